Context: an optimization exercise on an open-source flow, tuned for a short achievable clock period and few clock cycles. The choices shown serve that exercise and are no tape-out recipe. In this exercise RTL edits were held to simulation tests only and were not proved equivalent to the original. The runs stand in the order in which they began. Some may have run side by side, so a run need not build on the results above it, and the first need not be the original design. Not every run is shown, and edits may drop behaviour that the tests do not exercise. Power figures rest on the tool's default switching activity, not on a simulated workload.

==> flow/config.mk <==
export PLATFORM = sky130hd
export DESIGN_NAME = CPU
export DESIGN_NICKNAME = CPU
export VERILOG_FILES = /design/flow/design.v
export SDC_FILE = /design/flow/constraint.sdc
export NUM_CORES = 4
export LEC_CHECK = 0
export CAP_MARGIN = 40
export CORE_MARGIN = 2
export CORE_UTILIZATION = 40
export SLEW_MARGIN = 30
==> flow/constraint.sdc <==
create_clock -name core_clock -period 9.5 [get_ports {clk}]
set_input_delay 1.9000 -clock core_clock [delete_from_list [all_inputs] [get_ports {clk}]]
set_output_delay 1.9000 -clock core_clock [all_outputs]
set_load 0.01 [all_outputs]
==> flow/design.v <==
module ALU(in1, in2, out, sign, funct);
input [31:0] in1;
input [31:0] in2;
input sign;
input [5:0] funct;
output reg [31:0] out;
wire [31:0]in2_2;
wire [31:0]out_1;
wire [32:0]out_2;
wire [32:0]in1_ext;
wire [32:0]in2_ext;
wire [32:0]in2_ext_2;
reg [63:0] out_ext;
wire [32:0] out_ext_;
wire Z, V, N;
assign in1_ext[31:0] = in1;
assign in2_ext[31:0] = in2;
assign in1_ext[32] = 0;
assign in2_ext[32] = 0;
assign in2_ext_2 = ~in2_ext + 1; 
assign out_ext_ = in1_ext + in2_ext_2;  
assign in2_2 = ~in2 + 1; 
assign out_1 = in1 + in2; 
assign out_2 = in1 + in2_2;  
assign Z = (in1 == in2);
assign N = sign ? ((in1[31] ^ in2[31]) ? in1[31] : out_2[31]) : out_ext_[32];
assign V = (sign&&(in1[31]&&in2_2[31]&&(out_2[31]==0)||(in1[31]==0)&&(in2_2[31]==0)&&out_2[31]))||((~sign)&&out_ext_[32]);
always @(*)
begin
out_ext = 64'd0;
case (funct)
    6'b000000: out = in1 + in2;
    6'b000001: out = in1 + in2_2;
    6'b011000: out = in1 & in2;
    6'b011110: out = in1 | in2;
    6'b010110: out = in1 ^ in2;
    6'b010001: out = ~(in1|in2);
    6'b011010: out = in2;
    6'b100000: begin
            out_ext = {32'b0, in2};
            if (in1[0]) out_ext = out_ext << 1;
            if (in1[1]) out_ext = out_ext << 2;
            if (in1[2]) out_ext = out_ext << 4;
            if (in1[3]) out_ext = out_ext << 8;
            if (in1[4]) out_ext = out_ext << 16;
            out = out_ext[31:0];
    end
    6'b100001: begin
            out_ext = {32'b0, in2};
            if (in1[0]) out_ext = out_ext >> 1;
            if (in1[1]) out_ext = out_ext >> 2;
            if (in1[2]) out_ext = out_ext >> 4;
            if (in1[3]) out_ext = out_ext >> 8;
            if (in1[4]) out_ext = out_ext >> 16;
            out = out_ext[31:0];
    end
    6'b100011: begin
            out_ext = {{32{in2[31]}}, in2};
            if (in1[0]) out_ext = out_ext >> 1;
            if (in1[1]) out_ext = out_ext >> 2;
            if (in1[2]) out_ext = out_ext >> 4;
            if (in1[3]) out_ext = out_ext >> 8;
            if (in1[4]) out_ext = out_ext >> 16;
            out = out_ext[31:0];
    end
    6'b110011: out = (Z==1)?1:0;
    6'b110001: out = (Z==1)?0:1;
    6'b110101: out = (N==1)?1:0;
    6'b111101: out = (in1[31] == 1 || in1 == 32'b0)?1:0;
    6'b111011: out = (in1[31] == 0 && in1 != 32'b0)?1:0;
    6'b111111: out = (in1[31] == 1)?1:0;
    default: out = 32'd0;
endcase
end
endmodule
module Control(OpCode, Funct, ker, IRQ,
	PCSrc, RegWrite, RegDst, 
	MemRead, MemWrite, MemtoReg, 
	ALUSrc1, ALUSrc2, ExtOp, LuOp, ALUFun, sign, Interrupt);
	input wire[5:0] OpCode;
	input wire[5:0] Funct;
	input wire ker;
	input wire IRQ;
	output wire [2:0] PCSrc;
	output wire RegWrite;
	output wire [1:0] RegDst;
	output wire MemRead;
	output wire MemWrite;
	output wire [1:0] MemtoReg;
	output wire ALUSrc1;
	output wire ALUSrc2;
	output wire ExtOp;
	output wire LuOp;
	output wire [5:0] ALUFun;
	output wire sign;
	output wire Interrupt;
	wire Exception;
	assign Exception = ~((OpCode == 6'h0 &&(Funct == 6'h0 || (Funct >= 6'h20 && Funct <= 6'h27) || Funct == 6'h02 || Funct == 6'h03 || Funct == 6'h2a || Funct == 6'h08 || Funct == 6'h09)) || (OpCode >= 6'h01 && OpCode <= 6'h0c) || OpCode == 6'h0f || OpCode == 6'h23 || OpCode == 6'h2b);
	assign Interrupt = IRQ&&(~ker);
	assign PCSrc =  Interrupt?3'd4: Exception?3'd5: (OpCode == 6'h01 || (OpCode >= 6'h04 && OpCode <= 6'h07))?3'd1:
				   (OpCode >= 6'h02 && OpCode <= 6'h03)?3'd2:
				   (OpCode == 6'h00 && (Funct >= 6'h08 && Funct <= 6'h09))?3'd3:3'd0;
	assign RegWrite = (~Interrupt && (OpCode == 6'h2b || (OpCode >= 6'h04 && OpCode <= 6'h07) || OpCode == 6'h02 || OpCode == 6'h01 || (OpCode == 0 && Funct == 6'h08)))?0:1;
	assign RegDst = (Interrupt || Exception)?2'd3:
					(OpCode == 6'h03)?2'd2:
					(OpCode == 6'h00)?2'd0:2'd1;
	assign MemRead = (~Interrupt) && (OpCode == 6'h23);
	assign MemWrite = (~Interrupt) && (OpCode == 6'h2b);
	assign MemtoReg = (OpCode == 6'h03 || (OpCode == 6'h00 && Funct == 6'h09) || (Interrupt || Exception))?2'd2:
					  (OpCode == 6'h23)?2'd1:2'd0;
	assign ALUSrc1 = (OpCode == 6'h00 && (Funct == 6'h00||Funct == 6'h02||Funct == 6'h03));
	assign ALUSrc2 = ~(OpCode >= 6'h00 && OpCode <= 6'h07);
	assign ExtOp = (OpCode == 6'h23||OpCode == 6'h2b||OpCode == 6'h08||OpCode == 6'h09||OpCode == 6'h0a||OpCode == 6'h0b||(OpCode >= 6'h04 && OpCode <= 6'h07)||OpCode == 6'h01)?1:0;
	assign LuOp = (OpCode == 6'h0f)?1:0;
	assign ALUFun = (OpCode == 6'h00 && (Funct == 6'h22 || Funct == 6'h23))?6'b000001:
					((OpCode == 6'h00 && Funct == 6'h24) || OpCode == 6'h0c)?6'b011000:
					(OpCode == 6'h00 && Funct == 6'h25)?6'b011110:
					(OpCode == 6'h00 && Funct == 6'h26)?6'b010110:
					(OpCode == 6'h00 && Funct == 6'h27)?6'b010001:
					(OpCode == 6'h0f)?6'b011010:
					(Funct == 6'h00 && OpCode == 6'h00)?6'b100000:
					(OpCode == 6'h00 && Funct == 6'h02)?6'b100001:
					(OpCode == 6'h00 && Funct == 6'h03)?6'b100011:
					(OpCode == 6'h04)?6'b110011:
					(OpCode == 6'h05)?6'b110001:
					(OpCode == 6'h0a || OpCode == 6'h0b || (OpCode == 6'h00 && Funct == 6'h2a))?6'b110101:
					(OpCode == 6'h06)?6'b111101:
					(OpCode == 6'h07)?6'b111011:
					(OpCode == 6'h01)?6'b111111:6'b000000;
	assign sign = (OpCode == 6'h0b)?0:1;
endmodule
module RegFile (reset,clk,addr1,data1,addr2,data2,wr,addr3,data3);
input reset,clk;
input wr;
input [4:0] addr1,addr2,addr3;
output [31:0] data1,data2;
input [31:0] data3;
reg [31:0] RF_DATA[31:1];
integer i;
assign data1=(addr1==5'b0)?32'b0:RF_DATA[addr1];	 
assign data2=(addr2==5'b0)?32'b0:RF_DATA[addr2];
always@(posedge reset or posedge clk) begin
	if(reset) begin
		for(i=1;i<32;i=i+1) RF_DATA[i]<=32'b0;
	end
	else begin
		if(wr && addr3) RF_DATA[addr3] <= data3;
	end
end
endmodule
module CPU(reset, clk, imem_addr, imem_data, dmem_addr, dmem_wdata, dmem_we, dmem_re, dmem_rdata);
input reset, clk;
output [31:0] imem_addr;
input [31:0] imem_data;
output [31:0] dmem_addr;
output [31:0] dmem_wdata;
output dmem_we, dmem_re;
input [31:0] dmem_rdata;
reg [31:0] PC;
wire [31:0] PC_plus_4, PC_next, Instruction;
reg [31:0] IFID_PC, IFID_PC4, IFID_Instru;
wire IRQ, RegWrite, MemRead, MemWrite, ALUSrc1, ALUSrc2, ExtOp, LuOp, sign, interrupt;
wire [2:0] PCSrc;
wire [1:0] RegDst, MemtoReg;
wire [5:0] ALUFun;
wire [4:0] Write_register;
wire [31:0] Databus1, Databus2, Ext_out, LU_out;
wire Branch, Jump, Jr;
wire [31:0] Branch_target;
wire [31:0] Jump_target;
reg [2:0] IDEX_PCSrc;
reg [31:0] IDEX_PC, IDEX_Databus1, IDEX_Databus2, IDEX_LUout;
reg [4:0] IDEX_Writereg, IDEX_Rs, IDEX_Rt, IDEX_Shamt;
reg IDEX_ExtOp, IDEX_ALUSrc1, IDEX_ALUSrc2, IDEX_sign, IDEX_LuOp, IDEX_MemRead, IDEX_MemWrite, IDEX_RegWrite, IDEX_Jump;
reg [1:0] IDEX_MemtoReg;
reg [5:0] IDEX_ALUFun;
reg [31:0] IDEX_Brantar, IDEX_Jt;
wire Load_use;
wire [31:0] ALU_in1, ALU_in2, ALU_out;
reg [31:0] EXME_PC, EXME_ALUout, EXME_Databus2;
reg [4:0] EXME_Writereg;
reg EXME_MemRead, EXME_MemWrite, EXME_RegWrite;
reg [1:0] EXME_MemtoReg;
wire [31:0] rdata1, rdata2, Read_data, Databus3;
reg MEWB_RegWrite;
reg [31:0] MEWB_Databus3;
reg [4:0] MEWB_Writereg;
reg [1:0] MEWB_MemtoReg;
wire [31:0] Fwd_rs, Fwd_rt;
assign IRQ = 1'b0;
assign PC_plus_4 = PC + 32'd4;
always @(posedge clk or posedge reset)
	if(reset)
		PC <= 32'h00000000;
	else if(PCSrc == 3'd4 && ~Branch)
		PC <= 32'h80000004;
	else if(PCSrc == 3'd5 && ~Branch)
		PC <= 32'h80000008;
	else if(~Load_use)
		PC <= (Branch)? IDEX_Brantar: (Jump)? Jump_target: (Jr)?Fwd_rs: PC_plus_4;
assign imem_addr = PC;
assign Instruction = imem_data;
always @(posedge clk or posedge reset) begin
	if(reset) begin
		IFID_PC <= 32'h00000000;
		IFID_PC4 <= 32'h00000000;
		IFID_Instru <= 32'h0;
	end
	else if(interrupt) begin
		IFID_PC <= 32'h80000000;
		IFID_PC4 <= 32'h80000000;
		IFID_Instru <= 32'd0;
	end
	else if(Branch || ((Jump || Jr) && ~Load_use)) begin
		IFID_PC <= {IFID_PC[31], 31'd0};
		IFID_PC4 <= {IFID_PC4[31], 31'd0};
		IFID_Instru <= 32'd0;
	end
	else if(~Load_use) begin
		IFID_PC <= PC;
		IFID_PC4 <= PC_plus_4;
		IFID_Instru <= Instruction;
	end
end
Control control(
		.OpCode(IFID_Instru[31:26]), .Funct(IFID_Instru[5:0]), .ker(IFID_PC[31]), .IRQ(IRQ),   
		.PCSrc(PCSrc), .RegWrite(RegWrite), .RegDst(RegDst), 
		.MemRead(MemRead),	.MemWrite(MemWrite), .MemtoReg(MemtoReg),
		.ALUSrc1(ALUSrc1), .ALUSrc2(ALUSrc2), .ExtOp(ExtOp), .LuOp(LuOp), .ALUFun(ALUFun), .sign(sign), .Interrupt(interrupt));
assign Write_register = (RegDst == 2'b00)? IFID_Instru[15:11]: 
						(RegDst == 2'b01)? IFID_Instru[20:16]:
						(RegDst == 2'b10)? 5'd31: 5'd26;
RegFile regfile(.reset(reset), .clk(clk), .addr1(IFID_Instru[25:21]), .data1(Databus1), .addr2(IFID_Instru[20:16]),
				.data2(Databus2), .wr(MEWB_RegWrite), .addr3(MEWB_Writereg), .data3(MEWB_Databus3));
assign Ext_out = {ExtOp? {16{IFID_Instru[15]}}: 16'd0, IFID_Instru[15:0]};
assign LU_out = LuOp? {IFID_Instru[15:0], 16'd0}: Ext_out;
assign Jump = (PCSrc == 3'd2);
assign Jr = (PCSrc == 3'd3);
assign Jump_target = {IFID_PC4[31:28], IFID_Instru[25:0], 2'b00};
assign Branch_target = IFID_PC4 + {Ext_out[29:0], 2'b00};
assign Fwd_rs = (IFID_Instru[25:21] == 5'd0)?32'd0:
				(IDEX_RegWrite && IDEX_Writereg == IFID_Instru[25:21])?ALU_out:
				(EXME_RegWrite && EXME_Writereg == IFID_Instru[25:21])?Databus3:
				(MEWB_RegWrite && MEWB_Writereg == IFID_Instru[25:21])?MEWB_Databus3: Databus1;
assign Fwd_rt = (IFID_Instru[20:16] == 5'd0)?32'd0:
				(IDEX_RegWrite && IDEX_Writereg == IFID_Instru[20:16])?ALU_out:
				(EXME_RegWrite && EXME_Writereg == IFID_Instru[20:16])?Databus3:
				(MEWB_RegWrite && MEWB_Writereg == IFID_Instru[20:16])?MEWB_Databus3: Databus2;
always @(posedge clk or posedge reset) begin
	if (reset) begin
		IDEX_ALUFun <= 6'd0;
		IDEX_ALUSrc1 <= 1'b0;
		IDEX_ALUSrc2 <= 1'b0;
		IDEX_Databus1 <= 32'd0;
		IDEX_Databus2 <= 32'd0;
		IDEX_ExtOp <= 1'b0;
		IDEX_LUout <= 32'd0;
		IDEX_LuOp <= 1'b0;
		IDEX_MemRead <= 1'b0;
		IDEX_MemWrite <= 1'b0;
		IDEX_MemtoReg <= 2'd0;
		IDEX_PC <= 32'd0;
		IDEX_PCSrc <= 3'd0;
		IDEX_RegWrite <= 1'b0;
		IDEX_Rs <= 5'd0;
		IDEX_Rt <= 5'd0;
		IDEX_Shamt <= 5'd0;
		IDEX_Writereg <= 5'd0;
		IDEX_sign <= 1'b0;
		IDEX_Brantar <= 32'd0;
		IDEX_Jump <= 1'b0;
		IDEX_Jt <= 1'b0;
	end
	else begin
		IDEX_ALUFun <= ALUFun;
		IDEX_ALUSrc1 <= ALUSrc1;
		IDEX_ALUSrc2 <= ALUSrc2;
		IDEX_Databus1 <= Fwd_rs;
		IDEX_Databus2 <= Fwd_rt;
		IDEX_ExtOp <= ExtOp;
		IDEX_LUout <= LU_out;
		IDEX_LuOp <= LuOp;
		IDEX_MemtoReg <= MemtoReg;
		IDEX_PC <= (IDEX_Jump)?IDEX_Jt: (Jump || Jr)?IFID_PC4: IFID_PC;
		IDEX_Rs <= IFID_Instru[25:21];
		IDEX_Rt <= IFID_Instru[20:16];
		IDEX_Shamt <= IFID_Instru[10:6];
		IDEX_Writereg <= Write_register;
		IDEX_sign <= sign;
		IDEX_Brantar <= Branch_target;
		if ((Branch || Load_use) && ~interrupt) begin
			IDEX_MemRead <= 1'b0;
			IDEX_MemWrite <= 1'b0;
			IDEX_RegWrite <= 1'b0;
			IDEX_Jump <= 1'b0;
			IDEX_Jt <= 32'd0; 
			IDEX_PCSrc <= 3'd0;
		end
		else begin
			IDEX_PCSrc <= PCSrc;
			IDEX_MemRead <= MemRead;
			IDEX_MemWrite <= MemWrite;
			IDEX_RegWrite <=RegWrite;
			IDEX_Jump <= Jump;
			IDEX_Jt <= Jump_target; 
		end
	end
end
assign Load_use = (IDEX_MemRead && (IDEX_Rt==IFID_Instru[20:16] || IDEX_Rt==IFID_Instru[25:21]));	
assign ALU_in1 = IDEX_ALUSrc1? {27'd0, IDEX_Shamt}: IDEX_Databus1;
assign ALU_in2 = IDEX_ALUSrc2? IDEX_LUout: IDEX_Databus2;		
ALU alu(.in1(ALU_in1), .in2(ALU_in2), .out(ALU_out), .sign(IDEX_sign), .funct(IDEX_ALUFun));
assign Branch = (IDEX_PCSrc == 3'd1 && ALU_out[0]);	
always @(posedge clk or posedge reset) begin
	if (reset) begin
			EXME_ALUout <= 32'd0;
			EXME_Databus2 <= 32'd0;
			EXME_MemRead <= 1'b0;
			EXME_MemWrite <= 1'b0;
			EXME_MemtoReg <= 2'd0;
			EXME_PC <= 32'd0;
			EXME_RegWrite <= 1'b0;
			EXME_Writereg <= 5'd0;
	end
	else begin
		EXME_ALUout <= ALU_out;
		EXME_Databus2 <= IDEX_Databus2;
		EXME_MemRead <= IDEX_MemRead;
		EXME_MemWrite <= IDEX_MemWrite;
		EXME_MemtoReg <= IDEX_MemtoReg;
		EXME_PC <= IDEX_PC;
		EXME_RegWrite <= IDEX_RegWrite;
		EXME_Writereg <= IDEX_Writereg;
	end
end
assign dmem_addr = EXME_ALUout;
assign dmem_wdata = EXME_Databus2;
assign dmem_we = EXME_MemWrite;
assign dmem_re = EXME_MemRead;
assign Read_data = dmem_rdata;
assign Databus3 = (EXME_MemtoReg == 2'b00)? EXME_ALUout: (EXME_MemtoReg == 2'b01)? Read_data: EXME_PC;
always @(posedge clk or posedge reset) begin
	if (reset) begin
		MEWB_Databus3 <= 32'd0;
		MEWB_RegWrite <= 1'b0;
		MEWB_Writereg <= 5'd0;
		MEWB_MemtoReg <= 2'd0;
	end
	else begin
		MEWB_Databus3 <= Databus3;
		MEWB_RegWrite <= EXME_RegWrite;
		MEWB_Writereg <= EXME_Writereg;
		MEWB_MemtoReg <= EXME_MemtoReg;
	end
end
endmodule
==> flow/run.sh <==
#!/bin/bash
# synth_recipe.tcl (not shown) runs the flow's synth.tcl, then flattens the netlist and writes it again
# the make line also repeats each setting of config.mk as NAME=value (left out here)
make -C /OpenROAD-flow-scripts/flow DESIGN_CONFIG=/design/flow/config.mk WORK_HOME=/design/flow/orfs CLKGATE_MAP_FILE= SYNTH_SCRIPT=/design/flow/synth_recipe.tcl finish
==> impl_metrics.py, run 1 <==
metrics = {
    "die": {
        "core-area_um2": 205000,
        "initial_core_util_pct": 40.2,
        "die_y_um": 458,
        "io_pins": 164,
        "core.rowCount": 166,
        "die_x_um": 458,
        "die-area_um2": 209000,
    },
    "sta": {
        "rsz0062_at_grt": "no",
        "worst_pin_slew_ps": 1080,
        "tns_ps": 0,
        "clock_skew_ps": 47.5,
        "finalSetupViolCount": 0,
        "finalCritPeriodShare_pct": 79.4,
        "report.final.slew_viol_count": 0,
        "fin_crit_ps": 7550,
        "hold_viol": 0,
        "fmax_mhz": 132,
        "max_slew_margin_pct": 27.8,
    },
    "global_routing": {
        "grt_first_pass_wirelength_um": 616000,
        "grt_max_degree": 161,
        "grt_pass1_vias": 73800,
        "grt_use_met3_pct": 15.6,
        "gr-max-usage-layer": "met2",
        "grtUsageMet1_pct": 55.4,
        "grt.overflow.total": 0,
        "grtUsageTotal_pct": 42.0,
        "antenna_found_initial": 38,
        "met2_usage_pct": 56.2,
    },
    "synthesis": {
        "synth_seq_cells": 1485,
        "synth-xor-area-share_pct": 1.72,
        "synth.distinct_cells": 90,
        "synthMuxAreaShare_pct": 17.3,
        "yosysSeqAreaShare_pct": 45.1,
        "synth_fa_ha_area_share_pct": 2.46,
        "yosys.area_share.simple_pct": 11.4,
        "synthesis.nets": 8085,
        "syn_avg_cell_area_um2": 10.5,
        "yosys_warnings": 4,
        "synth_edf_count": 0,
        "synth_top_family_by_area": "compound AO/OA/AOI/OAI gates",
        "synth_cells": 7859,
        "syn-cell-area_um2": 82300,
        "synth_compound_area_share_pct": 18.2,
        "synth_ff_type": "dfrtp_1",
        "async_flop_share_pct": 100,
    },
    "final_layout": {
        "most-common-layout-cells": "1468 x dfrtp_1, 1019 x mux2_2, 791 x a22oi_1, 434 x nand2_1, 407 x nor2_1",
        "final_common_cell": "dfrtp_1",
        "nNetsFinal": 8105,
        "area_growth_pct": 15.4,
        "layout.cells.non_filler": 10700,
        "n_fill_cell": 18900,
        "drive_gt1_share_pct": 23.8,
    },
    "placed_design": {
        "dp.cells": 10400,
        "place.gp.congestion": 1.06,
        "portBuffers": 163,
        "detailed_place_hpwl_um": 302000,
    },
    "drt": {
        "routed_via_density": 7.28,
        "dr_total_vias": 78100,
        "drc": 0,
        "wirelength_um": 452000,
        "final_antenna_net_count": 0,
        "drt_iter0_drc": 15000,
        "wl_per_cell_um": 42.2,
        "drtPass1Iterations": 13,
    },
    "clock_network": {
        "clk_path_buf_depth": 3,
        "clock_latency_ps": 860,
        "ctsHtreeMaxLevel": 4,
        "cts_resized": 0,
        "cts_setup_buffers": 0,
        "cts_tree": "done",
        "root_buffer": "clkbuf_16",
        "cts_made_buffers": 159,
        "postCtsHoldBufs": 0,
        "cts.sinks": 1485,
        "clkTransAtPathRegs_ps": 60,
    },
    "critical_path": {
        "worst-r2r-cell-count": 20,
        "reg2reg_from": "IDEX_ALUSrc2$_DFF_PP0_",
        "rrSetupSlack_ps": 1950,
        "cp_max_fo": 42,
        "critical_path.startpoint": "IDEX_ALUSrc2$_DFF_PP0_",
        "worst_setup_path_start_kind": "flip-flop",
        "worst_ep_arrival_time_ps": 8300,
        "critPathCaptureType": "flip-flop",
        "cp_data_required_time_ps": 10260,
        "r2r-end": "IFID_Instru[22]$_DFFE_PP0P_",
        "path_class": "flip-flop to flip-flop",
        "crit_end": "IFID_Instru[22]$_DFFE_PP0P_",
    },
    "power_and_ir_drop": {
        "p_per_area_nw_per_um2": 282,
        "p_leak_uw": 0.0436,
        "irDropWorstVdd_mv": 0.166,
        "power_uw": 26800,
    },
    "min_path": {
        "hold_class": "flip-flop to flip-flop",
    },
    "run_status": {
        "status": "timing/DRC/antenna clean",
    },
    "job": {
        "cap_violations": 0,
    },
}
## how the worst min path moves through the flow
stage / from / to / slack (ps) / depth (start not counted)
floorplan: IDEX_MemWrite$_DFF_PP0_ / EXME_MemWrite$_DFF_PP0_ / 330 / 0
global placement: IDEX_MemtoReg[1]$_DFF_PP0_ / EXME_MemtoReg[1]$_DFF_PP0_ / 330 / 0
detailed placement: IDEX_PC[10]$_DFF_PP0_ / EXME_PC[10]$_DFF_PP0_ / 330 / 0
CTS: IDEX_PC[17]$_DFF_PP0_ / EXME_PC[17]$_DFF_PP0_ / 330 / 0
global route: IDEX_PC[17]$_DFF_PP0_ / EXME_PC[17]$_DFF_PP0_ / 330 / 0
finish: IDEX_PC[17]$_DFF_PP0_ / EXME_PC[17]$_DFF_PP0_ / 330 / 0
## worst max-delay path, cell delays in order, from the launching register on
cell	delay, ps
dfrtp_2	740
buf_4	590
mux2i_2	670
clkinv_1	430
nor3_1	520
nand4_1	410
nor2_1	270
xnor2_1	150
ha_1	340
a21oi_1	230
o21a_1	200
o21a_1	170
nor2_1	70
nor3_1	320
a211oi_1	180
a2111o_1	560
and2_1	320
buf_4	290
nor3_4	230
buf_4	440
a22o_1	220
## layout make-up
type                            count  area (um^2)  area share (%)
Antenna cell                       26         65.1          0.0685
Clock buffer                      222         4620            4.86
Clock inverter                     74          998            1.05
Inverter                          116          439           0.462
Multi-Input combinational cell   5572        43000            45.2
Sequential cell                  1485        37200            39.1
Tap cell                         2688         3360            3.54
Timing Repair Buffer              545         5400            5.68
## cell usage after synthesis (40+ instances only)
library cell / number / area [um^2]
dfrtp_1: 1485 / 37200
mux2_2: 1019 / 11500
a22oi_1: 791 / 5940
clkbuf_1: 534 / 2000
nor2_1: 489 / 1840
nand2_1: 448 / 1680
a21oi_1: 294 / 1470
mux2i_1: 249 / 2490
o21ai_0: 189 / 946
nand4_1: 182 / 1140
nand3_1: 164 / 821
ha_1: 157 / 1960
nor3_1: 143 / 716
buf_1: 114 / 428
inv_1: 96 / 360
a22o_1: 95 / 832
xnor2_1: 93 / 815
and3_1: 89 / 557
xor2_1: 67 / 587
a222oi_1: 65 / 651
nor4_1: 63 / 394
a211oi_1: 62 / 465
nand2b_1: 59 / 369
or3_1: 57 / 357
a21o_1: 54 / 405
and2_1: 50 / 313
o211ai_1: 49 / 368
o22ai_1: 47 / 294
a221oi_1: 40 / 350
## stage by stage
stage	instance area (um^2)	setup slack [ps]	hold slack, ps	util [%]
after floorplan	82300	-12960	331	-
after global placement	87600	2220	332	42.8
after detailed placement	89000	2190	335	43.5
after CTS	94700	2130	329	46.3
after global routing	95000	1540	332	46.4
final	95000	1950	326	46.5
## layer usage
metal | vias up | share of wire (%)
met4 | 16 | 9.0
met5 | - | 0.030
met1 | 39100 | 38
met2 | 7100 | 39
li1 | 29800 | -
met3 | 2048 | 14
## state kept, by name, summed over array words and instances (netlist names), 2 cells and up
register,flops
IFID_Instru,32
EXME_ALUout,32
IDEX_Rt,5
IDEX_Jt,30
EXME_Writereg,5
IDEX_Databus2,32
IDEX_ALUFun,6
regfile.RF_DATA,992
IDEX_Writereg,5
IFID_PC,32
PC,32
IDEX_Shamt,5
MEWB_Databus3,32
MEWB_Writereg,5
IDEX_LUout,32
IDEX_PCSrc,3
IDEX_PC,32
IDEX_Databus1,32
EXME_MemtoReg,2
IDEX_MemtoReg,2
EXME_PC,32
EXME_Databus2,32
IFID_PC4,30
IDEX_Brantar,32
## report_power, final
| part | leakage [uW] | switching, uW | internal, uW |
|---|---|---|---|
| Sequential | 0.0201 | 1500 | 7490 |
| Clock | 0.00275 | 2880 | 3870 |
| Combinational | 0.0207 | 7630 | 3400 |
## kinds of logic after synthesis
group           after synthesis
xor+xnor                    161
fa+ha+maj                   160
buf+inv                     802
flops                      1485
simple gates               1901
mux                        1284
compound gates             2066
Testbench counts, summed over its fixed seeds: cycles 26,904.
==> run 2, diff against run 1 <==
==> flow/design.v (replaced) <==
module ALU(A, B, Sh, SelAdd, Sub, SelLog, LogOp, SelSlt, SltSigned, SelSh, ShOp, SelPass, Out);
	input  [31:0] A, B;
	input  [4:0] Sh;
	input  SelAdd, Sub, SelLog, SelSlt, SltSigned, SelSh, SelPass;
	input  [1:0] LogOp, ShOp;
	output [31:0] Out;
	wire [31:0] sum = Sub ? (A - B) : (A + B);
	wire ltu = (A < B);
	wire lt = (SltSigned && (A[31] ^ B[31])) ? A[31] : ltu;
	reg [31:0] lg;
	always @(*)
		case (LogOp)
			2'd0: lg = A & B;
			2'd1: lg = A | B;
			2'd2: lg = A ^ B;
			default: lg = ~(A | B);
		endcase
	wire fill = ShOp[0] && B[31];
	wire [31:0] sh = ShOp[1] ? (((B ^ {32{fill}}) >> Sh) ^ {32{fill}}) : (B << Sh);
	assign Out = ({32{SelAdd}} & sum) | ({32{SelLog}} & lg) | {31'd0, SelSlt & lt} |
	             ({32{SelSh}} & sh) | ({32{SelPass}} & B);
endmodule
module Control(Instr, IsBr, BrEq, BrNe, BrLtz, BrLez, BrGtz, IsJ, IsJr, IsLink,
	IsLoad, IsStore, RegWr, WrReg, UseImm, Imm, Shamt,
	SelAdd, Sub, SelLog, LogOp, SelSlt, SltSigned, SelSh, ShOp, SelPass);
	input  [31:0] Instr;
	output IsBr, BrEq, BrNe, BrLtz, BrLez, BrGtz, IsJ, IsJr, IsLink;
	output IsLoad, IsStore, RegWr;
	output [4:0] WrReg;
	output UseImm;
	output [31:0] Imm;
	output [4:0] Shamt;
	output SelAdd, Sub, SelLog, SelSlt, SltSigned, SelSh, SelPass;
	output [1:0] LogOp;    
	output [1:0] ShOp;     
	wire [5:0] op = Instr[31:26];
	wire [5:0] fn = Instr[5:0];
	wire [4:0] rt = Instr[20:16];
	wire [4:0] rd = Instr[15:11];
	wire rtype = (op == 6'h00);
	wire r_sh  = rtype && (fn[5:2] == 4'b0000);           
	wire r_jr  = rtype && (fn[5:1] == 5'b00100);          
	wire r_add = rtype && (fn[5:1] == 5'b10000);          
	wire r_sub = rtype && (fn[5:1] == 5'b10001);          
	wire r_log = rtype && (fn[5:2] == 4'b1001);           
	wire r_slt = rtype && (fn == 6'h2a);
	wire i_add = (op[5:1] == 5'b00100);                   
	wire i_slt = (op == 6'h0a);
	wire i_sltu = (op == 6'h0b);
	wire i_and = (op == 6'h0c);
	wire i_lui = (op == 6'h0f);
	wire jal   = (op == 6'h03);
	assign IsBr  = (op == 6'h01) || (op[5:2] == 4'b0001);
	assign BrEq  = (op == 6'h04);
	assign BrNe  = (op == 6'h05);
	assign BrLtz = (op == 6'h01);
	assign BrLez = (op == 6'h06);
	assign BrGtz = (op == 6'h07);
	assign IsJ   = (op[5:1] == 5'b00001);
	assign IsJr  = r_jr;
	assign IsLink = jal || (r_jr && fn[0]);
	assign IsLoad  = (op == 6'h23);
	assign IsStore = (op == 6'h2b);
	wire wr_rd = r_sh || r_add || r_sub || r_log || r_slt || (r_jr && fn[0]);
	wire wr_rt = i_add || i_slt || i_sltu || i_and || i_lui || IsLoad;
	assign WrReg = jal ? 5'd31 : wr_rd ? rd : rt;
	assign RegWr = (jal || wr_rd || wr_rt) && (WrReg != 5'd0);
	assign UseImm = i_add || i_slt || i_sltu || i_and || i_lui;
	assign Imm = i_lui ? {Instr[15:0], 16'd0} :
	             i_and ? {16'd0, Instr[15:0]} : {{16{Instr[15]}}, Instr[15:0]};
	assign Shamt = Instr[10:6];
	assign SelAdd = r_add || r_sub || i_add;
	assign Sub    = r_sub || r_slt || i_slt || i_sltu;
	assign SelLog = r_log || i_and;
	assign LogOp  = i_and ? 2'd0 : fn[1:0];
	assign SelSlt = r_slt || i_slt || i_sltu;
	assign SltSigned = !i_sltu;
	assign SelSh  = r_sh;
	assign ShOp   = fn[1:0];
	assign SelPass = i_lui || IsLink;
endmodule
module RegFile (reset, clk, addr1, data1, addr2, data2, wr, addr3, data3);
input reset, clk;
input wr;
input [4:0] addr1, addr2, addr3;
output [31:0] data1, data2;
input [31:0] data3;
reg [31:0] RF_DATA [31:1];
integer i;
assign data1 = (addr1 == 5'b0) ? 32'b0 : RF_DATA[addr1];
assign data2 = (addr2 == 5'b0) ? 32'b0 : RF_DATA[addr2];
always @(posedge reset or posedge clk) begin
	if (reset) begin
		for (i = 1; i < 32; i = i + 1) RF_DATA[i] <= 32'b0;
	end
	else begin
		if (wr && addr3 != 5'b0) RF_DATA[addr3] <= data3;
	end
end
endmodule
module CPU(reset, clk, imem_addr, imem_data, dmem_addr, dmem_wdata, dmem_we, dmem_re, dmem_rdata);
input reset, clk;
output [31:0] imem_addr;
input [31:0] imem_data;
output [31:0] dmem_addr;
output [31:0] dmem_wdata;
output dmem_we, dmem_re;
input [31:0] dmem_rdata;
localparam BI = 5;                
localparam BT = 5;                
localparam BN = 1 << BI;
reg [31:0] PC;
reg        IFID_valid;
reg [31:0] IFID_instr, IFID_pc4;
reg [BI+BT+1:2] IFID_pcb;
reg        IFID_hit, IFID_ptaken;
reg [1:0]  IFID_ctr;
reg [31:0] IFID_ptgt;
reg        IDEX_valid;
reg [31:0] IDEX_A, IDEX_B, IDEX_pc4, IDEX_ctgt, IDEX_ptgt;
reg [4:0]  IDEX_sh, IDEX_rd;
reg        IDEX_wr, IDEX_load, IDEX_isbr, IDEX_isj, IDEX_isjr;
reg        IDEX_beq, IDEX_bne, IDEX_bltz, IDEX_blez, IDEX_bgtz;
reg        IDEX_seladd, IDEX_sub, IDEX_sellog, IDEX_selslt, IDEX_sltsigned, IDEX_selsh, IDEX_selpass;
reg [1:0]  IDEX_logop, IDEX_shop;
reg [BI+BT+1:2] IDEX_pcb;
reg        IDEX_hit, IDEX_ptaken;
reg [1:0]  IDEX_ctr;
reg [31:0] dmem_addr_r, dmem_wdata_r;
reg        dmem_we_r, dmem_re_r;
reg        WB_we;
reg [4:0]  WB_rd;
reg [31:0] WB_val;
reg [BN-1:0] btb_v;
reg [BT-1:0] btb_tag [0:BN-1];
reg [31:0]   btb_tgt [0:BN-1];
reg [1:0]    btb_ctr [0:BN-1];
reg          U_we, U_v;
reg [BI-1:0] U_idx;
reg [BT-1:0] U_tag;
reg [31:0]   U_tgt;
reg [1:0]    U_ctr;
wire [31:0] pc4_if = PC + 32'd4;
wire [BI-1:0] f_idx = PC[BI+1:2];
wire f_hit = btb_v[f_idx] && (btb_tag[f_idx] == PC[BI+BT+1:BI+2]);
wire [1:0] f_ctr = btb_ctr[f_idx];
wire [31:0] f_tgt = btb_tgt[f_idx];
wire f_ptaken = f_hit && f_ctr[1];
assign imem_addr = PC;
wire d_isbr, d_beq, d_bne, d_bltz, d_blez, d_bgtz, d_isj, d_isjr, d_link;
wire d_load, d_store, d_wr, d_useimm;
wire [4:0] d_wrreg, d_shamt;
wire [31:0] d_imm;
wire d_seladd, d_sub, d_sellog, d_selslt, d_sltsigned, d_selsh, d_selpass;
wire [1:0] d_logop, d_shop;
Control control(.Instr(IFID_instr), .IsBr(d_isbr), .BrEq(d_beq), .BrNe(d_bne), .BrLtz(d_bltz),
	.BrLez(d_blez), .BrGtz(d_bgtz), .IsJ(d_isj), .IsJr(d_isjr), .IsLink(d_link),
	.IsLoad(d_load), .IsStore(d_store), .RegWr(d_wr), .WrReg(d_wrreg), .UseImm(d_useimm),
	.Imm(d_imm), .Shamt(d_shamt), .SelAdd(d_seladd), .Sub(d_sub), .SelLog(d_sellog),
	.LogOp(d_logop), .SelSlt(d_selslt), .SltSigned(d_sltsigned), .SelSh(d_selsh),
	.ShOp(d_shop), .SelPass(d_selpass));
wire [4:0] rs = IFID_instr[25:21];
wire [4:0] rt = IFID_instr[20:16];
wire [31:0] rf_rs, rf_rt;
RegFile regfile(.reset(reset), .clk(clk), .addr1(rs), .data1(rf_rs), .addr2(rt), .data2(rf_rt),
	.wr(WB_we), .addr3(WB_rd), .data3(WB_val));
wire [31:0] alu_out;
wire [31:0] ex_result = IDEX_load ? dmem_rdata : alu_out;
wire ex_w = IDEX_valid && IDEX_wr;
wire hit_ex_rs = ex_w && (IDEX_rd == rs);
wire hit_ex_rt = ex_w && (IDEX_rd == rt);
wire hit_wb_rs = WB_we && (WB_rd == rs) && (rs != 5'd0);
wire hit_wb_rt = WB_we && (WB_rd == rt) && (rt != 5'd0);
wire [31:0] old_rs = hit_wb_rs ? WB_val : rf_rs;
wire [31:0] old_rt = hit_wb_rt ? WB_val : rf_rt;
wire [31:0] fwd_rs = hit_ex_rs ? ex_result : old_rs;
wire [31:0] fwd_rt = hit_ex_rt ? ex_result : old_rt;
wire stall = IFID_valid && (d_load || d_store) && hit_ex_rs;
wire [31:0] d_btgt = IFID_pc4 + {d_imm[29:0], 2'b00};
wire [31:0] d_jtgt = {IFID_pc4[31:28], IFID_instr[25:0], 2'b00};
wire fix_j = d_isj && !(IFID_ptaken && IFID_ptgt == d_jtgt);
wire fix_other = !d_isbr && !d_isj && !d_isjr && IFID_ptaken;
wire static_bt = d_isbr && !IFID_hit && IFID_instr[15];
wire id_redirect = IFID_valid && !stall && (fix_j || fix_other || static_bt);
wire [31:0] id_target = d_isj ? d_jtgt : d_isbr ? d_btgt : IFID_pc4;
wire d_ptaken = d_isj || (d_isbr && (IFID_ptaken || static_bt)) || (d_isjr && IFID_ptaken);
wire [31:0] d_ptgt = d_isj ? d_jtgt : static_bt ? d_btgt : IFID_ptgt;
ALU alu(.A(IDEX_A), .B(IDEX_B), .Sh(IDEX_sh), .SelAdd(IDEX_seladd), .Sub(IDEX_sub),
	.SelLog(IDEX_sellog), .LogOp(IDEX_logop), .SelSlt(IDEX_selslt), .SltSigned(IDEX_sltsigned),
	.SelSh(IDEX_selsh), .ShOp(IDEX_shop), .SelPass(IDEX_selpass), .Out(alu_out));
wire eq = (IDEX_A == IDEX_B);
wire taken = (IDEX_beq && eq) || (IDEX_bne && !eq) || (IDEX_bltz && IDEX_A[31]) ||
             (IDEX_blez && (IDEX_A[31] || eq)) || (IDEX_bgtz && !IDEX_A[31] && !eq);
wire ctgt_ok = (IDEX_ptgt == IDEX_ctgt);
wire jr_ok = (IDEX_ptgt == IDEX_A);
wire mis_br = taken ? !(IDEX_ptaken && ctgt_ok) : IDEX_ptaken;
wire mis_jr = !(IDEX_ptaken && jr_ok);
wire ex_redirect = IDEX_valid && ((IDEX_isbr && mis_br) || (IDEX_isjr && mis_jr));
wire [31:0] ex_target = IDEX_isjr ? IDEX_A : taken ? IDEX_ctgt : IDEX_pc4;
assign dmem_addr = dmem_addr_r;
assign dmem_wdata = dmem_wdata_r;
assign dmem_we = dmem_we_r;
assign dmem_re = dmem_re_r;
always @(posedge clk or posedge reset)
	if (reset)
		PC <= 32'd0;
	else if (ex_redirect)
		PC <= ex_target;
	else if (id_redirect)
		PC <= id_target;
	else if (!stall)
		PC <= f_ptaken ? f_tgt : pc4_if;
always @(posedge clk or posedge reset)
	if (reset)
		IFID_valid <= 1'b0;
	else if (ex_redirect || id_redirect)
		IFID_valid <= 1'b0;
	else if (!stall)
		IFID_valid <= 1'b1;
always @(posedge clk)
	if (!stall) begin
		IFID_instr <= imem_data;
		IFID_pc4 <= pc4_if;
		IFID_pcb <= PC[BI+BT+1:2];
		IFID_hit <= f_hit;
		IFID_ptaken <= f_ptaken;
		IFID_ctr <= f_ctr;
		IFID_ptgt <= f_tgt;
	end
always @(posedge clk or posedge reset)
	if (reset) begin
		IDEX_valid <= 1'b0;
		dmem_we_r <= 1'b0;
		dmem_re_r <= 1'b0;
	end else begin
		IDEX_valid <= IFID_valid && !stall && !ex_redirect;
		dmem_we_r <= IFID_valid && !stall && !ex_redirect && d_store;
		dmem_re_r <= IFID_valid && !stall && !ex_redirect && d_load;
	end
always @(posedge clk) begin
	IDEX_A <= fwd_rs;
	IDEX_B <= d_useimm ? d_imm : d_link ? IFID_pc4 : fwd_rt;
	IDEX_pc4 <= IFID_pc4;
	IDEX_ctgt <= d_isj ? d_jtgt : d_btgt;
	IDEX_ptgt <= d_ptgt;
	IDEX_ptaken <= d_ptaken;
	IDEX_hit <= IFID_hit;
	IDEX_ctr <= IFID_ctr;
	IDEX_pcb <= IFID_pcb;
	IDEX_sh <= d_shamt;
	IDEX_rd <= d_wrreg;
	IDEX_wr <= d_wr;
	IDEX_load <= d_load;
	IDEX_isbr <= d_isbr;
	IDEX_isj <= d_isj;
	IDEX_isjr <= d_isjr;
	IDEX_beq <= d_beq;
	IDEX_bne <= d_bne;
	IDEX_bltz <= d_bltz;
	IDEX_blez <= d_blez;
	IDEX_bgtz <= d_bgtz;
	IDEX_seladd <= d_seladd;
	IDEX_sub <= d_sub;
	IDEX_sellog <= d_sellog;
	IDEX_logop <= d_logop;
	IDEX_selslt <= d_selslt;
	IDEX_sltsigned <= d_sltsigned;
	IDEX_selsh <= d_selsh;
	IDEX_shop <= d_shop;
	IDEX_selpass <= d_selpass;
	dmem_addr_r <= old_rs + d_imm;
	dmem_wdata_r <= fwd_rt;
end
always @(posedge clk or posedge reset)
	if (reset)
		WB_we <= 1'b0;
	else
		WB_we <= ex_w;
always @(posedge clk) begin
	WB_rd <= IDEX_rd;
	WB_val <= ex_result;
end
wire [1:0] ctr_inc = (IDEX_ctr == 2'b11) ? 2'b11 : IDEX_ctr + 2'b01;
wire [1:0] ctr_dec = (IDEX_ctr == 2'b00) ? 2'b00 : IDEX_ctr - 2'b01;
always @(posedge clk or posedge reset)
	if (reset)
		U_we <= 1'b0;
	else
		U_we <= IDEX_valid && (IDEX_isbr ? (taken || IDEX_hit) : (IDEX_isj || IDEX_isjr || IDEX_hit));
always @(posedge clk) begin
	U_v <= IDEX_isbr || IDEX_isj || IDEX_isjr;
	U_idx <= IDEX_pcb[BI+1:2];
	U_tag <= IDEX_pcb[BI+BT+1:BI+2];
	U_tgt <= IDEX_isjr ? IDEX_A : IDEX_ctgt;
	U_ctr <= !IDEX_isbr ? 2'b11 : taken ? (IDEX_hit ? ctr_inc : 2'b11) : ctr_dec;
end
always @(posedge clk or posedge reset)
	if (reset)
		btb_v <= {BN{1'b0}};
	else if (U_we)
		btb_v[U_idx] <= U_v;
always @(posedge clk)
	if (U_we) begin
		btb_tag[U_idx] <= U_tag;
		btb_tgt[U_idx] <= U_tgt;
		btb_ctr[U_idx] <= U_ctr;
	end
endmodule
--- a/flow/config.mk
+++ b/flow/config.mk
@@ -7,2 +7,3 @@
 export LEC_CHECK = 0
+export ABC_CLOCK_PERIOD_IN_PS = 3500
 export CAP_MARGIN = 40
@@ -10,2 +11,3 @@
 export CORE_UTILIZATION = 40
+export SETUP_SLACK_MARGIN = 5
 export SLEW_MARGIN = 30
==> impl_metrics.py, run 2 <==
metrics = {
    "clock_network": {
        "ctsHtreeMaxLevel": 5,
        "cts_made_buffers": 307,
        "clk_path_buf_depth": 4,
        "clkTransAtPathRegs_ps": 60,
        "cts.sinks": 2771,
        "root_buffer": "clkbuf_16",
        "cts_tree": "done",
        "clock_latency_ps": 980,
    },
    "synthesis": {
        "synth-xor-area-share_pct": 1.56,
        "yosysSeqAreaShare_pct": 57.0,
        "synth_top_family_by_area": "multiplexers",
        "async_flop_share_pct": 38.3,
        "synth_common_cells": "1358 x edfxtp_1, 1062 x dfrtp_1, 1045 x mux2_2",
        "synthesis.nets": 10500,
        "synth_edf_count": 1358,
        "synth_seq_cells": 2771,
        "post-synth-top-count-cell": "edfxtp_1",
        "synth_ff_type": "edfxtp_1",
        "synth.distinct_cells": 101,
        "synth_top_area_share_pct": 31.3,
        "synthMuxAreaShare_pct": 16.2,
        "synth_cells": 10300,
        "syn-cell-area_um2": 130000,
        "synth_compound_area_share_pct": 13.5,
        "synth_fa_ha_area_share_pct": 1.61,
        "synth.area.top_cells": "edfxtp_1 31%, dfrtp_1 20%, mux2_2 9.0%",
        "yosys.area_share.simple_pct": 7.06,
        "yosys_warnings": 4,
        "syn_avg_cell_area_um2": 12.6,
        "yosys.area.top_type": "edfxtp_1",
    },
    "drt": {
        "drc": 0,
        "wl_per_cell_um": 39.6,
        "wirelength_um": 603000,
        "final_antenna_net_count": 0,
        "drtPass1Iterations": 13,
        "routed_via_density": 6.72,
        "drt_iter0_drc": 15900,
        "dr_total_vias": 102000,
    },
    "min_path": {
        "hold_class": "flip-flop to flip-flop",
        "hold_path_depth": 0,
    },
    "sta": {
        "rsz0062_at_grt": "yes",
        "worst_pin_slew_ps": 1070,
        "fmax_mhz": 200,
        "finalCritPeriodShare_pct": 52.7,
        "clock_skew_ps": 119,
        "fin_crit_ps": 5010,
        "layout_setup_ws_ps": 4490,
        "max_slew_margin_pct": 28.5,
        "report.final.slew_viol_count": 0,
        "hold_viol": 0,
        "finalSetupViolCount": 0,
    },
    "global_routing": {
        "grt_first_pass_wirelength_um": 815000,
        "antenna_found_initial": 37,
        "grt_pass1_vias": 98400,
        "grt.overflow.total": 0,
        "grt_max_degree": 178,
        "grtUsageTotal_pct": 35.2,
    },
    "final_layout": {
        "final_common_cell": "edfxtp_1",
        "area_growth_pct": 18.0,
        "drive_gt1_share_pct": 26.4,
        "most-common-layout-cells": "1358 x edfxtp_1, 1057 x dfrtp_1, 1044 x mux2_2, 753 x a22oi_1, 665 x nand2_1",
        "largest_reg_flops": 1024,
        "reg_top3": "btb_tgt (1024), regfile.RF_DATA (992), btb_tag (160)",
        "nNetsFinal": 10800,
        "layout.cells.non_filler": 15200,
        "final_cell_area_um2": 154000,
        "top_register": "btb_tgt",
    },
    "placed_design": {
        "place.gp.congestion": 0.987,
        "dp_slack_ps": 3120,
        "place_area_um2": 139000,
        "dp.cells": 14400,
        "detailed_place_hpwl_um": 382000,
        "portBuffers": 163,
    },
    "critical_path": {
        "worst-r2r-cell-count": 19,
        "worst_setup_path_start_kind": "flip-flop",
        "cp_data_required_time_ps": 10290,
        "path_class": "flip-flop to flip-flop",
        "critPathCaptureType": "flip-flop",
        "cp_max_fo": 11,
        "worst_ep_arrival_time_ps": 5790,
    },
    "power_and_ir_drop": {
        "p_per_area_nw_per_um2": 238,
        "p_leak_uw": 0.0609,
        "irDropWorstVdd_mv": 0.186,
    },
    "die": {
        "core.rowCount": 209,
        "die-area_um2": 331000,
        "initial_core_util_pct": 40.2,
        "die_x_um": 575,
        "core-area_um2": 325000,
        "io_pins": 164,
        "die_y_um": 575,
    },
    "run_status": {
        "status": "timing/DRC/antenna clean",
    },
    "job": {
        "cap_violations": 0,
    },
}
## run 2: cell count changes after synthesis, moves of 46 or more
cell      previous run  this run
nand2_1            448       679
dfxtp_1              0       351
mux2i_1            249       395
o21ai_0            189       358
and3_1              89        31
mux4_2               4       239
edfxtp_1             0      1358
o31ai_1             21        67
o221ai_1            20       172
dfrtp_1           1485      1062
a221oi_1            40        97
inv_1               96       195
a21oi_1            294       420
xnor2_1             93       159
## run 2: cells by family (layout without fill, tap and decap cells)
group | after synthesis | count (layout)
flops | 2771 | 2771
compound gates | 2507 | 2507
simple gates | 1957 | 1960
mux | 1680 | 1680
buf+inv | 1004 | 1545
xor+xnor | 233 | 233
fa+ha+maj | 165 | 165
other cells | 0 | 21
## run 2: area by class of cell
class	count	area, um^2
clock buffer	421	8730
sequential	2771	74500
inverter	201	764
tap	4325	5410
fill	28400	171000
timing repair buffer	780	8380
antenna	21	52.6
multi-input combinational	6545	54500
clock inverter	143	1690
## run 2: critical path, cell delays in order (launching register included)
cell	delay (ps)
edfxtp_1	440
buf_6	140
buf_16	100
or3b_4	180
nor2_4	90
buf_4	170
bufbuf_16	310
a221oi_2	250
nand3_1	150
nor4_4	760
o31ai_4	180
ha_4	330
nand3_4	120
nor3_4	240
a21oi_4	100
o41a_1	460
a311oi_2	410
a211o_1	210
a21oi_2	60
xnor2_1	130
## run 2: worst paths after layout
path                                                       to                startpoint  slack [ps]
setup / recovery                      dmem_addr_r[30]$_DFF_P_  IFID_instr[21]$_DFFE_PN_        4490
hold / removal                               U_tag[4]$_DFF_P_      IDEX_pcb[11]$_DFF_P_         330
setup reg to reg                      dmem_addr_r[30]$_DFF_P_  IFID_instr[21]$_DFFE_PN_        4490
max in group asynchronous  regfile.RF_DATA[3][15]$_DFFE_PP0P_                     reset        5980
min in group asynchronous                  PC[31]$_DFFE_PP0P_                     reset        1350
hold reg to reg                              U_tag[4]$_DFF_P_      IDEX_pcb[11]$_DFF_P_         330
## run 2: power breakdown
part / internal, uW / total, uW / switching (uW)
combinational: 3230 / 8750 / 5510
sequential: 14100 / 15400 / 1310
clock: 7270 / 12400 / 5160
## run 2: repair_timing
action	in CTS	in global routing
cloned	13	8
setup buffers	114	46
hold buffers	0	0
gates resized for setup	274	148
endpoints found under the setup margin	158	87
pin swaps	74	54
## run 2: metrics by stage
stage               power [uW]  setup TNS, ps  hold slack (ps)  util, %
finish                   36600              0              327     47.5
detailed placement       23800              0              315     43.0
global placement         23600              0              311     42.5
floorplan                20100       -7482280              310        -
global route             37700              0              326     47.4
CTS                      36400              0              329     47.0
## run 2: per-layer routing
layer | up-vias | track usage, % | routed length (um)
li1 | 40400 | - | -
met1 | 52800 | 46.8 | 236000
met2 | 7176 | 52.5 | 260000
met3 | 1921 | 8.05 | 62300
met4 | 12 | 20.8 | 44100
met5 | - | 0.129 | 89
Testbench counts for the RTL of run 2, summed over its fixed seeds: cycles 22,910.
==> run 3, diff against run 2 <==
--- a/flow/design.v
+++ b/flow/design.v
@@ -22,2 +22,28 @@
 endmodule
+module PAdd #(parameter W = 32, parameter L = 6) (a, b, ci, s, co);   
+	input  [W-1:0] a, b;
+	input  ci;
+	output [W-1:0] s;
+	output co;
+	wire [W:0] g [0:L];
+	wire [W:0] p [0:L];
+	assign g[0] = {a & b, ci};
+	assign p[0] = {a ^ b, 1'b0};
+	genvar k, i;
+	generate
+		for (k = 0; k < L; k = k + 1) begin : lvl
+			for (i = 0; i <= W; i = i + 1) begin : bt
+				if (i >= (1 << k)) begin : m
+					assign g[k+1][i] = g[k][i] | (p[k][i] & g[k][i-(1<<k)]);
+					assign p[k+1][i] = p[k][i] & p[k][i-(1<<k)];
+				end else begin : pass
+					assign g[k+1][i] = g[k][i];
+					assign p[k+1][i] = p[k][i];
+				end
+			end
+		end
+	endgenerate
+	assign s = p[0][W:1] ^ g[L][W-1:0];
+	assign co = g[L][W];
+endmodule
 module Control(Instr, IsBr, BrEq, BrNe, BrLtz, BrLez, BrGtz, IsJ, IsJr, IsLink,
@@ -108,4 +134,4 @@
 input [31:0] dmem_rdata;
-localparam BI = 5;                
-localparam BT = 5;                
+localparam BI = 6;                
+localparam BT = 4;                
 localparam BN = 1 << BI;
@@ -113,3 +139,4 @@
 reg        IFID_valid;
-reg [31:0] IFID_instr, IFID_pc4;
+reg [31:0] IFID_instr, IFID_pc4, IFID_ptgt;
+reg [31:0] IFID_rsraw, IFID_rtraw;
 reg [BI+BT+1:2] IFID_pcb;
@@ -117,7 +144,6 @@
 reg [1:0]  IFID_ctr;
-reg [31:0] IFID_ptgt;
 reg        IDEX_valid;
-reg [31:0] IDEX_A, IDEX_B, IDEX_pc4, IDEX_ctgt, IDEX_ptgt;
+reg [31:0] IDEX_A, IDEX_B, IDEX_pc4, IDEX_btgt, IDEX_ptgt;
 reg [4:0]  IDEX_sh, IDEX_rd;
-reg        IDEX_wr, IDEX_load, IDEX_isbr, IDEX_isj, IDEX_isjr;
+reg        IDEX_wr, IDEX_load, IDEX_isbr, IDEX_isjr, IDEX_jrchk;
 reg        IDEX_beq, IDEX_bne, IDEX_bltz, IDEX_blez, IDEX_bgtz;
@@ -130,5 +156,5 @@
 reg        dmem_we_r, dmem_re_r;
-reg        WB_we;
-reg [4:0]  WB_rd;
-reg [31:0] WB_val;
+reg        WB_we, WB2_we, WB3_we;
+reg [4:0]  WB_rd, WB2_rd, WB3_rd;
+reg [31:0] WB_val, WB2_val, WB3_val;
 reg [BN-1:0] btb_v;
@@ -137,3 +163,4 @@
 reg [1:0]    btb_ctr [0:BN-1];
-reg          U_we, U_v;
+reg          btb_jr  [0:BN-1];
+reg          U_we, U_jr;
 reg [BI-1:0] U_idx;
@@ -142,3 +169,12 @@
 reg [1:0]    U_ctr;
+reg [31:0] ras0, ras1, ras2, ras3;
+wire stall, ex_redirect, id_redirect;
+assign imem_addr = PC;
 wire [31:0] pc4_if = PC + 32'd4;
+wire [5:0] f_op = imem_data[31:26];
+wire pd_j = (f_op[5:1] == 5'b00001);
+wire pd_ret = (imem_data == 32'h03e00008);
+wire pd_br = (f_op == 6'h01) || (f_op[5:2] == 4'b0001);
+wire pd_jr = (f_op == 6'h00) && (imem_data[5:1] == 5'b00100);
+wire [31:0] pd_jtgt = {pc4_if[31:28], imem_data[25:0], 2'b00};
 wire [BI-1:0] f_idx = PC[BI+1:2];
@@ -146,5 +182,9 @@
 wire [1:0] f_ctr = btb_ctr[f_idx];
-wire [31:0] f_tgt = btb_tgt[f_idx];
-wire f_ptaken = f_hit && f_ctr[1];
-assign imem_addr = PC;
+wire [31:0] f_btgt = btb_tgt[f_idx];
+wire f_btb_taken = f_hit && (btb_jr[f_idx] ? (pd_jr && !pd_ret) : (pd_br && f_ctr[1]));
+wire f_ptaken = pd_j || pd_ret || f_btb_taken;
+wire [31:0] f_ptgt = pd_j ? pd_jtgt : pd_ret ? ras0 : f_btgt;
+wire [31:0] rf_rs, rf_rt;
+RegFile regfile(.reset(reset), .clk(clk), .addr1(imem_data[25:21]), .data1(rf_rs), .addr2(imem_data[20:16]), .data2(rf_rt),
+	.wr(WB_we), .addr3(WB_rd), .data3(WB_val));
 wire d_isbr, d_beq, d_bne, d_bltz, d_blez, d_bgtz, d_isj, d_isjr, d_link;
@@ -163,5 +203,2 @@
 wire [4:0] rt = IFID_instr[20:16];
-wire [31:0] rf_rs, rf_rt;
-RegFile regfile(.reset(reset), .clk(clk), .addr1(rs), .data1(rf_rs), .addr2(rt), .data2(rf_rt),
-	.wr(WB_we), .addr3(WB_rd), .data3(WB_val));
 wire [31:0] alu_out;
@@ -169,20 +206,14 @@
 wire ex_w = IDEX_valid && IDEX_wr;
-wire hit_ex_rs = ex_w && (IDEX_rd == rs);
-wire hit_ex_rt = ex_w && (IDEX_rd == rt);
-wire hit_wb_rs = WB_we && (WB_rd == rs) && (rs != 5'd0);
-wire hit_wb_rt = WB_we && (WB_rd == rt) && (rt != 5'd0);
-wire [31:0] old_rs = hit_wb_rs ? WB_val : rf_rs;
-wire [31:0] old_rt = hit_wb_rt ? WB_val : rf_rt;
+reg sx_rs, sx_rt, s1_rs, s1_rt, s2_rs, s2_rt, s3_rs, s3_rt;
+wire hit_ex_rs = IDEX_valid && sx_rs;
+wire hit_ex_rt = IDEX_valid && sx_rt;
+wire [31:0] old_rs = s1_rs ? WB_val : s2_rs ? WB2_val : s3_rs ? WB3_val : IFID_rsraw;
+wire [31:0] old_rt = s1_rt ? WB_val : s2_rt ? WB2_val : s3_rt ? WB3_val : IFID_rtraw;
 wire [31:0] fwd_rs = hit_ex_rs ? ex_result : old_rs;
 wire [31:0] fwd_rt = hit_ex_rt ? ex_result : old_rt;
-wire stall = IFID_valid && (d_load || d_store) && hit_ex_rs;
+assign stall = IFID_valid && (d_load || d_store) && hit_ex_rs;
 wire [31:0] d_btgt = IFID_pc4 + {d_imm[29:0], 2'b00};
-wire [31:0] d_jtgt = {IFID_pc4[31:28], IFID_instr[25:0], 2'b00};
-wire fix_j = d_isj && !(IFID_ptaken && IFID_ptgt == d_jtgt);
-wire fix_other = !d_isbr && !d_isj && !d_isjr && IFID_ptaken;
-wire static_bt = d_isbr && !IFID_hit && IFID_instr[15];
-wire id_redirect = IFID_valid && !stall && (fix_j || fix_other || static_bt);
-wire [31:0] id_target = d_isj ? d_jtgt : d_isbr ? d_btgt : IFID_pc4;
-wire d_ptaken = d_isj || (d_isbr && (IFID_ptaken || static_bt)) || (d_isjr && IFID_ptaken);
-wire [31:0] d_ptgt = d_isj ? d_jtgt : static_bt ? d_btgt : IFID_ptgt;
+wire static_bt = d_isbr && !IFID_hit && (IFID_instr[15] || (d_beq && rs == rt));
+wire jr_id = d_isjr && !IFID_ptaken;
+assign id_redirect = IFID_valid && !stall && (static_bt || jr_id);
 ALU alu(.A(IDEX_A), .B(IDEX_B), .Sh(IDEX_sh), .SelAdd(IDEX_seladd), .Sub(IDEX_sub),
@@ -193,8 +224,7 @@
              (IDEX_blez && (IDEX_A[31] || eq)) || (IDEX_bgtz && !IDEX_A[31] && !eq);
-wire ctgt_ok = (IDEX_ptgt == IDEX_ctgt);
-wire jr_ok = (IDEX_ptgt == IDEX_A);
-wire mis_br = taken ? !(IDEX_ptaken && ctgt_ok) : IDEX_ptaken;
-wire mis_jr = !(IDEX_ptaken && jr_ok);
-wire ex_redirect = IDEX_valid && ((IDEX_isbr && mis_br) || (IDEX_isjr && mis_jr));
-wire [31:0] ex_target = IDEX_isjr ? IDEX_A : taken ? IDEX_ctgt : IDEX_pc4;
+wire tgt_ok = (IDEX_ptgt == IDEX_btgt);
+wire mis_br = taken ? !(IDEX_ptaken && tgt_ok) : IDEX_ptaken;
+wire mis_jr = IDEX_ptgt != IDEX_A;
+assign ex_redirect = IDEX_valid && ((IDEX_isbr && mis_br) || (IDEX_jrchk && mis_jr));
+wire [31:0] ex_target = IDEX_isjr ? IDEX_A : taken ? IDEX_btgt : IDEX_pc4;
 assign dmem_addr = dmem_addr_r;
@@ -209,5 +239,5 @@
 	else if (id_redirect)
-		PC <= id_target;
+		PC <= jr_id ? fwd_rs : d_btgt;
 	else if (!stall)
-		PC <= f_ptaken ? f_tgt : pc4_if;
+		PC <= f_ptaken ? f_ptgt : pc4_if;
 always @(posedge clk or posedge reset)
@@ -219,12 +249,26 @@
 		IFID_valid <= 1'b1;
-always @(posedge clk)
+wire [4:0] n_rs = stall ? rs : imem_data[25:21];
+wire [4:0] n_rt = stall ? rt : imem_data[20:16];
+always @(posedge clk) begin
+	sx_rs <= d_wr && !stall && (d_wrreg == n_rs);
+	sx_rt <= d_wr && !stall && (d_wrreg == n_rt);
+	s1_rs <= ex_w && (IDEX_rd == n_rs);
+	s1_rt <= ex_w && (IDEX_rd == n_rt);
+	s2_rs <= WB_we && (WB_rd == n_rs);
+	s2_rt <= WB_we && (WB_rd == n_rt);
+	s3_rs <= stall && WB2_we && (WB2_rd == n_rs);
+	s3_rt <= stall && WB2_we && (WB2_rd == n_rt);
 	if (!stall) begin
+		IFID_rsraw <= rf_rs;
+		IFID_rtraw <= rf_rt;
 		IFID_instr <= imem_data;
 		IFID_pc4 <= pc4_if;
+		IFID_ptgt <= f_ptgt;
+		IFID_ptaken <= f_ptaken;
 		IFID_pcb <= PC[BI+BT+1:2];
 		IFID_hit <= f_hit;
-		IFID_ptaken <= f_ptaken;
 		IFID_ctr <= f_ctr;
-		IFID_ptgt <= f_tgt;
 	end
+end
+wire id_go = IFID_valid && !stall && !ex_redirect;
 always @(posedge clk or posedge reset)
@@ -235,5 +279,5 @@
 	end else begin
-		IDEX_valid <= IFID_valid && !stall && !ex_redirect;
-		dmem_we_r <= IFID_valid && !stall && !ex_redirect && d_store;
-		dmem_re_r <= IFID_valid && !stall && !ex_redirect && d_load;
+		IDEX_valid <= id_go;
+		dmem_we_r <= id_go && d_store;
+		dmem_re_r <= id_go && d_load;
 	end
@@ -243,5 +287,6 @@
 	IDEX_pc4 <= IFID_pc4;
-	IDEX_ctgt <= d_isj ? d_jtgt : d_btgt;
-	IDEX_ptgt <= d_ptgt;
-	IDEX_ptaken <= d_ptaken;
+	IDEX_btgt <= d_btgt;
+	IDEX_ptgt <= static_bt ? d_btgt : IFID_ptgt;
+	IDEX_ptaken <= IFID_ptaken || static_bt;
+	IDEX_jrchk <= d_isjr && IFID_ptaken;
 	IDEX_hit <= IFID_hit;
@@ -254,3 +299,2 @@
 	IDEX_isbr <= d_isbr;
-	IDEX_isj <= d_isj;
 	IDEX_isjr <= d_isjr;
@@ -273,7 +317,20 @@
 end
+wire push = IFID_valid && d_link;
+wire pop = IFID_valid && d_isjr && (rs == 5'd31) && !d_link;
+always @(posedge clk)
+	if (push) begin
+		ras0 <= IFID_pc4; ras1 <= ras0; ras2 <= ras1; ras3 <= ras2;
+	end else if (pop) begin
+		ras0 <= ras1; ras1 <= ras2; ras2 <= ras3;
+	end
 always @(posedge clk or posedge reset)
-	if (reset)
+	if (reset) begin
 		WB_we <= 1'b0;
-	else
+		WB2_we <= 1'b0;
+		WB3_we <= 1'b0;
+	end else begin
 		WB_we <= ex_w;
+		WB2_we <= WB_we;
+		WB3_we <= WB2_we;
+	end
 always @(posedge clk) begin
@@ -281,2 +338,6 @@
 	WB_val <= ex_result;
+	WB2_rd <= WB_rd;
+	WB2_val <= WB_val;
+	WB3_rd <= WB2_rd;
+	WB3_val <= WB2_val;
 end
@@ -284,2 +345,3 @@
 wire [1:0] ctr_dec = (IDEX_ctr == 2'b00) ? 2'b00 : IDEX_ctr - 2'b01;
+wire ex_ret = IDEX_isjr && IDEX_jrchk && !IDEX_hit;    
 always @(posedge clk or posedge reset)
@@ -288,9 +350,9 @@
 	else
-		U_we <= IDEX_valid && (IDEX_isbr ? (taken || IDEX_hit) : (IDEX_isj || IDEX_isjr || IDEX_hit));
+		U_we <= IDEX_valid && (IDEX_isbr ? (taken || IDEX_hit) : (IDEX_isjr && !ex_ret));
 always @(posedge clk) begin
-	U_v <= IDEX_isbr || IDEX_isj || IDEX_isjr;
+	U_jr <= !IDEX_isbr;
 	U_idx <= IDEX_pcb[BI+1:2];
 	U_tag <= IDEX_pcb[BI+BT+1:BI+2];
-	U_tgt <= IDEX_isjr ? IDEX_A : IDEX_ctgt;
-	U_ctr <= !IDEX_isbr ? 2'b11 : taken ? (IDEX_hit ? ctr_inc : 2'b11) : ctr_dec;
+	U_tgt <= IDEX_isjr ? IDEX_A : IDEX_btgt;
+	U_ctr <= taken ? (IDEX_hit ? ctr_inc : 2'b11) : ctr_dec;
 end
@@ -300,3 +362,3 @@
 	else if (U_we)
-		btb_v[U_idx] <= U_v;
+		btb_v[U_idx] <= 1'b1;
 always @(posedge clk)
@@ -306,2 +368,3 @@
 		btb_ctr[U_idx] <= U_ctr;
+		btb_jr[U_idx] <= U_jr;
 	end
==> flow/flow/run.sh (new file) <==
#!/bin/bash
# The standard layout (standard.sh, unchanged synthesis) with three changes to
# how it is made:
#  - the port buffers are plain buffers (buf_4) rather than the delay cells
#    buffer_ports picks on its own;
#  - the resizer may change a cell's footprint (MATCH_CELL_FOOTPRINT=0);
#  - timing repair aims at 6.5 ns of setup slack instead of config.mk's 5.
# The clock, constraints and everything else are the standard flow's.
set -euo pipefail
cd "$(dirname "$0")/.."
export BUFFER_PORTS_ARGS="-buffer_cell sky130_fd_sc_hd__buf_4"
bash standard.sh MATCH_CELL_FOOTPRINT=0 SETUP_SLACK_MARGIN=6.5 finish > standard_flow.log 2>&1
==> flow/standard.sh (new file) <==
#!/bin/bash
# synth_recipe.tcl (not shown) runs the flow's synth.tcl, then flattens the netlist and writes it again
# the make line also repeats each setting of config.mk as NAME=value (left out here)
make -C /OpenROAD-flow-scripts/flow DESIGN_CONFIG=/design/flow/config.mk WORK_HOME=/design/flow/orfs CLKGATE_MAP_FILE= SYNTH_SCRIPT=/design/flow/synth_recipe.tcl "${@:-finish}"
--- a/flow/config.mk
+++ b/flow/config.mk
@@ -7,3 +7,2 @@
 export LEC_CHECK = 0
-export ABC_CLOCK_PERIOD_IN_PS = 3500
 export CAP_MARGIN = 40
removed: flow/run.sh
==> impl_metrics.py, run 3 <==
metrics = {
    "run_status": {
        "status": "timing/DRC/antenna clean",
    },
    "job": {
        "cap_violations": 0,
    },
    "critical_path": {
        "critical_path.startpoint": "IFID_instr[26]$_DFFE_PN_",
        "path_common_cell": "buf_4",
        "cp_data_required_time_ps": 10430,
        "critPathCaptureType": "flip-flop",
        "slowest_stage": "edfxtp_1",
        "crit_path_max_incr_delay_ps": 450,
        "worst_setup_path_start_kind": "flip-flop",
        "worst_ep_arrival_time_ps": 5250,
        "reg2reg_from": "IFID_instr[26]$_DFFE_PN_",
        "path_class": "flip-flop to flip-flop",
        "cp_cell_sequence": "buf_4 > nand2_1 > nor2_4 > clkbuf_8 > nor2_1 > ha_1 > and4_1 > and3_1 > nand3_4 > a41oi_4 > o21ai_4 > a21oi_4 > buf_4 > nand2b_1 > a311oi_4 > a32oi_1 > o211ai_1",
        "cp_max_fo": 10,
    },
    "placed_design": {
        "portBuffers": 163,
        "place.gp.congestion": 1.02,
        "dp.cells": 18400,
        "dp_slack_ps": 3370,
        "detailed_place_hpwl_um": 460000,
    },
    "clock_network": {
        "clock_latency_ps": 1080,
        "ctsHtreeMaxLevel": 5,
        "root_buffer": "clkbuf_16",
        "clkTransAtPathRegs_ps": 60,
        "clk_path_buf_depth": 4,
        "cts_tree": "done",
        "cts_made_buffers": 442,
        "cts.sinks": 4319,
        "postCtsHoldBufs": 0,
    },
    "power_and_ir_drop": {
        "p_leak_uw": 0.0912,
        "power_uw": 61500,
        "p_per_area_nw_per_um2": 252,
        "irDropWorstVdd_mv": 0.217,
    },
    "drt": {
        "wirelength_um": 821000,
        "final_antenna_net_count": 0,
        "drt_iter0_drc": 24400,
        "dr_total_vias": 139000,
        "route.met2.wl_um": 347000,
        "drtPass1Iterations": 13,
        "wl_met1_um": 291000,
        "top_layer_used": "met5",
        "wl_per_cell_um": 39.7,
        "wl_met3_um": 111000,
        "drc": 0,
        "routed_via_density": 6.70,
    },
    "die": {
        "die_x_um": 692,
        "core-area_um2": 471000,
        "io_pins": 164,
        "initial_core_util_pct": 40.1,
        "die-area_um2": 478000,
        "die_y_um": 692,
        "core.rowCount": 252,
    },
    "synthesis": {
        "yosysSeqAreaShare_pct": 63.4,
        "synth_top_area_share_pct": 44.4,
        "yosys_warnings": 4,
        "synth_ff_type": "edfxtp_1",
        "yosys.area.top_type": "edfxtp_1",
        "synth_cells": 12400,
        "syn_avg_cell_area_um2": 15.3,
        "async_flop_share_pct": 25.4,
        "synth_edf_count": 2798,
        "synth_seq_cells": 4319,
        "synth_common_cells": "2798 x edfxtp_1, 1169 x mux2_2, 1095 x dfrtp_1",
        "post-synth-top-count-cell": "edfxtp_1",
        "synth.area.top_cells": "edfxtp_1 44%, dfrtp_1 14%, mux4_2 9.7%",
        "syn-cell-area_um2": 189000,
        "synth.distinct_cells": 94,
        "synthesis.nets": 12600,
    },
    "final_layout": {
        "most-common-layout-cells": "2798 x edfxtp_1, 1103 x mux2_2, 1067 x dfrtp_1, 999 x buf_4, 816 x mux4_2",
        "nNetsFinal": 14300,
        "n_fill_cell": 38000,
        "post-route-util_pct": 51.8,
        "drive_gt1_share_pct": 43.8,
        "top_register": "btb_tgt",
        "largest_reg_flops": 2048,
        "reg_top3": "btb_tgt (2048), regfile.RF_DATA (992), btb_tag (256)",
        "final_common_cell": "edfxtp_1",
        "area_growth_pct": 29.1,
        "layout.cells.non_filler": 20700,
    },
    "sta": {
        "hold_viol": 0,
        "finalSetupViolCount": 0,
        "worst_pin_slew_ps": 1010,
        "layout_setup_ws_ps": 5180,
        "report.final.slew_viol_count": 0,
        "timing.hold.ws_ps": 327,
        "finalCritPeriodShare_pct": 45.5,
        "max_slew_margin_pct": 31.9,
        "fmax_mhz": 231,
        "rsz0062_at_grt": "yes",
        "fin_crit_ps": 4320,
        "clock_skew_ps": 119,
    },
    "global_routing": {
        "antenna_found_initial": 70,
        "grt_max_degree": 173,
        "grt_first_pass_wirelength_um": 1090000,
        "grtUsageTotal_pct": 32.9,
        "grt.overflow.total": 0,
        "grt_pass1_vias": 129000,
    },
    "min_path": {
        "hold_class": "flip-flop to flip-flop",
        "holdCritStartpoint": "IDEX_pcb[5]$_DFF_P_",
    },
}
run 3: cell types whose count changed after synthesis, moves of 66 or more:
cell,previous run,this run
o221ai_1,172,19
a22oi_1,756,404
nor2_1,489,588
o21ai_0,358,292
mux2_2,1045,1169
a22o_1,66,242
dfxtp_1,351,426
mux4_2,239,816
nand2_1,679,443
edfxtp_1,1358,2798
mux2i_1,395,257
a221oi_1,97,270
run 3: worst paths after layout:
check	endpoint	slack [ps]	cells after the start
worst max register to register	PC[28]$_DFFE_PP0P_	5180	17
worst min register to register	U_idx[3]$_DFF_P_	330	0
worst max-delay path	PC[28]$_DFFE_PP0P_	5180	17
min in group asynchronous	regfile.RF_DATA[1][14]$_DFFE_PP0P_	990	3
max in group asynchronous	regfile.RF_DATA[13][6]$_DFFE_PP0P_	6620	5
worst min-delay path	U_idx[3]$_DFF_P_	330	0
run 3: area by class of cell:
class / instances / area [um^2] / area share (%)
sequential: 4319 / 120000 / 49.3
multi-input combinational: 6929 / 73900 / 30.3
timing repair buffer: 2127 / 26400 / 10.8
clock buffer: 590 / 12300 / 5.04
tap: 6223 / 7790 / 3.19
clock inverter: 224 / 2330 / 0.954
inverter: 220 / 887 / 0.363
antenna: 45 / 113 / 0.0461
timing repair inverter: 2 / 32.5 / 0.0133
run 3: metrics by stage:
| stage | cell area [um^2] | TNS (ps) |
|---|---|---|
| final | 244000 | 0 |
| after global placement | 199000 | 0 |
| after CTS | 238000 | 0 |
| after global routing | 244000 | 0 |
| after detailed placement | 201000 | 0 |
| after floorplan | 189000 | -8220220 |
run 3: repair_timing:
item / 4_1_cts / 5_1_grt
cloned: 147 / 21
setup endpoints to repair: 2153 / 1165
pin swaps: 605 / 503
setup buffers: 887 / 327
gates resized for setup: 2489 / 646
run 3: report_power, final:
part           internal [uW]  leakage [uW]  switching [uW]  total (uW)
Sequential             22600        0.0443            1810       24400
Clock                   9980       0.00716            7840       17800
Combinational           8570        0.0397           10600       19200
run 3: layer usage:
layer | global-route usage [%] | up-vias
li1 | - | 52500
met3 | 11.1 | 3348
met4 | 21.9 | 46
met1 | 42.0 | 71200
met5 | 0.150 | -
met2 | 47.6 | 11400
run 3: worst max-delay path: cells and delay by family, from the launching register on:
kind | cells | cell delay (ps)
compound gates | 6 | 1360
fa+ha+maj | 1 | 320
buf+inv | 3 | 590
flops | 1 | 450
simple gates | 7 | 1440
run 3: logic make-up (layout without fill, tap and decap cells):
kind of cell               count (synthesis)  after routing  share of synthesized area, %
AOI/OAI and AO/OA                       2427           2427                          9.17
xor gates and xnor gates                 218            218                          1.01
muxes                                   2242           2242                          18.0
adders and majority gates                166            166                          1.11
and+or+nand+nor                         1876           1876                          4.71
buffers and inverters                   1127           3163                          2.52
DFF                                     4319           4319                          63.4
other                                      0             45                             0
Testbench counts for the RTL of run 3, summed over its fixed seeds: cycles 22,391.
==> run 4, diff against run 3 <==
--- a/flow/design.v
+++ b/flow/design.v
@@ -1,3 +1,4 @@
-module ALU(A, B, Sh, SelAdd, Sub, SelLog, LogOp, SelSlt, SltSigned, SelSh, ShOp, SelPass, Out);
+module ALU(A, B, Bx, Sh, SelAdd, Sub, SelLog, LogOp, SelSlt, SltSigned, SelSh, ShOp, SelPass, Out);
 	input  [31:0] A, B;
+	input  [31:0] Bx;      
 	input  [4:0] Sh;
@@ -6,5 +7,6 @@
 	output [31:0] Out;
-	wire [31:0] sum = Sub ? (A - B) : (A + B);
-	wire ltu = (A < B);
-	wire lt = (SltSigned && (A[31] ^ B[31])) ? A[31] : ltu;
+	wire [31:0] sum;
+	wire co;
+	PAdd #(32, 6) add(.a(A), .b(Bx), .ci(Sub), .s(sum), .co(co));
+	wire lt = (A[31] ^ B[31]) ? (SltSigned ? A[31] : B[31]) : (A < B);
 	reg [31:0] lg;
@@ -134,6 +136,7 @@
 input [31:0] dmem_rdata;
-localparam BI = 6;                
-localparam BT = 4;                
+localparam BI = 4;                
+localparam BT = 3;                
 localparam BN = 1 << BI;
-reg [31:0] PC;
+reg [31:0] PCn;                   
+reg [31:0] pc_i;                  
 reg        IFID_valid;
@@ -145,3 +148,3 @@
 reg        IDEX_valid;
-reg [31:0] IDEX_A, IDEX_B, IDEX_pc4, IDEX_btgt, IDEX_ptgt;
+reg [31:0] IDEX_A, IDEX_B, IDEX_Bx, IDEX_pc4, IDEX_btgt, IDEX_ptgt;
 reg [4:0]  IDEX_sh, IDEX_rd;
@@ -161,3 +164,3 @@
 reg [BT-1:0] btb_tag [0:BN-1];
-reg [31:0]   btb_tgt [0:BN-1];
+reg [15:0]   btb_tgt [0:BN-1];
 reg [1:0]    btb_ctr [0:BN-1];
@@ -167,3 +170,3 @@
 reg [BT-1:0] U_tag;
-reg [31:0]   U_tgt;
+reg [15:0]   U_tgt;
 reg [1:0]    U_ctr;
@@ -171,4 +174,4 @@
 wire stall, ex_redirect, id_redirect;
-assign imem_addr = PC;
-wire [31:0] pc4_if = PC + 32'd4;
+assign imem_addr = ~PCn;
+wire [31:0] pc4_if = pc_i + 32'd4;
 wire [5:0] f_op = imem_data[31:26];
@@ -179,7 +182,11 @@
 wire [31:0] pd_jtgt = {pc4_if[31:28], imem_data[25:0], 2'b00};
-wire [BI-1:0] f_idx = PC[BI+1:2];
-wire f_hit = btb_v[f_idx] && (btb_tag[f_idx] == PC[BI+BT+1:BI+2]);
-wire [1:0] f_ctr = btb_ctr[f_idx];
-wire [31:0] f_btgt = btb_tgt[f_idx];
-wire f_btb_taken = f_hit && (btb_jr[f_idx] ? (pd_jr && !pd_ret) : (pd_br && f_ctr[1]));
+wire [BI-1:0] s_idx = pc4_if[BI+1:2];
+wire s_hit = btb_v[s_idx] && (btb_tag[s_idx] == pc4_if[BI+BT+1:BI+2]);
+reg P_ok, P_hit, P_jr;
+reg [1:0] P_ctr;
+reg [15:0] P_tgt;
+wire f_hit = P_ok && P_hit;
+wire [1:0] f_ctr = P_ctr;
+wire [31:0] f_btgt = {pc_i[31:18], P_tgt, 2'b00};
+wire f_btb_taken = f_hit && (P_jr ? (pd_jr && !pd_ret) : (pd_br && f_ctr[1]));
 wire f_ptaken = pd_j || pd_ret || f_btb_taken;
@@ -202,2 +209,3 @@
 wire [4:0] rs = IFID_instr[25:21];
+wire [31:0] d_simm = {{16{IFID_instr[15]}}, IFID_instr[15:0]};
 wire [4:0] rt = IFID_instr[20:16];
@@ -206,11 +214,21 @@
 wire ex_w = IDEX_valid && IDEX_wr;
-reg sx_rs, sx_rt, s1_rs, s1_rt, s2_rs, s2_rt, s3_rs, s3_rt;
-wire hit_ex_rs = IDEX_valid && sx_rs;
-wire hit_ex_rt = IDEX_valid && sx_rt;
+reg hxa_rs, hxa_rt, hxl_rs, hxl_rt, s1_rs, s1_rt, s2_rs, s2_rt, s3_rs, s3_rt;
+wire hit_ex_rs = hxa_rs || hxl_rs;
 wire [31:0] old_rs = s1_rs ? WB_val : s2_rs ? WB2_val : s3_rs ? WB3_val : IFID_rsraw;
 wire [31:0] old_rt = s1_rt ? WB_val : s2_rt ? WB2_val : s3_rt ? WB3_val : IFID_rtraw;
-wire [31:0] fwd_rs = hit_ex_rs ? ex_result : old_rs;
-wire [31:0] fwd_rt = hit_ex_rt ? ex_result : old_rt;
+wire [31:0] fwd_rs = hxa_rs ? alu_out : hxl_rs ? dmem_rdata : old_rs;
+wire [31:0] fwd_rt = hxa_rt ? alu_out : hxl_rt ? dmem_rdata : old_rt;
+wire b_reg = !d_useimm && !d_link;
+wire [31:0] b_next = (b_reg && hxa_rt) ? alu_out : (b_reg && hxl_rt) ? dmem_rdata :
+                     d_useimm ? d_imm : d_link ? IFID_pc4 : old_rt;
+wire [31:0] ag0, ag1, ag2, ag3;
+wire [3:0] agco;
+PAdd #(32, 6) agadd0(.a(IFID_rsraw), .b(d_simm), .ci(1'b0), .s(ag0), .co(agco[0]));
+PAdd #(32, 6) agadd1(.a(WB_val), .b(d_simm), .ci(1'b0), .s(ag1), .co(agco[1]));
+PAdd #(32, 6) agadd2(.a(WB2_val), .b(d_simm), .ci(1'b0), .s(ag2), .co(agco[2]));
+PAdd #(32, 6) agadd3(.a(WB3_val), .b(d_simm), .ci(1'b0), .s(ag3), .co(agco[3]));
 assign stall = IFID_valid && (d_load || d_store) && hit_ex_rs;
-wire [31:0] d_btgt = IFID_pc4 + {d_imm[29:0], 2'b00};
+wire [31:0] d_btgt;
+wire d_btco;
+PAdd #(32, 6) btadd(.a(IFID_pc4), .b({{14{IFID_instr[15]}}, IFID_instr[15:0], 2'b00}), .ci(1'b0), .s(d_btgt), .co(d_btco));
 wire static_bt = d_isbr && !IFID_hit && (IFID_instr[15] || (d_beq && rs == rt));
@@ -218,3 +236,3 @@
 assign id_redirect = IFID_valid && !stall && (static_bt || jr_id);
-ALU alu(.A(IDEX_A), .B(IDEX_B), .Sh(IDEX_sh), .SelAdd(IDEX_seladd), .Sub(IDEX_sub),
+ALU alu(.A(IDEX_A), .B(IDEX_B), .Bx(IDEX_Bx), .Sh(IDEX_sh), .SelAdd(IDEX_seladd), .Sub(IDEX_sub),
 	.SelLog(IDEX_sellog), .LogOp(IDEX_logop), .SelSlt(IDEX_selslt), .SltSigned(IDEX_sltsigned),
@@ -226,3 +244,4 @@
 wire mis_br = taken ? !(IDEX_ptaken && tgt_ok) : IDEX_ptaken;
-wire mis_jr = IDEX_ptgt != IDEX_A;
+wire jr_ok = (IDEX_ptgt == IDEX_A);
+wire mis_jr = !jr_ok;
 assign ex_redirect = IDEX_valid && ((IDEX_isbr && mis_br) || (IDEX_jrchk && mis_jr));
@@ -233,11 +252,32 @@
 assign dmem_re = dmem_re_r;
+wire [31:0] normal_pc = id_redirect ? (jr_id ? fwd_rs : d_btgt) : stall ? pc_i :
+                        pd_j ? pd_jtgt : pd_ret ? ras0 : f_btb_taken ? f_btgt : pc4_if;
+wire br_ex = IDEX_valid && IDEX_isbr;
+wire br_ex_any = br_ex && (taken ? !(IDEX_ptaken && tgt_ok) : IDEX_ptaken);
+wire jr_ex = IDEX_valid && IDEX_jrchk;
+wire [31:0] pc_t = (IDEX_ptaken && tgt_ok) ? normal_pc : IDEX_btgt;
+wire [31:0] pc_n = IDEX_ptaken ? IDEX_pc4 : normal_pc;
+wire [31:0] next_pc = br_ex ? (taken ? pc_t : pc_n) : (jr_ex && !jr_ok) ? IDEX_A : normal_pc;
+wire pc_seq = !br_ex_any && !(jr_ex && !jr_ok) && !id_redirect && !stall && !pd_j && !pd_ret && !f_btb_taken;
+wire pc_hold = !br_ex_any && !(jr_ex && !jr_ok) && stall;
 always @(posedge clk or posedge reset)
 	if (reset)
-		PC <= 32'd0;
-	else if (ex_redirect)
-		PC <= ex_target;
-	else if (id_redirect)
-		PC <= jr_id ? fwd_rs : d_btgt;
-	else if (!stall)
-		PC <= f_ptaken ? f_ptgt : pc4_if;
+		P_ok <= 1'b0;
+	else
+		P_ok <= pc_seq || (pc_hold && P_ok);
+always @(posedge clk)
+	if (!pc_hold) begin
+		P_hit <= s_hit;
+		P_ctr <= btb_ctr[s_idx];
+		P_jr <= btb_jr[s_idx];
+		P_tgt <= btb_tgt[s_idx];
+	end
+always @(posedge clk or posedge reset)
+	if (reset) begin
+		pc_i <= 32'd0;
+		PCn <= 32'hffffffff;
+	end else begin
+		pc_i <= next_pc;
+		PCn <= ~next_pc;
+	end
 always @(posedge clk or posedge reset)
@@ -249,2 +289,3 @@
 		IFID_valid <= 1'b1;
+wire id_go = IFID_valid && !stall && !ex_redirect;
 wire [4:0] n_rs = stall ? rs : imem_data[25:21];
@@ -252,4 +293,6 @@
 always @(posedge clk) begin
-	sx_rs <= d_wr && !stall && (d_wrreg == n_rs);
-	sx_rt <= d_wr && !stall && (d_wrreg == n_rt);
+	hxa_rs <= IFID_valid && !stall && d_wr && !d_load && (d_wrreg == n_rs);
+	hxa_rt <= IFID_valid && !stall && d_wr && !d_load && (d_wrreg == n_rt);
+	hxl_rs <= IFID_valid && !stall && d_wr && d_load && (d_wrreg == n_rs);
+	hxl_rt <= IFID_valid && !stall && d_wr && d_load && (d_wrreg == n_rt);
 	s1_rs <= ex_w && (IDEX_rd == n_rs);
@@ -267,3 +310,3 @@
 		IFID_ptaken <= f_ptaken;
-		IFID_pcb <= PC[BI+BT+1:2];
+		IFID_pcb <= pc_i[BI+BT+1:2];
 		IFID_hit <= f_hit;
@@ -272,3 +315,2 @@
 end
-wire id_go = IFID_valid && !stall && !ex_redirect;
 always @(posedge clk or posedge reset)
@@ -285,3 +327,4 @@
 	IDEX_A <= fwd_rs;
-	IDEX_B <= d_useimm ? d_imm : d_link ? IFID_pc4 : fwd_rt;
+	IDEX_B <= b_next;
+	IDEX_Bx <= b_next ^ {32{d_sub}};
 	IDEX_pc4 <= IFID_pc4;
@@ -314,3 +357,3 @@
 	IDEX_selpass <= d_selpass;
-	dmem_addr_r <= old_rs + d_imm;
+	dmem_addr_r <= s1_rs ? ag1 : s2_rs ? ag2 : s3_rs ? ag3 : ag0;
 	dmem_wdata_r <= fwd_rt;
@@ -355,3 +398,3 @@
 	U_tag <= IDEX_pcb[BI+BT+1:BI+2];
-	U_tgt <= IDEX_isjr ? IDEX_A : IDEX_btgt;
+	U_tgt <= IDEX_isjr ? IDEX_A[17:2] : IDEX_btgt[17:2];
 	U_ctr <= taken ? (IDEX_hit ? ctr_inc : 2'b11) : ctr_dec;
==> impl_metrics.py, run 4 <==
metrics = {
    "run_status": {
        "status": "timing/DRC/antenna clean",
    },
    "global_routing": {
        "grtUsageTotal_pct": 39.3,
        "grt_first_pass_wirelength_um": 793000,
        "antenna_found_initial": 84,
        "grt_pass1_vias": 98300,
        "grt_max_degree": 189,
        "grt.overflow.total": 0,
    },
    "die": {
        "die-area_um2": 288000,
        "core.rowCount": 195,
        "initial_core_util_pct": 40.2,
        "die_x_um": 536,
        "core-area_um2": 282000,
        "die_y_um": 536,
        "io_pins": 164,
    },
    "sta": {
        "rsz0062_at_grt": "yes",
        "fmax_mhz": 255,
        "fin_crit_ps": 3920,
        "report.final.slew_viol_count": 0,
        "tns_ps": 0,
        "clock_skew_ps": 99.1,
        "hold_viol": 0,
        "finalCritPeriodShare_pct": 41.3,
        "max_slew_margin_pct": 31.4,
        "finalSetupViolCount": 0,
        "worst_pin_slew_ps": 1030,
    },
    "synthesis": {
        "synthesis.nets": 10200,
        "synth_ff_type": "dfrtp_1",
        "synth_cells": 9858,
        "async_flop_share_pct": 49.3,
        "synth.area.top_cells": "dfrtp_1 23%, edfxtp_1 18%, mux2_2 12%",
        "yosys_warnings": 5,
        "yosys.area.top_type": "dfrtp_1",
        "syn_avg_cell_area_um2": 11.5,
        "synth.distinct_cells": 107,
        "post-synth-top-count-cell": "mux2_2",
        "synth_common_cells": "1169 x mux2_2, 1048 x dfrtp_1, 671 x edfxtp_1",
        "syn-cell-area_um2": 113000,
        "yosysSeqAreaShare_pct": 49.4,
        "synth_seq_cells": 2189,
        "synth_edf_count": 671,
        "synth_top_area_share_pct": 23.1,
    },
    "critical_path": {
        "worst_ep_arrival_time_ps": 4750,
        "reg2reg_from": "IFID_instr[1]$_DFFE_PN_",
        "critical_path.startpoint": "imem_data[17]",
        "worst_setup_path_start_kind": "primary input",
        "critPathCaptureType": "flip-flop",
        "cp_data_required_time_ps": 10330,
        "path_class": "primary input to flip-flop",
        "cp_max_fo": 5,
    },
    "final_layout": {
        "drive_gt1_share_pct": 43.8,
        "top_register": "regfile.RF_DATA",
        "most-common-layout-cells": "1044 x dfrtp_1, 1034 x mux2_2, 775 x buf_4, 671 x edfxtp_1, 468 x buf_6",
        "post-route-util_pct": 54.4,
        "final_common_cell": "dfrtp_1",
        "largest_reg_flops": 992,
        "area_growth_pct": 35.4,
        "reg_top3": "regfile.RF_DATA (992), btb_tgt (256), btb_tag (48)",
        "final_cell_area_um2": 153000,
        "nNetsFinal": 11400,
    },
    "drt": {
        "wl_per_cell_um": 40.0,
        "routed_via_density": 7.12,
        "drtPass1Iterations": 21,
        "drt_iter0_drc": 22800,
        "drc": 0,
        "dr_total_vias": 107000,
        "final_antenna_net_count": 0,
        "wirelength_um": 604000,
    },
    "placed_design": {
        "place_area_um2": 120000,
        "place.gp.congestion": 1.02,
        "detailed_place_hpwl_um": 331000,
        "portBuffers": 163,
    },
    "power_and_ir_drop": {
        "p_clk_share_pct": 33.8,
        "irDropWorstVdd_mv": 0.226,
        "p_leak_uw": 0.0643,
        "combPwrFrac_pct": 24.2,
        "p_seq_share_pct": 42.1,
        "switchingPower_uw": 9390,
        "p_int_uw": 19500,
        "swShare_pct": 32.6,
        "p_per_area_nw_per_um2": 188,
    },
    "clock_network": {
        "cts.sinks": 2189,
        "clkTransAtPathRegs_ps": 70,
        "clk_path_buf_depth": 4,
        "cts_tree": "done",
        "root_buffer": "clkbuf_16",
        "clock_latency_ps": 1000,
        "postCtsHoldBufs": 0,
        "cts_made_buffers": 232,
        "ctsHtreeMaxLevel": 4,
    },
    "min_path": {
        "hold_class": "flip-flop to flip-flop",
        "holdCritStartpoint": "IDEX_pcb[3]$_DFF_P_",
    },
    "job": {
        "cap_violations": 0,
    },
}
-- run 4: cell types whose count changed after synthesis, sizes merged, moves of 32 or more --
cell / before / now
buf: 313 / 169
mux4: 816 / 177
a21o: 77 / 111
xnor2: 131 / 207
ha: 162 / 286
edfxtp: 2798 / 671
clkbuf: 594 / 556
dfrtp: 1095 / 1048
a21oi: 470 / 575
xor2: 87 / 126
nand2: 443 / 505
dfstp: 0 / 32
-- run 4: final cells by class --
class / instances / area [um^2]
Antenna cell: 80 / 200
Clock buffer: 299 / 6450
Clock inverter: 128 / 1470
Fill cell: 22600 / 129000
Inverter: 245 / 990
Multi-Input combinational cell: 6707 / 62600
Sequential cell: 2189 / 56300
Tap cell: 3743 / 4680
Timing Repair Buffer: 1708 / 20700
-- run 4: worst max-delay path: stages --
cell,delay [ps]
buf_12,120
nor4_4,320
buf_6,200
nand4_1,110
buf_6,170
buf_6,110
buf_6,110
o31ai_4,210
buf_6,190
nor2_4,70
nor2_2,150
o31ai_2,90
a22o_1,280
a221oi_4,370
o41ai_2,150
o221a_2,160
-- run 4: worst paths after layout --
kind                       slack, ps                                   to  cells after the start
max                             5580                   pc_i[28]$_DFF_PP0_                     16
min                              340                     U_idx[1]$_DFF_P_                      0
max reg2reg                     5720              dmem_addr_r[30]$_DFF_P_                     15
min reg2reg                      340                     U_idx[1]$_DFF_P_                      0
max in group asynchronous       6770                     PCn[4]$_DFF_PP1_                      5
min in group asynchronous        990  regfile.RF_DATA[13][31]$_DFFE_PP0P_                      2
-- run 4: power groups by stage --
stage	combinational, uW	clock [uW]	sequential (uW)
3_5_place_dp	4970	0	12300
4_1_cts	6200	9670	12000
6_report	6980	9740	12100
5_1_grt	7160	10100	12200
3_3_place_gp	4920	0	12300
2_1_floorplan	3240	0	11500
-- run 4: repair_timing --
| item | in CTS | in global routing |
|---|---|---|
| cloned | 112 | 27 |
| buffers inserted | 763 | 319 |
| setup endpoints to repair | 1073 | 1333 |
| gates resized for setup | 2138 | 847 |
| pin swaps | 564 | 492 |
-- run 4: kinds of logic (layout without fill, tap and decap cells) --
group | count (synthesis) | count (layout) | share of synthesized area [%]
xor gates and xnor gates | 333 | 333 | 2.57
buffers and inverters | 970 | 2380 | 3.37
adders and majority gates | 292 | 292 | 3.26
muxes | 1605 | 1605 | 17.4
AOI/OAI and AO/OA | 2555 | 2558 | 16.0
DFF | 2189 | 2189 | 49.4
and+or+nand+nor | 1914 | 1919 | 7.97
other | 0 | 80 | 0
-- run 4: layer usage --
metal	up-vias	global-route usage [%]	share of wire [%]
met2	10800	52.3	38
met4	82	30.1	11
met1	52400	47.0	34
li1	40200	-	-
met5	-	3.76	0.39
met3	4002	20.5	16
-- run 4: stage by stage --
step	setup WS (ps)	hold WS, ps	total power (uW)	cells
after floorplan	-7270	310	14800	9858
after global placement	3460	319	17200	13300
after detailed placement	3390	321	17200	13400
after CTS	5690	343	27900	14700
after global routing	5580	350	29400	15000
final	5580	345	28900	15100
Testbench counts for the RTL of run 4, summed over its fixed seeds: cycles 22,391.
==> run 5, diff against run 4 <==
--- a/flow/config.mk
+++ b/flow/config.mk
@@ -9,3 +9,4 @@
 export CORE_MARGIN = 2
-export CORE_UTILIZATION = 40
+export CORE_UTILIZATION = 35
+export PLACE_DENSITY = 0.5
 export SETUP_SLACK_MARGIN = 5
==> impl_metrics.py, run 5 <==
metrics = {
    "run_status": {
        "status": "timing/DRC/antenna clean",
    },
    "die": {
        "core-area_um2": 322000,
        "die-area_um2": 328000,
        "core.rowCount": 208,
        "die_x_um": 573,
        "initial_core_util_pct": 35.2,
        "io_pins": 164,
        "die_y_um": 573,
    },
    "global_routing": {
        "grtUsageTotal_pct": 35.0,
        "grt_first_pass_wirelength_um": 810000,
        "grt_max_degree": 177,
        "antenna_found_initial": 78,
        "grt.overflow.total": 0,
        "grt_pass1_vias": 96700,
    },
    "sta": {
        "fin_crit_ps": 3800,
        "clock_skew_ps": 72.1,
        "max_slew_margin_pct": 33.3,
        "finalSetupViolCount": 0,
        "report.final.slew_viol_count": 0,
        "rsz0062_at_grt": "yes",
        "finalCritPeriodShare_pct": 40.0,
        "hold_viol": 0,
        "timing.hold.ws_ps": 336,
        "worst_pin_slew_ps": 1000,
        "fmax_mhz": 263,
    },
    "min_path": {
        "hold_path_depth": 0,
        "holdCritStartpoint": "IDEX_pcb[3]$_DFF_P_",
        "whs_endpoint": "U_idx[1]$_DFF_P_",
        "hold_class": "flip-flop to flip-flop",
    },
    "drt": {
        "wirelength_um": 607000,
        "dr_total_vias": 103000,
        "routed_via_density": 6.64,
        "final_antenna_net_count": 0,
        "drt_iter0_drc": 17600,
        "wl_per_cell_um": 39.1,
        "drc": 0,
        "drtPass1Iterations": 12,
    },
    "critical_path": {
        "cp_max_fo": 1,
        "cp_data_required_time_ps": 7600,
        "worst_ep_arrival_time_ps": 1900,
        "slowest_stage": "dfstp_2",
        "critPathCaptureType": "primary output",
        "worst_setup_path_start_kind": "flip-flop",
        "path_class": "flip-flop to primary output",
        "reg2reg_from": "IDEX_A[23]$_DFF_P_",
        "cp_cell_sequence": "inv_1 > buf_4",
        "worst-r2r-cell-count": 13,
        "rrSetupSlack_ps": 5740,
        "crit_path_max_incr_delay_ps": 530,
        "r2r-end": "pc_i[18]$_DFF_PP0_",
    },
    "final_layout": {
        "reg_top3": "regfile.RF_DATA (992), btb_tgt (256), btb_tag (48)",
        "final_common_cell": "mux2_2",
        "nNetsFinal": 11300,
        "n_fill_cell": 28700,
        "top_register": "regfile.RF_DATA",
        "most-common-layout-cells": "1043 x mux2_2, 1042 x dfrtp_1, 755 x buf_4, 671 x edfxtp_1, 439 x nand2_1",
        "layout.cells.non_filler": 15500,
        "seqCellArea_um2": 56300,
        "multi_input_area_um2": 62600,
        "largest_reg_flops": 992,
        "drive_gt1_share_pct": 43.0,
        "area_growth_pct": 34.7,
        "post-route-util_pct": 47.5,
    },
    "placed_design": {
        "dp.cells": 13900,
        "detailed_place_hpwl_um": 348000,
        "place.gp.congestion": 1.00,
        "portBuffers": 163,
    },
    "clock_network": {
        "clock_latency_ps": 990,
        "cts_tree": "done",
        "clk_path_buf_depth": 4,
        "root_buffer": "clkbuf_16",
        "cts_made_buffers": 238,
        "clkTransAtPathRegs_ps": 60,
        "cts.sinks": 2189,
        "postCtsHoldBufs": 0,
        "ctsHtreeMaxLevel": 4,
    },
    "synthesis": {
        "yosysSeqAreaShare_pct": 49.4,
        "synth_seq_cells": 2189,
        "syn-cell-area_um2": 113000,
        "synth_cells": 9858,
        "synth.distinct_cells": 107,
        "syn_avg_cell_area_um2": 11.5,
        "yosys_warnings": 5,
        "yosys.area.top_type": "dfrtp_1",
        "synthesis.nets": 10200,
        "post-synth-top-count-cell": "mux2_2",
        "synth_top_area_share_pct": 23.1,
        "synth_ff_type": "dfrtp_1",
        "synth_common_cells": "1169 x mux2_2, 1048 x dfrtp_1, 671 x edfxtp_1",
        "synth_edf_count": 671,
        "async_flop_share_pct": 49.3,
        "synth.area.top_cells": "dfrtp_1 23%, edfxtp_1 18%, mux2_2 12%",
    },
    "job": {
        "cap_violations": 0,
    },
    "power_and_ir_drop": {
        "irDropWorstVdd_mv": 0.240,
        "p_per_area_nw_per_um2": 190,
        "p_leak_uw": 0.0635,
    },
}
## run 5: cell counts after synthesis
No cell type changed its count.
## run 5: how the worst max path moves through the flow
stage                                  startpoint                       to  slack [ps]  depth (start not counted)
after floorplan                             reset     IDEX_valid$_DFF_PP0_       -7270                          1
after detailed placement            imem_data[20]       pc_i[16]$_DFF_PP0_        3750                         10
after global placement              imem_data[20]       pc_i[16]$_DFF_PP0_        3730                         10
after CTS                 IFID_instr[0]$_DFFE_PN_  dmem_addr_r[26]$_DFF_P_        5740                         14
final                           PCn[25]$_DFF_PP1_            imem_addr[25]        5700                          2
after global routing                imem_data[20]       pc_i[31]$_DFF_PP0_        5670                         14
## run 5: timing repair
item / in CTS / in global routing
gates resized for setup: 2035 / 792
endpoints found under the setup margin: 1034 / 739
buffers inserted: 730 / 250
cloned: 99 / 21
pin swaps: 556 / 492
endpoints found under the hold margin: 0 / 0
## run 5: cells by family after synthesis
| group | synth area share, % |
|---|---|
| adder cells (fa/ha/maj) | 3.26 |
| buffers and inverters | 3.37 |
| multiplexers | 17.4 |
| flip-flops | 49.4 |
| AO/OA/AOI/OAI | 16.0 |
| XOR/XNOR | 2.57 |
| AND/OR/NAND/NOR | 7.97 |
## run 5: layout make-up
class | instances | share of cell area, %
sequential | 2189 | 36.9
multi-input combinational | 6707 | 41.0
tap | 4305 | 3.53
clock buffer | 331 | 4.43
inverter | 245 | 0.653
timing repair buffer | 1593 | 12.5
antenna | 44 | 0.0721
clock inverter | 115 | 0.966
timing repair inverter | 2 | 0.0148
## run 5: worst max-delay path: cells and delay by family (launching register included)
kind / cells / cell delay, ps
buffers and inverters: 2 / 440
DFF: 1 / 530
## run 5: metrics by stage
stage	worst slack (ps)	instance area, um^2	total power (uW)	TNS, ps
floorplan	-7270	113000	14800	-7716080
detailed placement	3750	121000	17300	0
global placement	3730	120000	17300	0
CTS	5740	146000	28300	0
global route	5670	153000	29700	0
finish	5700	153000	29000	0
## run 5: where the power goes
group | internal, uW | switching [uW] | total [uW]
combinational | 3020 | 3900 | 6920
sequential | 10900 | 1210 | 12100
clock | 5680 | 4290 | 9970
total | 19600 | 9400 | 29000
## run 5: layer usage
| layer | routed length, um | GRT usage (%) | part of all wire, % | up-vias |
|---|---|---|---|---|
| met3 | 84100 | 13.8 | 14 | 2726 |
| met1 | 226000 | 44.3 | 37 | 51700 |
| li1 | - | - | - | 40000 |
| met4 | 54000 | 23.2 | 8.9 | 48 |
| met2 | 242000 | 48.9 | 40 | 8744 |
| met5 | 1270 | 1.55 | 0.21 | - |
==> run 6, diff against run 5 <==
--- a/flow/design.v
+++ b/flow/design.v
@@ -150,3 +150,3 @@
 reg [4:0]  IDEX_sh, IDEX_rd;
-reg        IDEX_wr, IDEX_load, IDEX_isbr, IDEX_isjr, IDEX_jrchk;
+reg        IDEX_wr, IDEX_load, IDEX_isbr, IDEX_isjr, IDEX_jrchk, IDEX_ret;
 reg        IDEX_beq, IDEX_bne, IDEX_bltz, IDEX_blez, IDEX_bgtz;
@@ -166,4 +166,5 @@
 reg [1:0]    btb_ctr [0:BN-1];
-reg          btb_jr  [0:BN-1];
-reg          U_we, U_jr;
+reg [1:0]    btb_ty  [0:BN-1];    
+reg          U_we;
+reg [1:0]    U_ty;
 reg [BI-1:0] U_idx;
@@ -178,5 +179,2 @@
 wire pd_j = (f_op[5:1] == 5'b00001);
-wire pd_ret = (imem_data == 32'h03e00008);
-wire pd_br = (f_op == 6'h01) || (f_op[5:2] == 4'b0001);
-wire pd_jr = (f_op == 6'h00) && (imem_data[5:1] == 5'b00100);
 wire [31:0] pd_jtgt = {pc4_if[31:28], imem_data[25:0], 2'b00};
@@ -184,4 +182,4 @@
 wire s_hit = btb_v[s_idx] && (btb_tag[s_idx] == pc4_if[BI+BT+1:BI+2]);
-reg P_ok, P_hit, P_jr;
-reg [1:0] P_ctr;
+reg P_ok, P_hit;
+reg [1:0] P_ctr, P_ty;
 reg [15:0] P_tgt;
@@ -190,5 +188,7 @@
 wire [31:0] f_btgt = {pc_i[31:18], P_tgt, 2'b00};
-wire f_btb_taken = f_hit && (P_jr ? (pd_jr && !pd_ret) : (pd_br && f_ctr[1]));
-wire f_ptaken = pd_j || pd_ret || f_btb_taken;
-wire [31:0] f_ptgt = pd_j ? pd_jtgt : pd_ret ? ras0 : f_btgt;
+wire [1:0] f_ty = P_ty;
+wire f_btb_taken = f_hit && (f_ty != 2'd0 || f_ctr[1]);
+wire [31:0] f_bptgt = f_ty[1] ? ras0 : f_btgt;
+wire f_ptaken = pd_j || f_btb_taken;
+wire [31:0] f_ptgt = pd_j ? pd_jtgt : f_bptgt;
 wire [31:0] rf_rs, rf_rt;
@@ -234,4 +234,7 @@
 wire static_bt = d_isbr && !IFID_hit && (IFID_instr[15] || (d_beq && rs == rt));
-wire jr_id = d_isjr && !IFID_ptaken;
-assign id_redirect = IFID_valid && !stall && (static_bt || jr_id);
+wire d_ret = d_isjr && !d_link && (rs == 5'd31);
+wire ret_id = d_ret && !IFID_ptaken;
+wire jr_id = d_isjr && !d_ret && !IFID_ptaken;
+wire fix_other = IFID_ptaken && !d_isbr && !d_isj && !d_isjr;
+assign id_redirect = IFID_valid && !stall && (static_bt || jr_id || ret_id || fix_other);
 ALU alu(.A(IDEX_A), .B(IDEX_B), .Bx(IDEX_Bx), .Sh(IDEX_sh), .SelAdd(IDEX_seladd), .Sub(IDEX_sub),
@@ -252,4 +255,4 @@
 assign dmem_re = dmem_re_r;
-wire [31:0] normal_pc = id_redirect ? (jr_id ? fwd_rs : d_btgt) : stall ? pc_i :
-                        pd_j ? pd_jtgt : pd_ret ? ras0 : f_btb_taken ? f_btgt : pc4_if;
+wire [31:0] normal_pc = id_redirect ? (jr_id ? fwd_rs : ret_id ? ras0 : fix_other ? IFID_pc4 : d_btgt) : stall ? pc_i :
+                        pd_j ? pd_jtgt : f_btb_taken ? f_bptgt : pc4_if;
 wire br_ex = IDEX_valid && IDEX_isbr;
@@ -260,3 +263,3 @@
 wire [31:0] next_pc = br_ex ? (taken ? pc_t : pc_n) : (jr_ex && !jr_ok) ? IDEX_A : normal_pc;
-wire pc_seq = !br_ex_any && !(jr_ex && !jr_ok) && !id_redirect && !stall && !pd_j && !pd_ret && !f_btb_taken;
+wire pc_seq = !br_ex_any && !(jr_ex && !jr_ok) && !id_redirect && !stall && !pd_j && !f_btb_taken;
 wire pc_hold = !br_ex_any && !(jr_ex && !jr_ok) && stall;
@@ -271,3 +274,3 @@
 		P_ctr <= btb_ctr[s_idx];
-		P_jr <= btb_jr[s_idx];
+		P_ty <= btb_ty[s_idx];
 		P_tgt <= btb_tgt[s_idx];
@@ -331,5 +334,6 @@
 	IDEX_btgt <= d_btgt;
-	IDEX_ptgt <= static_bt ? d_btgt : IFID_ptgt;
+	IDEX_ptgt <= static_bt ? d_btgt : ret_id ? ras0 : IFID_ptgt;
 	IDEX_ptaken <= IFID_ptaken || static_bt;
-	IDEX_jrchk <= d_isjr && IFID_ptaken;
+	IDEX_jrchk <= d_isjr && (IFID_ptaken || ret_id);
+	IDEX_ret <= d_ret;
 	IDEX_hit <= IFID_hit;
@@ -388,3 +392,2 @@
 wire [1:0] ctr_dec = (IDEX_ctr == 2'b00) ? 2'b00 : IDEX_ctr - 2'b01;
-wire ex_ret = IDEX_isjr && IDEX_jrchk && !IDEX_hit;    
 always @(posedge clk or posedge reset)
@@ -393,5 +396,5 @@
 	else
-		U_we <= IDEX_valid && (IDEX_isbr ? (taken || IDEX_hit) : (IDEX_isjr && !ex_ret));
+		U_we <= IDEX_valid && (IDEX_isbr ? (taken || IDEX_hit) : IDEX_isjr);
 always @(posedge clk) begin
-	U_jr <= !IDEX_isbr;
+	U_ty <= IDEX_isbr ? 2'd0 : IDEX_ret ? 2'd2 : 2'd1;
 	U_idx <= IDEX_pcb[BI+1:2];
@@ -411,3 +414,3 @@
 		btb_ctr[U_idx] <= U_ctr;
-		btb_jr[U_idx] <= U_jr;
+		btb_ty[U_idx] <= U_ty;
 	end
==> impl_metrics.py, run 6 <==
metrics = {
    "sta": {
        "hold_viol": 0,
        "rsz0062_at_grt": "yes",
        "fmax_mhz": 261,
        "clock_skew_ps": 103,
        "finalCritPeriodShare_pct": 40.3,
        "finalSetupViolCount": 0,
        "fin_crit_ps": 3830,
        "tns_ps": 0,
        "worst_pin_slew_ps": 992,
        "report.final.slew_viol_count": 0,
        "max_slew_margin_pct": 33.6,
    },
    "run_status": {
        "status": "timing/DRC/antenna clean",
    },
    "min_path": {
        "holdCritStartpoint": "IDEX_pcb[3]$_DFF_P_",
        "hold_path_depth": 0,
        "hold_class": "flip-flop to flip-flop",
        "whs_endpoint": "U_idx[1]$_DFF_P_",
    },
    "placed_design": {
        "dp.cells": 14400,
        "detailed_place_hpwl_um": 363000,
        "place_area_um2": 123000,
        "place.gp.congestion": 0.999,
        "portBuffers": 163,
    },
    "clock_network": {
        "clock_latency_ps": 1010,
        "ctsHtreeMaxLevel": 4,
        "cts_made_buffers": 243,
        "clk_path_buf_depth": 4,
        "clkTransAtPathRegs_ps": 70,
        "cts.sinks": 2208,
        "cts_tree": "done",
        "root_buffer": "clkbuf_16",
    },
    "global_routing": {
        "grt_first_pass_wirelength_um": 817000,
        "grt_pass1_vias": 98500,
        "grt.overflow.total": 0,
        "grt_max_degree": 152,
        "grtUsageTotal_pct": 35.1,
        "antenna_found_initial": 64,
    },
    "power_and_ir_drop": {
        "p_per_area_nw_per_um2": 197,
        "p_leak_uw": 0.0637,
        "irDropWorstVdd_mv": 0.205,
        "power_uw": 30100,
    },
    "critical_path": {
        "r2r-end": "PCn[29]$_DFF_PP1_",
        "worst-r2r-cell-count": 13,
        "cp_max_fo": 6,
        "rrSetupSlack_ps": 5670,
        "critPathCaptureType": "flip-flop",
        "worst_setup_path_start_kind": "flip-flop",
        "reg2reg_from": "IDEX_sh[0]$_DFF_P_",
        "path_class": "flip-flop to flip-flop",
        "worst_ep_arrival_time_ps": 4620,
        "cp_data_required_time_ps": 10290,
    },
    "die": {
        "die_x_um": 576,
        "die-area_um2": 332000,
        "core.rowCount": 210,
        "io_pins": 164,
        "core-area_um2": 327000,
        "initial_core_util_pct": 35.1,
        "die_y_um": 576,
    },
    "job": {
        "cap_violations": 0,
    },
    "final_layout": {
        "final_cell_area_um2": 153000,
        "reg_top3": "regfile.RF_DATA (992), btb_tgt (256), btb_tag (48)",
        "most-common-layout-cells": "1080 x mux2_2, 1044 x dfrtp_1, 782 x buf_4, 713 x nand2_1, 688 x edfxtp_1",
        "largest_reg_flops": 992,
        "drive_gt1_share_pct": 39.9,
        "area_growth_pct": 33.0,
        "nNetsFinal": 11700,
        "top_register": "regfile.RF_DATA",
        "layout.cells.non_filler": 15900,
        "final_common_cell": "mux2_2",
    },
    "synthesis": {
        "synth_seq_cells": 2208,
        "synth_top_area_share_pct": 22.9,
        "syn-cell-area_um2": 115000,
        "yosys.area.top_type": "dfrtp_1",
        "synth_ff_type": "dfrtp_1",
        "synth.distinct_cells": 103,
        "synth.area.top_cells": "dfrtp_1 23%, edfxtp_1 18%, mux2_2 11%",
        "post-synth-top-count-cell": "mux2_2",
        "yosysSeqAreaShare_pct": 49.3,
        "syn_avg_cell_area_um2": 11.2,
        "synth_edf_count": 688,
        "yosys_warnings": 5,
        "synthesis.nets": 10600,
        "async_flop_share_pct": 48.9,
        "synth_common_cells": "1095 x mux2_2, 1048 x dfrtp_1, 780 x nand2_1",
        "synth_cells": 10200,
    },
    "drt": {
        "final_antenna_net_count": 0,
        "drt_iter0_drc": 17300,
        "dr_total_vias": 106000,
        "drc": 0,
        "drtPass1Iterations": 19,
        "wl_per_cell_um": 39.2,
        "routed_via_density": 6.65,
        "wirelength_um": 622000,
    },
}
==> run 6: layer usage <==
| layer | vias to the layer above | GRT usage, % | wire [um] |
|---|---|---|---|
| met5 | - | 1.87 | 983 |
| met4 | 42 | 27.6 | 63000 |
| met3 | 3056 | 13.6 | 82900 |
| met2 | 8711 | 49.8 | 251000 |
| met1 | 52800 | 42.3 | 224000 |
| li1 | 41100 | - | - |
==> run 6: how the worst max path moves through the flow <==
| stage | slack [ps] | depth (start not counted) | startpoint | to |
|---|---|---|---|---|
| after floorplan | -7270 | 1 | reset | IDEX_valid$_DFF_PP0_ |
| after global placement | 4060 | 13 | IDEX_B[28]$_DFF_P_ | pc_i[23]$_DFF_PP0_ |
| after detailed placement | 4000 | 13 | IDEX_B[28]$_DFF_P_ | pc_i[23]$_DFF_PP0_ |
| after CTS | 5690 | 16 | IDEX_B[27]$_DFF_P_ | pc_i[23]$_DFF_PP0_ |
| after global routing | 5620 | 17 | IDEX_B[17]$_DFF_P_ | pc_i[23]$_DFF_PP0_ |
| final | 5670 | 13 | IDEX_sh[0]$_DFF_P_ | PCn[29]$_DFF_PP1_ |
==> run 6: area by class of cell <==
type                    count  area [um^2]
diodes                     41          103
repair buffers           1558        18500
clock buffers             353         7210
well taps                4346         5440
repair inverters            3         28.8
clock inverters            93         1120
fillers                 29100       174000
inverters                 258         1060
flip-flops and latches   2208        56900
multi-input cells        7021        62300
==> run 6: where the power goes <==
part	total, uW	leakage, uW	switching, uW	internal, uW
clock	10100	0.00409	4200	5870
combinational	7960	0.0345	4730	3230
sequential	12100	0.0252	1110	11000
==> run 6: repair_timing <==
| item | in CTS | in global routing |
|---|---|---|
| pin swaps | 456 | 479 |
| setup buffers | 596 | 332 |
| resized for setup | 1769 | 788 |
| hold buffers | 0 | 0 |
| endpoints found under the setup margin | 1530 | 654 |
| gates cloned | 60 | 47 |
==> run 6: cells by family after synthesis <==
group / share of synthesized area (%)
AO/OA/AOI/OAI: 16.2
AND/OR/NAND/NOR: 9.07
flip-flops: 49.3
multiplexers: 16.3
buffers and inverters: 3.43
XOR/XNOR: 2.53
adder cells (fa/ha/maj): 3.22
==> run 6: stage by stage <==
step                hold WS, ps  utilization (%)  setup slack (ps)
floorplan                   310                -             -7270
global placement            316             37.2              4060
detailed placement          315             37.5              4000
CTS                         337             44.4              5690
global route                348             46.7              5620
finish                      333             46.7              5670
==> run 6: critical path, cell delays in order, from the launching register on <==
cell	delay, ps
dfxtp_4	370
buf_6	90
buf_6	80
buf_6	120
clkbuf_16	160
mux4_2	540
mux2i_4	220
o21ai_0	100
o211ai_1	590
o311ai_2	250
buf_4	210
a211oi_4	440
nor3_1	140
o31ai_2	360
Testbench counts for the RTL of run 6, summed over its fixed seeds: cycles 22,584.
==> run 7, diff against run 6 <==
==> flow/design.v: back to that of run 4 <==
--- a/flow/config.mk
+++ b/flow/config.mk
@@ -9,4 +9,4 @@
 export CORE_MARGIN = 2
-export CORE_UTILIZATION = 35
-export PLACE_DENSITY = 0.5
+export CORE_UTILIZATION = 30
+export PLACE_DENSITY = 0.45
 export SETUP_SLACK_MARGIN = 5
==> impl_metrics.py, run 7 <==
metrics = {
    "die": {
        "core.rowCount": 225,
        "core-area_um2": 376000,
        "die-area_um2": 383000,
        "die_y_um": 619,
        "io_pins": 164,
        "die_x_um": 619,
        "initial_core_util_pct": 30.2,
    },
    "synthesis": {
        "synth_ff_type": "dfrtp_1",
        "syn_avg_cell_area_um2": 11.5,
        "yosys_warnings": 5,
        "synth_cells": 9858,
        "yosys.area.top_type": "dfrtp_1",
        "synth_seq_cells": 2189,
        "synth_edf_count": 671,
        "async_flop_share_pct": 49.3,
        "synth_top_area_share_pct": 23.1,
        "synth.distinct_cells": 107,
        "synth.area.top_cells": "dfrtp_1 23%, edfxtp_1 18%, mux2_2 12%",
        "synth_common_cells": "1169 x mux2_2, 1048 x dfrtp_1, 671 x edfxtp_1",
        "post-synth-top-count-cell": "mux2_2",
        "synthesis.nets": 10200,
        "yosysSeqAreaShare_pct": 49.4,
        "syn-cell-area_um2": 113000,
    },
    "placed_design": {
        "portBuffers": 163,
        "place_area_um2": 122000,
        "dp_slack_ps": 3690,
        "place.gp.congestion": 0.965,
        "dp.cells": 14600,
        "detailed_place_hpwl_um": 368000,
    },
    "critical_path": {
        "critical_path.startpoint": "imem_data[0]",
        "worst-r2r-cell-count": 11,
        "path_class": "primary input to flip-flop",
        "crit_end": "pc_i[31]$_DFF_PP0_",
        "worst_ep_arrival_time_ps": 4720,
        "critPathCaptureType": "flip-flop",
        "r2r-end": "pc_i[28]$_DFF_PP0_",
        "cp_data_required_time_ps": 10310,
        "rrSetupSlack_ps": 5800,
        "cp_max_fo": 4,
        "reg2reg_from": "pc_i[5]$_DFF_PP0_",
        "worst_setup_path_start_kind": "primary input",
    },
    "sta": {
        "layout_setup_ws_ps": 5590,
        "rsz0062_at_grt": "yes",
        "hold_viol": 0,
        "finalSetupViolCount": 0,
        "fmax_mhz": 256,
        "clock_skew_ps": 55.6,
        "fin_crit_ps": 3910,
        "worst_pin_slew_ps": 1010,
        "finalCritPeriodShare_pct": 41.2,
        "report.final.slew_viol_count": 0,
        "max_slew_margin_pct": 32.5,
    },
    "min_path": {
        "hold_class": "flip-flop to flip-flop",
    },
    "final_layout": {
        "nNetsFinal": 11400,
        "n_fill_cell": 35000,
        "area_growth_pct": 36.5,
        "final_cell_area_um2": 155000,
        "largest_reg_flops": 992,
        "final_common_cell": "dfrtp_1",
        "reg_top3": "regfile.RF_DATA (992), btb_tgt (256), btb_tag (48)",
        "top_register": "regfile.RF_DATA",
        "most-common-layout-cells": "1045 x dfrtp_1, 1041 x mux2_2, 763 x buf_4, 671 x edfxtp_1, 438 x nor2_1",
        "drive_gt1_share_pct": 43.3,
        "layout.cells.non_filler": 16300,
    },
    "clock_network": {
        "clkTransAtPathRegs_ps": 60,
        "cts.sinks": 2189,
        "clk_path_buf_depth": 4,
        "root_buffer": "clkbuf_16",
        "cts_tree": "done",
        "ctsHtreeMaxLevel": 5,
        "cts_made_buffers": 262,
        "clock_latency_ps": 940,
    },
    "power_and_ir_drop": {
        "combPwrFrac_pct": 23.2,
        "switchingPower_uw": 9670,
        "power_uw": 30200,
        "p_leak_uw": 0.0642,
        "p_clk_share_pct": 36.7,
        "p_int_uw": 20500,
        "p_seq_share_pct": 40.1,
        "irDropWorstVdd_mv": 0.178,
        "swShare_pct": 32.0,
        "p_per_area_nw_per_um2": 195,
    },
    "drt": {
        "top_layer_used": "met5",
        "wirelength_um": 620000,
        "wl_met1_um": 240000,
        "routed_via_density": 6.26,
        "drtPass1Iterations": 12,
        "dr_total_vias": 102000,
        "route.met2.wl_um": 254000,
        "drt_iter0_drc": 16800,
        "drc": 0,
        "wl_per_cell_um": 38.2,
        "final_antenna_net_count": 0,
        "wl_met3_um": 73500,
    },
    "global_routing": {
        "grtUsageTotal_pct": 31.0,
        "grt_first_pass_wirelength_um": 827000,
        "grt_max_degree": 153,
        "antenna_found_initial": 60,
        "grt_pass1_vias": 97200,
        "grt.overflow.total": 0,
    },
    "run_status": {
        "status": "timing/DRC/antenna clean",
    },
    "job": {
        "cap_violations": 0,
    },
}
==> run 7: final cells by class <==
cell class / count / area, um^2 / area share, %
Timing Repair Buffer: 1613 / 19400 / 12.6
Antenna cell: 28 / 70.1 / 0.0453
Sequential cell: 2189 / 56300 / 36.4
Clock buffer: 362 / 7630 / 4.93
Multi-Input combinational cell: 6703 / 62500 / 40.4
Inverter: 245 / 985 / 0.636
Clock inverter: 116 / 1650 / 1.07
Tap cell: 4994 / 6250 / 4.04
==> run 7: logic make-up after synthesis <==
| kind of cell | count (synthesis) | share of synthesized area (%) |
|---|---|---|
| AO/OA/AOI/OAI | 2555 | 16.0 |
| adder cells (fa/ha/maj) | 292 | 3.26 |
| buffers and inverters | 970 | 3.37 |
| AND/OR/NAND/NOR | 1914 | 7.97 |
| multiplexers | 1605 | 17.4 |
| flip-flops | 2189 | 49.4 |
| XOR/XNOR | 333 | 2.57 |
==> run 7: repair_timing <==
item                       4_1_cts  5_1_grt
buffers inserted               753      239
gates cloned                    82       21
pin swaps                      542      420
hold buffers                     0        0
resized for setup             2066      766
setup endpoints to repair     1087      702
==> run 7: worst min-delay path by stage <==
stage / startpoint / endpoint / slack [ps] / cells past startpoint
2_1_floorplan: IDEX_pcb[2]$_DFF_P_ / U_idx[0]$_DFF_P_ / 310 / 0
3_3_place_gp: IDEX_pcb[5]$_DFF_P_ / U_idx[3]$_DFF_P_ / 320 / 0
3_5_place_dp: IDEX_pcb[2]$_DFF_P_ / U_idx[0]$_DFF_P_ / 320 / 0
4_1_cts: IDEX_pcb[2]$_DFF_P_ / U_idx[0]$_DFF_P_ / 330 / 0
5_1_grt: IDEX_pcb[3]$_DFF_P_ / U_idx[1]$_DFF_P_ / 350 / 0
6_report: IDEX_pcb[2]$_DFF_P_ / U_idx[0]$_DFF_P_ / 330 / 0
==> run 7: worst max-delay path, stage by stage <==
cell      delay [ps]
buf_8            100
nor4_4           460
nand4_1          210
buf_4            200
o21bai_4         160
a21oi_4           90
buf_12           160
or4_4            430
a32oi_4          280
buf_12           160
o31ai_2           60
o21ai_1          120
o311ai_2         140
a31o_2           240
==> run 7: through the flow <==
step,hold slack (ps),setup TNS [ps],utilization (%)
floorplan,310,-7716080,-
detailed placement,318,0,32.5
global placement,319,0,32.2
global route,349,0,41.2
CTS,329,0,39.6
finish,334,0,41.2
==> run 7: per-layer routing <==
| metal | vias to the layer above | track usage (%) |
|---|---|---|
| met3 | 2367 | 10.3 |
| met5 | - | 0.417 |
| met2 | 7692 | 44.3 |
| met4 | 29 | 20.9 |
| li1 | 40000 | - |
| met1 | 51600 | 39.4 |
==> run 7: power groups by stage <==
stage	Clock [uW]	Sequential (uW)	Combinational, uW
floorplan	0	11500	3240
global placement	0	12300	5140
detailed placement	0	12300	5170
CTS	11200	12000	6380
global route	11600	12100	7240
finish	11100	12100	6990
Testbench counts for the RTL of run 7, summed over its fixed seeds: cycles 22,391.

[separate check: timing with driven ports]
No port has a modelled driver above. Below, the same layouts with a new extraction and two added sets of constraints.
Step 1 sets driving cells, clkbuf_16 on the clock port and buf_2 on the other inputs (assumed; they add their load-dependent delay and slew).
Step 2 times the ports against the registers' clock, not the clock port: input delays grow and output delays shrink by t, the midpoint of the rising clock arrivals with the driver on.
Slacks: ideal ports / drivers / drivers and shift; pairs: ideal ports / drivers.
run | shift t [ns] | setup WS [ns] | clock arrival spread, ns | worst register clock-pin slew, ns
run 1 | 0.928 | 1.953 / 1.953 / 1.953 | 0.052 / 0.052 | 0.07 / 0.07
run 2 | 1.026 | 4.492 / 4.492 / 4.492 | 0.122 / 0.121 | 0.07 / 0.07
run 3 | 1.145 | 5.179 / 5.179 / 4.291 | 0.158 / 0.158 | 0.08 / 0.08
run 4 | 1.058 | 5.579 / 5.407 / 4.349 | 0.101 / 0.101 | 0.09 / 0.09
run 5 | 1.077 | 5.702 / 5.583 / 4.603 | 0.079 / 0.080 | 0.07 / 0.07
run 6 | 1.058 | 5.672 / 5.672 / 4.908 | 0.108 / 0.108 | 0.08 / 0.08
run 7 | 1.032 | 5.589 / 5.585 / 4.552 | 0.057 / 0.057 | 0.07 / 0.07
After both steps setup and hold are still met in every run listed. The setup slack of run 4, which loses most, moves by -0.172 ns with the drivers and by -1.230 ns with both steps.
